Source: an optimization exercise on an open RTL-to-GDS flow (aim: small area). Production flows keep margins and buffers that such runs may drop. The RTL was checked by simulation tests, not by an equivalence proof against the original design. Order is by start time. A run may have started before the one above it ended, and the first run may already hold edits. The series may have gaps, and a smaller design here may also do less where the tests do not look. The flow treats the clock pin as an ideal source, which a real chip does not have.

<file path="design/flow/run.sh">
#!/bin/bash
# synth_recipe.tcl (not shown) runs the flow's synth.tcl, then flattens the netlist and writes it again
# the make line also repeats each setting of config.mk as NAME=value (left out here)
make -C /OpenROAD-flow-scripts/flow DESIGN_CONFIG=/design/flow/config.mk WORK_HOME=/design/flow/orfs CLKGATE_MAP_FILE= SYNTH_SCRIPT=/design/flow/synth_recipe.tcl finish
</file>
<file path="design/flow/design.v">
`timescale 1ns / 1ps
`timescale 1ns / 1ps
module key_filter #(
    parameter CLK_FREQ = 100_000_000,  
    parameter DEBOUNCE_MS = 20         
)(
    input  wire clk,
    input  wire rst_n,
    input  wire key_in,        
    output wire key_pulse      
);
    reg key_sync_1, key_sync_2;
    always @(posedge clk or negedge rst_n) begin
        if (!rst_n) begin
            key_sync_1 <= 1'b0;
            key_sync_2 <= 1'b0;
        end else begin
            key_sync_1 <= key_in;
            key_sync_2 <= key_sync_1;
        end
    end
    localparam MAX_CNT = CLK_FREQ / 1000 * DEBOUNCE_MS;
    reg [$clog2(MAX_CNT)-1:0] cnt;
    reg key_state;
    reg key_prev;
    always @(posedge clk or negedge rst_n) begin
        if (!rst_n) begin
            cnt <= 0;
            key_state <= 1'b0;
        end else if (key_sync_2 != key_state) begin
            if (cnt == MAX_CNT - 1) begin
                key_state <= key_sync_2;  
                cnt <= 0;
            end else begin
                cnt <= cnt + 1;
            end
        end else begin
            cnt <= 0;
        end
    end
    always @(posedge clk or negedge rst_n) begin
        if (!rst_n) key_prev <= 1'b0;
        else        key_prev <= key_state;
    end
    assign key_pulse = (~key_prev) & key_state;
endmodule
`timescale 1ns / 1ps
`timescale 1ns / 1ps
module segment_driver #(
    parameter CLK_FREQ = 100_000_000
)(
    input  wire        clk,
    input  wire        rst_n,
    input  wire [31:0] display_data,  
    output reg  [7:0]  anode,         
    output reg  [6:0]  cathode        
);
    reg [$clog2(CLK_FREQ/1000)-1:0] scan_cnt;
    wire scan_tick = (scan_cnt == CLK_FREQ/1000 - 1); 
    always @(posedge clk or negedge rst_n) begin
        if (!rst_n) scan_cnt <= 0;
        else if (scan_tick) scan_cnt <= 0;
        else scan_cnt <= scan_cnt + 1;
    end
    reg [2:0] scan_idx;
    always @(posedge clk or negedge rst_n) begin
        if (!rst_n) scan_idx <= 0;
        else if (scan_tick) scan_idx <= scan_idx + 1;
    end
    reg [3:0] current_bcd;
    always @(*) begin
        case(scan_idx)
            3'd0: current_bcd = display_data[3:0];
            3'd1: current_bcd = display_data[7:4];
            3'd2: current_bcd = display_data[11:8];
            3'd3: current_bcd = display_data[15:12];
            3'd4: current_bcd = display_data[19:16];
            3'd5: current_bcd = display_data[23:20];
            3'd6: current_bcd = display_data[27:24];
            3'd7: current_bcd = display_data[31:28];
        endcase
    end
    always @(*) begin
        case(current_bcd)
            4'h0: cathode = 7'b0000001;  
            4'h1: cathode = 7'b1001111;  
            4'h2: cathode = 7'b0010010;  
            4'h3: cathode = 7'b0000110;  
            4'h4: cathode = 7'b1001100;  
            4'h5: cathode = 7'b0100100;  
            4'h6: cathode = 7'b0100000;  
            4'h7: cathode = 7'b0001111;  
            4'h8: cathode = 7'b0000000;  
            4'h9: cathode = 7'b0000100;  
            default: cathode = 7'b1111111;  
        endcase
    end
    always @(*) begin
        anode = ~(8'b0000_0001 << scan_idx);
    end
endmodule
`timescale 1ns / 1ps
module password_lock_top (
    input  wire clk,         
    input  wire rst_n,       
    input  wire [3:0] sw,    
    input  wire btnc,        
    input  wire btnu,        
    input  wire btnl,        
    input  wire btnr,        
    output wire [7:0] an,    
    output wire [6:0] seg,   
    output reg  [4:0] led    
);
    localparam CLK_FREQ = 20_000;
    wire pulse_num_enter, pulse_confirm, pulse_backspace, pulse_admin;
    key_filter #(.CLK_FREQ(CLK_FREQ)) kf_enter (.clk(clk), .rst_n(rst_n), .key_in(btnc), .key_pulse(pulse_num_enter));
    key_filter #(.CLK_FREQ(CLK_FREQ)) kf_conf  (.clk(clk), .rst_n(rst_n), .key_in(btnu), .key_pulse(pulse_confirm));
    key_filter #(.CLK_FREQ(CLK_FREQ)) kf_back  (.clk(clk), .rst_n(rst_n), .key_in(btnl), .key_pulse(pulse_backspace));
    key_filter #(.CLK_FREQ(CLK_FREQ)) kf_adm   (.clk(clk), .rst_n(rst_n), .key_in(btnr), .key_pulse(pulse_admin));
    wire action = pulse_num_enter || pulse_confirm || pulse_backspace || pulse_admin;
    localparam S_IDLE  = 3'd0,
               S_INPUT = 3'd1,
               S_OPEN  = 3'd2,
               S_ADMIN = 3'd3,
               S_ALARM = 3'd4,
               S_WEAK  = 3'd5;
    reg [2:0] current_state, next_state;
    reg [23:0] pwd_buffer;   
    reg [2:0]  pwd_idx;      
    reg [23:0] saved_pwd;    
    reg [1:0]  err_cnt;      
    wire is_weak = (pwd_buffer[23:20] == pwd_buffer[19:16]) &&
                   (pwd_buffer[19:16] == pwd_buffer[15:12]) &&
                   (pwd_buffer[15:12] == pwd_buffer[11:8])  &&
                   (pwd_buffer[11:8]  == pwd_buffer[7:4])   &&
                   (pwd_buffer[7:4]   == pwd_buffer[3:0]);
    reg [$clog2(CLK_FREQ)-1:0] clk_1hz_cnt;
    wire tick_1hz = (clk_1hz_cnt == CLK_FREQ - 1);
    reg [5:0]  timer_sec;    
    always @(posedge clk or negedge rst_n) begin
        if (!rst_n) clk_1hz_cnt <= 0;
        else if (action) clk_1hz_cnt <= 0;  
        else if (tick_1hz) clk_1hz_cnt <= 0;
        else clk_1hz_cnt <= clk_1hz_cnt + 1;
    end
    always @(posedge clk or negedge rst_n) begin
        if (!rst_n) current_state <= S_IDLE;
        else        current_state <= next_state;
    end
    always @(*) begin
        next_state = current_state; 
        case (current_state)
            S_IDLE: begin
                if (pulse_num_enter) next_state = S_INPUT;
                else if (pulse_admin) next_state = S_ADMIN;
            end
            S_INPUT: begin
                if (timer_sec == 0) next_state = S_IDLE; 
                else if (pulse_confirm) begin
                    if (pwd_buffer == saved_pwd && pwd_idx == 6) next_state = S_OPEN;
                    else if (err_cnt == 2) next_state = S_ALARM; 
                    else next_state = S_INPUT; 
                end
                else if (pulse_admin) next_state = S_ADMIN;
            end
            S_OPEN: begin
                if (timer_sec == 0) next_state = S_IDLE; 
                else if (pulse_confirm) next_state = S_IDLE; 
            end
            S_ALARM: begin
                if (pulse_admin) next_state = S_IDLE; 
            end
            S_ADMIN: begin
                if (pulse_confirm && pwd_idx == 6) begin
                    if (is_weak) next_state = S_WEAK; 
                    else next_state = S_IDLE;
                end
            end
            S_WEAK: begin
                if (pulse_confirm) next_state = S_ADMIN;
            end
            default: next_state = S_IDLE;
        endcase
    end
    always @(posedge clk or negedge rst_n) begin
        if (!rst_n) begin
            pwd_buffer <= 24'hFFFFFF; 
            pwd_idx    <= 0;
            saved_pwd  <= 24'h123456; 
            timer_sec  <= 0;
            err_cnt    <= 0;
            led        <= 5'b00000;
        end else begin
            if (tick_1hz && timer_sec > 0) timer_sec <= timer_sec - 1;
            case (current_state)
                S_IDLE: begin
                    pwd_buffer <= 24'hFFFFFF;
                    pwd_idx <= 0;
                    led <= 5'b00000; 
                    if (pulse_num_enter) timer_sec <= 15;  
                end
                S_INPUT: begin
                    led <= 5'b00001; 
                    if (pulse_num_enter && pwd_idx < 6 && sw <= 4'd9) begin
                        pwd_buffer <= {pwd_buffer[19:0], sw}; 
                        pwd_idx <= pwd_idx + 1;
                        timer_sec <= 15; 
                    end
                    else if (pulse_backspace && pwd_idx > 0) begin
                        pwd_buffer <= {4'hF, pwd_buffer[23:4]}; 
                        pwd_idx <= pwd_idx - 1;
                        timer_sec <= 15; 
                    end
                    else if (pulse_confirm && pwd_idx == 6) begin
                        if (pwd_buffer == saved_pwd) begin
                            err_cnt <= 0; 
                            timer_sec <= 30;  
                        end else begin
                            err_cnt <= err_cnt + 1;   
                            pwd_buffer <= 24'hFFFFFF; 
                            pwd_idx <= 0;
                            timer_sec <= 15;
                        end
                    end
                end
                S_OPEN: begin
                    led <= 5'b00010; 
                end
                S_ALARM: begin
                    led <= 5'b00100; 
                    pwd_buffer <= 24'hFFFFFF; 
                    if (pulse_admin) err_cnt <= 0; 
                end
                S_ADMIN: begin
                    led <= 5'b01000; 
                    if (pulse_num_enter && pwd_idx < 6 && sw <= 4'd9) begin
                        pwd_buffer <= {pwd_buffer[19:0], sw};
                        pwd_idx <= pwd_idx + 1;
                    end
                    else if (pulse_backspace && pwd_idx > 0) begin
                        pwd_buffer <= {4'hF, pwd_buffer[23:4]};
                        pwd_idx <= pwd_idx - 1;
                    end
                    else if (pulse_confirm && pwd_idx == 6) begin
                        if (!is_weak) saved_pwd <= pwd_buffer;  
                    end
                end
                S_WEAK: begin
                    led <= 5'b10000;  
                    if (pulse_confirm) begin
                        pwd_buffer <= 24'hFFFFFF;
                        pwd_idx <= 0;
                    end
                end
            endcase
        end
    end
    wire [31:0] display_bus;
    wire [3:0] sec_tens = timer_sec / 10;
    wire [3:0] sec_ones = timer_sec % 10;
    assign display_bus = (current_state == S_OPEN || current_state == S_INPUT) ? 
                         {sec_tens, sec_ones, pwd_buffer} : 
                         {4'hF, 4'hF, pwd_buffer}; 
    segment_driver #(.CLK_FREQ(CLK_FREQ)) seg_inst (
        .clk(clk),
        .rst_n(rst_n),
        .display_data(display_bus),
        .anode(an),
        .cathode(seg)
    );
endmodule
</file>
<file path="design/flow/constraint.sdc">
create_clock -name core_clock -period 10.0 [get_ports {clk}]
set_input_delay 2.0000 -clock core_clock [delete_from_list [all_inputs] [get_ports {clk}]]
set_output_delay 2.0000 -clock core_clock [all_outputs]
set_load 0.01 [all_outputs]
</file>
<file path="design/flow/config.mk">
export PLATFORM = sky130hd
export DESIGN_NAME = password_lock_top
export DESIGN_NICKNAME = password_lock_top
export VERILOG_FILES = /design/flow/design.v
export SDC_FILE = /design/flow/constraint.sdc
export NUM_CORES = 4
export LEC_CHECK = 0
export CAP_MARGIN = 20
export CORE_MARGIN = 2
export CORE_UTILIZATION = 40
export SLEW_MARGIN = 20
</file>
==> impl_metrics.yaml, run 1 <==
logic_synthesis:
  synth_cell_types: 78
  yosysTopAreaCell: "dfrtp_1"
  synth_commonest_cells: "109 x dfrtp_1, 108 x nand2_1, 81 x nor2_1"
  synth_area_per_cell_um2: 9.583
  synthFlopType: "dfrtp_1"
  async_reset_ff_share_pct: 100.0
  synth_area_leaders: "dfrtp_1 34%, dfstp_2 11%, xnor2_1 5.2%, nand2_1 5.0%, ha_1 4.8%"
  ys_seq_area_share_pct: 44.45
  ys_ff_latch: 142
  synth_edf_count: 0
  synth_nets: 885
  synth.most_common_cell: "dfrtp_1"
  synth_top_area_share_pct: 33.73
  synth_cells: 844
  yosysWarningCount: 3
  mappedNetlistArea_um2: 8088
place:
  dp_cells: 1091
  port_buffers: 29
  gp_congestion: 0.8156
  postPlaceCellArea_um2: 8493
  dp_slack_ns: 3.999
  dpl.hpwl_mm: 11.06
clocking:
  clkSinkCount: 142
  cts_root_buf: "clkbuf_16"
  cts_buffer_depth: 2
  clk_latency_ns: 0.42
  path_clk_slew_ns: 0.06
  cts_hold_buf: 0
  cts_buffers: 17
  post_cts_buffers: 0
  cts_tree: "built"
  htreeDepth: 4
  cts_resized: 0
sta:
  slew_headroom_pct: 33.90
  fmax_mhz: 154.4
  finalSetupViolations: 0
  setup_slack_ns: 3.525
  layout_min_cycle_time_ns: 6.475
  worst_pin_slew_ns: 0.9887
  period_share_pct: 64.75
  slew_viol_final: 0
  fin_setup_tns_ns: 0
  final_hold_viol_count: 0
  rsz0062_at_grt: "no"
  clock_skew_ns: 0.008303
drt:
  via_per_inst: 5.241
  drcViolationCount: 0
  routedWlPerCell_um: 14.35
  drt_iter0_markers: 337
  drt-pass1-iter-count: 4
  routed_wl_mm: 16.12
  via_count: 5886
  antenna_left: 0
worst_setup_path:
  cp.required_ns: 8.00
  max_stage_delay_ns: 0.60
  arrival_ns: 4.48
  critPathLaunchType: "register"
  crit_type: "reg -> out"
  cpMaxStageDelayCell: "dfrtp_1"
  crit_top_cell: "ha_1"
  crit_path_start: "timer_sec[4]$_DFF_PN0_"
  regToRegStartpoint: "kf_enter.key_state$_DFFE_PN0P_"
  cp_max_fo: 13
  critPathCaptureType: "output pin"
  cp_cell_sequence: "inv_2 > ha_1 > or2_2 > ha_1 > nor2b_1 > o22ai_2 > nand3_1 > a31oi_1 > a211oi_1 > nor3_2 > inv_2 > ha_1 > nor4_1 > a21oi_1 > clkdlybuf4s50_1"
global_route:
  track_usage_pct: 16.10
  use_met3_pct: 2.688
  first_global_vias: 5787
  antenna_found_initial: 0
  use_met1_pct: 22.41
  grt_max_degree: 74
  overflow: 0
  grt_pass1_wl_mm: 28.52
  grt-busiest-layer: "met2"
  met2_usage_pct: 25.40
die:
  io-pin-count: 30
  initial_core_util_pct: 40.36
  die-area_um2: 21370
  die_width_um: 146.2
  core-area_um2: 20040
  die_h_um: 146.2
  rows: 52
final_layout:
  final_layout_size_suffix_gt1_share_pct: 14.54
  final_area_um2: 9061
  syn_to_final_growth_pct: 12.04
  nFillCells: 1925
  antennaDiodeCount: 0
  nets: 882
  final_cells: 1123
run_status:
  outcome: "timing/DRC/antenna clean"
hold_path:
  min_from: "kf_conf.key_sync_1$_DFF_PN0_"
  min_path_type: "reg -> reg"
job:
  max_cap_violations: 0
critical path: cells and delay by family, from the launching register on:
kind                     cells  cell delay, ns
adder cells (fa/ha/maj)      3            0.72
AO/OA/AOI/OAI                4            0.71
buffers and inverters        3            0.75
flip-flops                   1            0.60
AND/OR/NAND/NOR              5            1.26
metal layers:
| layer | vias to the layer above | part of all wire [%] | wire length (µm) |
|---|---|---|---|
| met5 | - | 0 | 0 |
| met4 | 0 | 1.7 | 276 |
| met3 | 16 | 2.9 | 470 |
| met2 | 96 | 46 | 7460 |
| met1 | 2857 | 49 | 7912 |
| li1 | 2917 | - | - |
worst paths after layout:
| kind | endpoint | slack [ns] | cells past startpoint |
|---|---|---|---|
| max | seg[6] | 3.52 | 15 |
| min | kf_conf.key_sync_2$_DFF_PN0_ | 0.35 | 0 |
| max reg2reg | pwd_buffer[16]$_DFFE_PN1P_ | 6.82 | 9 |
| min reg2reg | kf_conf.key_sync_2$_DFF_PN0_ | 0.35 | 0 |
| max in group asynchronous | saved_pwd[23]$_DFFE_PN0P_ | 7.08 | 2 |
| min in group asynchronous | kf_adm.cnt[8]$_DFF_PN0_ | 1.58 | 1 |
layout make-up:
class                   instances  area, µm²  area share [%]
clock inverters                10      80.08          0.8837
flip-flops and latches        142       3595           39.67
well taps                     270      337.8           3.728
repair buffers                 32      334.1           3.687
multi-input cells             622       4156           45.87
clock buffers                  21      460.4           5.081
inverters                      26      97.59           1.077
registers in the layout, indices dropped and copies added, names as in the netlist, 6 cells and up:
name          count
timer_sec         6
kf_conf.cnt       9
kf_adm.cnt        9
pwd_buffer       24
kf_back.cnt       9
kf_enter.cnt      9
saved_pwd        24
clk_1hz_cnt      15
through the flow:
stage	util [%]	hold WS (ns)
after floorplan	-	0.3312
after global placement	42.35	0.3334
after detailed placement	42.38	0.3347
after CTS	45.08	0.3474
after global routing	45.22	0.3531
final	45.22	0.3459
cells in the final DEF (no fill, tap or decap), drive strengths merged, types with 3 or more instances in the layout:
| cell type | instances |
|---|---|
| and2 | 5 |
| inv | 31 |
| nand4 | 12 |
| a32o | 3 |
| a21o | 24 |
| o21a | 3 |
| o22ai | 7 |
| o31ai | 3 |
| nand3b | 3 |
| nand2b | 10 |
| nor2b | 12 |
| nor2 | 81 |
| a21oi | 15 |
| buf | 4 |
| nand3 | 32 |
| mux2 | 28 |
| xor2 | 30 |
| clkbuf | 21 |
| dfstp | 33 |
| nor4b | 4 |
| mux2i | 7 |
| xnor2 | 48 |
| clkinvlp | 3 |
| dfrtp | 109 |
| nand2 | 109 |
| a211oi | 4 |
| and3 | 23 |
| a31oi | 26 |
| o21ai | 37 |
| nor4 | 17 |
| nor3 | 8 |
| a22oi | 8 |
| clkdlybuf4s50 | 28 |
| ha | 31 |
cell families (layout without fill, tap and decap cells):
group | count (synthesis) | in the layout | synth area share, %
and+or+nand+nor | 327 | 327 | 19.99
AOI/OAI and AO/OA | 151 | 151 | 13.18
DFF | 142 | 142 | 44.45
buffers and inverters | 80 | 89 | 4.378
xor gates and xnor gates | 78 | 78 | 8.447
muxes | 35 | 35 | 4.765
adders and majority gates | 31 | 31 | 4.796
Power of run 1 is not shown: the default activity estimate is doubtful for this run.
==> run 2, diff against run 1 <==
==> design/flow/design.v (replaced) <==
`timescale 1ns / 1ps
module key_filter (
    input  wire clk,
    input  wire rst_n,
    input  wire key_in,
    output wire key_pulse
);
    localparam [8:0] TERM      = 9'b110010110;
    localparam [8:0] TERM_MASK = 9'b101111011;
    reg key_sync_1, key_sync_2, key_state;
    reg [8:0] cnt;
    reg key_prev;
    wire differ = key_sync_2 ^ key_state;
    wire term   = (cnt & TERM_MASK) == (TERM & TERM_MASK);
    always @(posedge clk or negedge rst_n) begin
        if (!rst_n) begin
            key_sync_1 <= 1'b0;
            key_sync_2 <= 1'b0;
            key_state  <= 1'b0;
        end else begin
            key_sync_1 <= key_in;
            key_sync_2 <= key_sync_1;
            if (differ && term) key_state <= key_sync_2;
        end
    end
    always @(posedge clk) begin
        cnt      <= (differ && !term) ? {~cnt[7:0], cnt[6] ^ cnt[8]} : 9'd0;
        key_prev <= key_state;
    end
    assign key_pulse = key_state & ~key_prev;
endmodule
`timescale 1ns / 1ps
module segment_driver (
    input  wire       clk,
    input  wire       rst_n,
    output reg  [2:0] scan_idx
);
    localparam [4:0] TERM      = 5'b11000;
    localparam [4:0] TERM_MASK = 5'b10011;
    reg [4:0] scan_cnt;
    wire scan_tick = (scan_cnt & TERM_MASK) == (TERM & TERM_MASK);
    always @(posedge clk or negedge rst_n) begin
        if (!rst_n) begin
            scan_cnt <= 5'd0;
            scan_idx <= 3'd0;
        end else begin
            scan_cnt <= scan_tick ? 5'd0 : {~scan_cnt[3:0], scan_cnt[1] ^ scan_cnt[4]};
            if (scan_tick) scan_idx <= scan_idx + 3'd1;
        end
    end
endmodule
`timescale 1ns / 1ps
module password_lock_top (
    input  wire clk,
    input  wire rst_n,
    input  wire [3:0] sw,
    input  wire btnc,
    input  wire btnu,
    input  wire btnl,
    input  wire btnr,
    output wire [7:0] an,
    output reg  [6:0] seg,
    output reg  [4:0] led
);
    wire p_enter, p_confirm, p_back, p_admin;
    key_filter kf_enter (.clk(clk), .rst_n(rst_n), .key_in(btnc), .key_pulse(p_enter));
    key_filter kf_conf  (.clk(clk), .rst_n(rst_n), .key_in(btnu), .key_pulse(p_confirm));
    key_filter kf_back  (.clk(clk), .rst_n(rst_n), .key_in(btnl), .key_pulse(p_back));
    key_filter kf_adm   (.clk(clk), .rst_n(rst_n), .key_in(btnr), .key_pulse(p_admin));
    wire action = p_enter | p_confirm | p_back | p_admin;
    localparam [14:0] HZ_TERM      = 15'b000011111000110;
    localparam [14:0] HZ_TERM_MASK = 15'b101011111111011;
    reg [14:0] hz_cnt;
    wire tick = (hz_cnt & HZ_TERM_MASK) == (HZ_TERM & HZ_TERM_MASK);
    always @(posedge clk)
        hz_cnt <= (action | tick) ? 15'd0 : {~hz_cnt[13:0], hz_cnt[6] ^ hz_cnt[14]};
    localparam S_IDLE  = 3'd0,
               S_INPUT = 3'd1,
               S_OPEN  = 3'd2,
               S_ADMIN = 3'd3,
               S_ALARM = 3'd4,
               S_WEAK  = 3'd5;
    reg [2:0]  state;
    reg [2:0]  next_state;
    reg [23:0] pwd_buffer;
    reg [23:0] saved_pwd;
    reg [1:0]  err_cnt;
    reg [1:0]  sec_tens;
    reg [3:0]  sec_ones;
    wire st_idle  = state == S_IDLE;
    wire st_input = state == S_INPUT;
    wire st_open  = state == S_OPEN;
    wire st_admin = state == S_ADMIN;
    wire st_alarm = state == S_ALARM;
    wire st_weak  = state == S_WEAK;
    wire full     = ~(pwd_buffer[23] & pwd_buffer[22]);
    wire nonempty = ~(pwd_buffer[3] & pwd_buffer[2]);
    wire digit_ok = ~(sw[3] & (sw[2] | sw[1]));
    wire match    = pwd_buffer == saved_pwd;
    wire is_weak  = (pwd_buffer[23:20] == pwd_buffer[19:16]) &&
                    (pwd_buffer[19:16] == pwd_buffer[15:12]) &&
                    (pwd_buffer[15:12] == pwd_buffer[11:8])  &&
                    (pwd_buffer[11:8]  == pwd_buffer[7:4])   &&
                    (pwd_buffer[7:4]   == pwd_buffer[3:0]);
    wire timer_zero = (sec_tens == 2'd0) && (sec_ones == 4'd0);
    wire do_digit   = p_enter & ~full & digit_ok;
    wire do_back    = ~do_digit & p_back & nonempty;
    wire do_confirm = ~do_digit & ~do_back & p_confirm & full;
    wire edit     = st_input | st_admin;
    wire shift_in = edit & do_digit;
    wire shift_out = edit & do_back;
    wire wrong    = st_input & do_confirm & ~match;
    wire clear    = st_idle | st_alarm | (st_weak & p_confirm) | wrong;
    wire load30   = st_input & do_confirm & match;
    wire load15   = (st_idle & p_enter) | (st_input & (do_digit | do_back)) | wrong;
    always @(*) begin
        next_state = state;
        case (state)
            S_IDLE:  if (p_enter) next_state = S_INPUT;
                     else if (p_admin) next_state = S_ADMIN;
            S_INPUT: if (timer_zero) next_state = S_IDLE;
                     else if (p_confirm) begin
                         if (match && full) next_state = S_OPEN;
                         else if (err_cnt == 2'd2) next_state = S_ALARM;
                     end
                     else if (p_admin) next_state = S_ADMIN;
            S_OPEN:  if (timer_zero || p_confirm) next_state = S_IDLE;
            S_ALARM: if (p_admin) next_state = S_IDLE;
            S_ADMIN: if (p_confirm && full) next_state = is_weak ? S_WEAK : S_IDLE;
            S_WEAK:  if (p_confirm) next_state = S_ADMIN;
            default: next_state = S_IDLE;
        endcase
    end
    always @(posedge clk or negedge rst_n) begin
        if (!rst_n) begin
            state     <= S_IDLE;
            led       <= 5'b00000;
            err_cnt   <= 2'd0;
            saved_pwd <= 24'h123456;
        end else begin
            state <= next_state;
            led   <= {st_weak, st_admin, st_alarm, st_open, st_input};
            if (load30 || (st_alarm && p_admin)) err_cnt <= 2'd0;
            else if (wrong) err_cnt <= err_cnt + 2'd1;
            if (st_admin && do_confirm && !is_weak) saved_pwd <= pwd_buffer;
        end
    end
    always @(posedge clk) begin
        if (clear) pwd_buffer <= 24'hFFFFFF;
        else if (shift_in) pwd_buffer <= {pwd_buffer[19:0], sw};
        else if (shift_out) pwd_buffer <= {4'hF, pwd_buffer[23:4]};
        if (load30) begin
            sec_tens <= 2'd3;
            sec_ones <= 4'd0;
        end else if (load15) begin
            sec_tens <= 2'd1;
            sec_ones <= 4'd5;
        end else if (tick && !timer_zero) begin
            if (sec_ones == 4'd0) begin
                sec_ones <= 4'd9;
                sec_tens <= sec_tens - 2'd1;
            end else begin
                sec_ones <= sec_ones - 4'd1;
            end
        end
    end
    wire [2:0] scan_idx;
    segment_driver seg_inst (.clk(clk), .rst_n(rst_n), .scan_idx(scan_idx));
    wire show_timer = st_input | st_open;
    wire blank = (led == 5'b00000) & ~(scan_idx[2] & scan_idx[1]);
    reg [3:0] digit;
    always @(*) begin
        case (scan_idx)
            3'd0: digit = pwd_buffer[3:0];
            3'd1: digit = pwd_buffer[7:4];
            3'd2: digit = pwd_buffer[11:8];
            3'd3: digit = pwd_buffer[15:12];
            3'd4: digit = pwd_buffer[19:16];
            3'd5: digit = pwd_buffer[23:20];
            3'd6: digit = show_timer ? sec_ones : 4'hF;
            default: digit = show_timer ? {2'b00, sec_tens} : 4'hF;
        endcase
    end
    wire [3:0] bcd = digit | {4{blank}};
    always @(*) begin
        case (bcd)
            4'h0: seg = 7'b0000001;
            4'h1: seg = 7'b1001111;
            4'h2: seg = 7'b0010010;
            4'h3: seg = 7'b0000110;
            4'h4: seg = 7'b1001100;
            4'h5: seg = 7'b0100100;
            4'h6: seg = 7'b0100000;
            4'h7: seg = 7'b0001111;
            4'h8: seg = 7'b0000000;
            4'h9: seg = 7'b0000100;
            default: seg = 7'b1111111;
        endcase
    end
    assign an = ~(8'b0000_0001 << scan_idx);
endmodule
==> impl_metrics.yaml, run 2 <==
die:
  die_width_um: 128.0
  die-area_um2: 16380
  io-pin-count: 30
  core-area_um2: 15090
  die_h_um: 128.0
  initial_core_util_pct: 40.74
  rows: 45
logic_synthesis:
  yosysTopAreaCell: "dfxtp_1"
  ys_seq_area_share_pct: 49.85
  synth_nets: 644
  ys_ff_latch: 139
  synth_commonest_cells: "85 x dfxtp_1, 84 x nor2_1, 54 x nand2_1"
  synthFlopType: "dfxtp_1"
  synth_area_per_cell_um2: 9.915
  mappedNetlistArea_um2: 6147
  synthAdderAreaFrac_pct: 2.850
  yosysWarningCount: 3
  synth.most_common_cell: "dfxtp_1"
  synth_top_family_by_area: "simple AND/OR/NAND/NOR gates"
  synth_top_area_share_pct: 27.68
  synth_cells: 620
  synth_cell_types: 63
  synth-compound-area-share_pct: 10.87
  synthXorXnorAreaFrac_pct: 5.272
  synth.mux.area_fraction_pct: 7.551
  yosys.area_share.simple_pct: 19.01
  synth_edf_count: 0
  async_reset_ff_share_pct: 38.85
  synth_area_leaders: "dfxtp_1 28%, dfrtp_1 18%, nor2_1 5.1%, mux2_4 4.9%, xnor2_1 4.6%"
worst_setup_path:
  arrival_ns: 4.06
  cp_cell_sequence: "inv_1 > ha_1 > nor4_1 > a22oi_1 > nand3_1 > inv_1 > ha_1 > a22o_1 > o21ai_1 > clkdlybuf4s50_1"
  critPathCaptureType: "output pin"
  cpMaxStageDelayCell: "dfrtp_1"
  cp.required_ns: 8.00
  regToRegStartpoint: "pwd_buffer[2]$_SDFFE_PP1P_"
  crit_path_start: "seg_inst.scan_idx[2]$_DFFE_PN0P_"
  cp_max_fo: 19
  critPathLaunchType: "register"
  max_stage_delay_ns: 0.68
  crit_type: "reg -> out"
clocking:
  post_cts_buffers: 0
  clkSinkCount: 139
  cts_buffers: 17
  cts_root_buf: "clkbuf_16"
  cts_hold_buf: 0
  cts_resized: 0
  clk_latency_ns: 0.42
  htreeDepth: 4
  cts_buffer_depth: 2
  cts_tree: "built"
  path_clk_slew_ns: 0.06
sta:
  slew_viol_final: 0
  slew_headroom_pct: 29.51
  clock_skew_ns: 0.01042
  fin_setup_tns_ns: 0
  period_share_pct: 60.62
  worst_pin_slew_ns: 1.055
  rsz0062_at_grt: "no"
  finalSetupViolations: 0
  layout_min_cycle_time_ns: 6.062
  fmax_mhz: 165.0
  hold_slack_ns: 0.3498
  final_hold_viol_count: 0
final_layout:
  syn_to_final_growth_pct: 14.61
  nFillCells: 1394
  final_common_cell: "dfxtp_1"
  final_layout_size_suffix_gt1_share_pct: 13.48
  largest_registers: "pwd_buffer (24), saved_pwd (24), hz_cnt (15)"
  final_cell_mix: "85 x dfxtp_1, 83 x nor2_1, 54 x nand2_1, 45 x dfrtp_1, 32 x xnor2_1"
  nets: 649
  antennaDiodeCount: 0
drt:
  routed_wl_mm: 13.33
  drcViolationCount: 0
  via_per_inst: 5.418
  routedWlPerCell_um: 16.13
  antenna_left: 0
  drt-pass1-iter-count: 5
  drt_iter0_markers: 376
  via_count: 4475
global_route:
  antenna_found_initial: 0
  grt_pass1_wl_mm: 22.54
  grt_max_degree: 55
  first_global_vias: 4475
  track_usage_pct: 17.49
  overflow: 0
hold_path:
  min_path_type: "reg -> reg"
  min_from: "kf_back.key_sync_1$_DFF_PN0_"
place:
  dpl.hpwl_mm: 9.144
  gp_congestion: 0.8896
  port_buffers: 29
job:
  max_cap_violations: 0
run_status:
  outcome: "timing/DRC/antenna clean"
-- run 2: worst paths after layout --
path | to | slack (ns) | depth (start not counted)
setup / recovery | seg[2] | 3.94 | 10
max in group asynchronous | kf_back.key_sync_1$_DFF_PN0_ | 7.79 | 2
setup reg to reg | saved_pwd[0]$_DFFE_PN0P_ | 7.43 | 5
hold reg to reg | kf_back.key_sync_2$_DFF_PN0_ | 0.35 | 0
min in group asynchronous | saved_pwd[9]$_DFFE_PN0P_ | 1.73 | 2
hold / removal | kf_back.key_sync_2$_DFF_PN0_ | 0.35 | 0
-- run 2: final cells by class --
| cell class | count | area, µm² | area share [%] |
|---|---|---|---|
| clock inverter | 12 | 138.9 | 1.971 |
| sequential | 139 | 3064 | 43.49 |
| inverter | 14 | 52.55 | 0.7459 |
| multi-input combinational | 420 | 2803 | 39.78 |
| clock buffer | 20 | 436.7 | 6.198 |
| timing repair buffer | 33 | 315.3 | 4.475 |
| tap | 188 | 235.2 | 3.339 |
-- run 2: through the flow --
step / cell area [µm²] / worst slack [ns] / std cells / utilization, %
5_1_grt: 7046 / 3.672 / 826 / 46.69
6_report: 7046 / 3.938 / 826 / 46.69
2_1_floorplan: 6147 / 5.500 / 620 / -
3_5_place_dp: 6467 / 4.519 / 794 / 42.86
3_3_place_gp: 6467 / 4.701 / 794 / 42.86
4_1_cts: 7043 / 4.048 / 826 / 46.68
-- run 2: cell families after synthesis --
| group | count (synthesis) |
|---|---|
| compound gates | 94 |
| xor+xnor | 37 |
| fa+ha+maj | 14 |
| buf+inv | 61 |
| flops | 139 |
| mux | 35 |
| simple gates | 240 |
-- run 2: metal layers --
layer  track usage [%]  wire, µm  share of wire [%]
met5                 0         0                  0
met4             6.917       145                1.1
met3             4.048       458                3.4
met2             29.73      6639                 50
met1             21.55      6082                 46
-- run 2: worst max-delay path: cells and delay by family (launching register included) --
kind | cells | cell delay [ns]
fa+ha+maj | 2 | 0.58
compound gates | 3 | 0.73
buf+inv | 3 | 0.92
flops | 1 | 0.68
simple gates | 2 | 0.72
Power of run 2 is not shown: the default activity estimate is doubtful for this run.
==> run 3, diff against run 2 <==
--- a/design/flow/design.v
+++ b/design/flow/design.v
@@ -22,3 +22,3 @@
             key_sync_2 <= key_sync_1;
-            if (differ && term) key_state <= key_sync_2;
+            if (term) key_state <= key_sync_2;
         end
@@ -26,3 +26,3 @@
     always @(posedge clk) begin
-        cnt      <= (differ && !term) ? {~cnt[7:0], cnt[6] ^ cnt[8]} : 9'd0;
+        cnt      <= (!differ || term) ? 9'd0 : {~cnt[7:0], cnt[6] ^ cnt[8]};
         key_prev <= key_state;
@@ -62,3 +62,3 @@
     output reg  [6:0] seg,
-    output reg  [4:0] led
+    output wire [4:0] led
 );
@@ -91,6 +91,11 @@
     wire st_input = state == S_INPUT;
-    wire st_open  = state == S_OPEN;
-    wire st_admin = state == S_ADMIN;
-    wire st_alarm = state == S_ALARM;
-    wire st_weak  = state == S_WEAK;
+    wire st_open  = state[1] & ~state[0];
+    wire st_admin = state[1] & state[0];
+    wire st_alarm = state[2] & ~state[0];
+    wire st_weak  = state[2] & state[0];
+    reg [2:0] prev_state;
+    assign led = {prev_state[2] & prev_state[0], prev_state[1] & prev_state[0],
+                  prev_state[2] & ~prev_state[0], prev_state[1] & ~prev_state[0],
+                  prev_state == S_INPUT};
+    wire prev_idle = prev_state == S_IDLE;
     wire full     = ~(pwd_buffer[23] & pwd_buffer[22]);
@@ -99,7 +104,7 @@
     wire match    = pwd_buffer == saved_pwd;
-    wire is_weak  = (pwd_buffer[23:20] == pwd_buffer[19:16]) &&
-                    (pwd_buffer[19:16] == pwd_buffer[15:12]) &&
-                    (pwd_buffer[15:12] == pwd_buffer[11:8])  &&
-                    (pwd_buffer[11:8]  == pwd_buffer[7:4])   &&
-                    (pwd_buffer[7:4]   == pwd_buffer[3:0]);
+    wire [3:0] bit_all1 = pwd_buffer[23:20] & pwd_buffer[19:16] & pwd_buffer[15:12] &
+                          pwd_buffer[11:8] & pwd_buffer[7:4] & pwd_buffer[3:0];
+    wire [3:0] bit_any1 = pwd_buffer[23:20] | pwd_buffer[19:16] | pwd_buffer[15:12] |
+                          pwd_buffer[11:8] | pwd_buffer[7:4] | pwd_buffer[3:0];
+    wire is_weak  = &(bit_all1 | ~bit_any1);
     wire timer_zero = (sec_tens == 2'd0) && (sec_ones == 4'd0);
@@ -117,17 +122,26 @@
         next_state = state;
-        case (state)
-            S_IDLE:  if (p_enter) next_state = S_INPUT;
-                     else if (p_admin) next_state = S_ADMIN;
-            S_INPUT: if (timer_zero) next_state = S_IDLE;
-                     else if (p_confirm) begin
-                         if (match && full) next_state = S_OPEN;
-                         else if (err_cnt == 2'd2) next_state = S_ALARM;
-                     end
-                     else if (p_admin) next_state = S_ADMIN;
-            S_OPEN:  if (timer_zero || p_confirm) next_state = S_IDLE;
-            S_ALARM: if (p_admin) next_state = S_IDLE;
-            S_ADMIN: if (p_confirm && full) next_state = is_weak ? S_WEAK : S_IDLE;
-            S_WEAK:  if (p_confirm) next_state = S_ADMIN;
-            default: next_state = S_IDLE;
-        endcase
+        if (st_idle) begin
+            if (p_enter) next_state = S_INPUT;
+            else if (p_admin) next_state = S_ADMIN;
+        end
+        if (st_input) begin
+            if (timer_zero) next_state = S_IDLE;
+            else if (p_confirm) begin
+                if (match && full) next_state = S_OPEN;
+                else if (err_cnt == 2'd2) next_state = S_ALARM;
+            end
+            else if (p_admin) next_state = S_ADMIN;
+        end
+        if (st_open) begin
+            if (timer_zero || p_confirm) next_state = S_IDLE;
+        end
+        if (st_alarm) begin
+            if (p_admin) next_state = S_IDLE;
+        end
+        if (st_admin) begin
+            if (p_confirm && full) next_state = is_weak ? S_WEAK : S_IDLE;
+        end
+        if (st_weak) begin
+            if (p_confirm) next_state = S_ADMIN;
+        end
     end
@@ -135,4 +149,4 @@
         if (!rst_n) begin
-            state     <= S_IDLE;
-            led       <= 5'b00000;
+            state      <= S_IDLE;
+            prev_state <= S_IDLE;
             err_cnt   <= 2'd0;
@@ -140,4 +154,4 @@
         end else begin
-            state <= next_state;
-            led   <= {st_weak, st_admin, st_alarm, st_open, st_input};
+            state      <= next_state;
+            prev_state <= state;
             if (load30 || (st_alarm && p_admin)) err_cnt <= 2'd0;
@@ -169,3 +183,3 @@
     wire show_timer = st_input | st_open;
-    wire blank = (led == 5'b00000) & ~(scan_idx[2] & scan_idx[1]);
+    wire blank = prev_idle & ~(scan_idx[2] & scan_idx[1]);
     reg [3:0] digit;
--- a/design/flow/config.mk
+++ b/design/flow/config.mk
@@ -10,2 +10,5 @@
 export CORE_UTILIZATION = 40
+export CTS_BUF_LIST = sky130_fd_sc_hd__clkbuf_8
+export CTS_CLUSTER_DIAMETER = 100
+export CTS_CLUSTER_SIZE = 40
 export SLEW_MARGIN = 20
==> impl_metrics.yaml, run 3 <==
logic_synthesis:
  synth_commonest_cells: "85 x dfxtp_1, 73 x nor2_1, 51 x nand2_1"
  synthXorXnorAreaFrac_pct: 5.156
  synth-compound-area-share_pct: 12.61
  ys_seq_area_share_pct: 50.69
  synth_area_per_cell_um2: 9.993
  synthAdderAreaFrac_pct: 2.946
  synth.most_common_cell: "dfxtp_1"
  async_reset_ff_share_pct: 37.96
  synth_area_leaders: "dfxtp_1 29%, dfrtp_1 18%, nor2_1 4.6%, dfstp_2 4.0%, mux2_1 3.8%"
  synth_edf_count: 0
  mappedNetlistArea_um2: 5946
  ys_ff_latch: 137
  synth_top_family_by_area: "simple AND/OR/NAND/NOR gates"
  yosysWarningCount: 3
  synthFlopType: "dfxtp_1"
  synth_nets: 619
  synth_cell_types: 61
  synth.mux.area_fraction_pct: 6.040
  synth_cells: 595
  yosys.area_share.simple_pct: 18.08
  yosysTopAreaCell: "dfxtp_1"
  synth_top_area_share_pct: 28.62
global_route:
  antenna_found_initial: 0
  grt_pass1_wl_mm: 21.36
  track_usage_pct: 16.70
  overflow: 0
  first_global_vias: 4242
  grt_max_degree: 53
worst_setup_path:
  critPathLaunchType: "register"
  r2r_cells: 6
  ff2ff_setup_slack_ns: 7.18
  regToRegStartpoint: "pwd_buffer[18]$_SDFFE_PP1P_"
  arrival_ns: 3.89
  crit_path_start: "seg_inst.scan_idx[2]$_DFFE_PN0P_"
  cp.required_ns: 8.00
  r2r_end: "pwd_buffer[3]$_SDFFE_PP1P_"
  crit_type: "reg -> out"
  cp_max_fo: 17
  critPathCaptureType: "output pin"
  critPathCapture: "seg[0]"
sta:
  clock_skew_ns: 0.01111
  layout_min_cycle_time_ns: 5.894
  slew_viol_final: 0
  final_hold_viol_count: 0
  slew_headroom_pct: 43.60
  rsz0062_at_grt: "no"
  fin_setup_tns_ns: 0
  fmax_mhz: 169.7
  finalSetupViolations: 0
  period_share_pct: 58.94
  worst_pin_slew_ns: 0.8442
die:
  io-pin-count: 30
  die_width_um: 125.9
  die-area_um2: 15860
  die_h_um: 125.9
  rows: 44
  core-area_um2: 14530
  initial_core_util_pct: 40.91
clocking:
  cts_hold_buf: 0
  path_clk_slew_ns: 0.08
  cts_buffer_depth: 2
  post_cts_buffers: 0
  cts_root_buf: "clkbuf_8"
  clk_latency_ns: 0.45
  cts_tree: "built"
  clkSinkCount: 137
  htreeDepth: 4
  cts_resized: 0
  cts_buffers: 17
final_layout:
  syn_to_final_growth_pct: 12.73
  antennaDiodeCount: 0
  final_cell_mix: "85 x dfxtp_1, 73 x nor2_1, 51 x nand2_1, 43 x dfrtp_1, 28 x clkdlybuf4s50_1"
  final_common_cell: "dfxtp_1"
  multi_input_area_um2: 2665
  seqCellArea_um2: 3014
  nets: 628
  largest_registers: "pwd_buffer (24), saved_pwd (24), hz_cnt (15)"
  nFillCells: 1386
  final_layout_size_suffix_gt1_share_pct: 10.70
place:
  gp_congestion: 0.9260
  dpl.hpwl_mm: 8.586
  port_buffers: 29
job:
  max_cap_violations: 0
drt:
  routedWlPerCell_um: 15.37
  drt-pass1-iter-count: 6
  via_per_inst: 5.413
  antenna_left: 0
  via_count: 4336
  drt_iter0_markers: 445
  drcViolationCount: 0
  routed_wl_mm: 12.31
hold_path:
  min_path_type: "reg -> reg"
run_status:
  outcome: "timing/DRC/antenna clean"
[run 3: cell count changes after synthesis, moves of 6 or more]
cell	before	now
mux2_1	0	20
mux2_4	20	0
xnor2_1	32	15
xor2_1	5	20
clkbuf_1	35	22
nor2_1	84	73
buf_2	5	12
nor3_1	14	8
[run 3: logic make-up (layout without fill, tap and decap cells)]
group | after synthesis | after routing
adder cells (fa/ha/maj) | 14 | 14
buffers and inverters | 58 | 80
flip-flops | 137 | 137
AO/OA/AOI/OAI | 100 | 100
multiplexers | 32 | 32
XOR/XNOR | 35 | 35
AND/OR/NAND/NOR | 219 | 219
[run 3: worst max-delay path, cell delays in order, from the launching register on]
cell,delay (ns)
dfrtp_1,0.66
inv_1,0.20
ha_1,0.33
a32oi_1,0.18
o211ai_1,0.16
a2111oi_4,0.55
inv_1,0.15
ha_1,0.25
a2111oi_0,0.38
a21oi_1,0.07
clkdlybuf4s50_1,0.50
[run 3: worst min-delay path by stage]
stage / start / end / slack, ns / depth (start not counted)
after floorplan: kf_adm.key_sync_1$_DFF_PN0_ / kf_adm.key_sync_2$_DFF_PN0_ / 0.33 / 0
after global placement: kf_enter.key_sync_1$_DFF_PN0_ / kf_enter.key_sync_2$_DFF_PN0_ / 0.33 / 0
after detailed placement: kf_adm.key_sync_1$_DFF_PN0_ / kf_adm.key_sync_2$_DFF_PN0_ / 0.33 / 0
after CTS: kf_adm.key_sync_1$_DFF_PN0_ / kf_adm.key_sync_2$_DFF_PN0_ / 0.35 / 0
after global routing: kf_conf.key_sync_1$_DFF_PN0_ / kf_conf.key_sync_2$_DFF_PN0_ / 0.37 / 0
final: kf_adm.key_sync_1$_DFF_PN0_ / kf_adm.key_sync_2$_DFF_PN0_ / 0.35 / 0
[run 3: metrics by stage]
| stage | utilization (%) | hold WS [ns] | cell area (µm²) | cells | setup slack, ns |
|---|---|---|---|---|---|
| global route | 46.12 | 0.3654 | 6703 | 801 | 3.756 |
| floorplan | - | 0.3312 | 5946 | 595 | 5.327 |
| global placement | 43.14 | 0.3331 | 6270 | 768 | 4.752 |
| finish | 46.12 | 0.3537 | 6703 | 801 | 4.106 |
| CTS | 46.12 | 0.3543 | 6703 | 801 | 4.111 |
| detailed placement | 43.22 | 0.3347 | 6281 | 769 | 4.621 |
[run 3: metal layers]
metal	global-route usage, %	up-vias	routed length [µm]
met3	4.078	23	709
li1	-	2136	-
met1	23.16	2050	5905
met4	8.662	0	292
met2	24.19	127	5405
met5	0	-	0
[run 3: area by class of cell]
cell class / instances / share of cell area, %
inverter: 16 / 0.8960
multi-input combinational: 400 / 39.76
sequential: 137 / 44.97
clock buffer: 17 / 3.491
clock inverter: 15 / 2.800
timing repair buffer: 32 / 4.648
tap: 184 / 3.435
Power of run 3 is not shown: the default activity estimate is doubtful for this run.
==> run 4, diff against run 3 <==
--- a/design/flow/config.mk
+++ b/design/flow/config.mk
@@ -10,5 +10,3 @@
 export CORE_UTILIZATION = 40
-export CTS_BUF_LIST = sky130_fd_sc_hd__clkbuf_8
-export CTS_CLUSTER_DIAMETER = 100
-export CTS_CLUSTER_SIZE = 40
+export CTS_BUF_LIST = sky130_fd_sc_hd__clkbuf_4 sky130_fd_sc_hd__clkbuf_8
 export SLEW_MARGIN = 20
==> impl_metrics.yaml, run 4 <==
worst_setup_path:
  crit_type: "reg -> out"
  critPathTopFamily: "compound AO/OA/AOI/OAI gates"
  arrival_ns: 3.89
  crit_path_start: "seg_inst.scan_idx[2]$_DFFE_PN0P_"
  critPathCaptureType: "output pin"
  r2r_cells: 6
  critPathLaunchType: "register"
  cp_max_fo: 17
  critPathCapture: "seg[0]"
  max_stage_delay_ns: 0.66
  cp_cell_sequence: "inv_1 > ha_1 > a32oi_1 > o211ai_1 > a2111oi_4 > inv_1 > ha_1 > a2111oi_0 > a21oi_1 > clkdlybuf4s50_1"
  cpMaxStageDelayCell: "dfrtp_1"
  ff2ff_setup_slack_ns: 7.18
  crit_buf_inv: 3
  regToRegStartpoint: "pwd_buffer[18]$_SDFFE_PP1P_"
  cp.required_ns: 8.00
  r2r_end: "pwd_buffer[3]$_SDFFE_PP1P_"
  critical_path_depth: 10
clocking:
  cts_root_buf: "clkbuf_8"
  clkSinkCount: 137
  cts_resized: 0
  clk_latency_ns: 0.45
  cts_buffers: 17
  path_clk_slew_ns: 0.08
  cts_hold_buf: 0
  htreeDepth: 4
  post_cts_buffers: 0
  cts_tree: "built"
  cts_buffer_depth: 2
logic_synthesis:
  synth_area_leaders: "dfxtp_1 29%, dfrtp_1 18%, nor2_1 4.6%, dfstp_2 4.0%, mux2_1 3.8%"
  synthFlopType: "dfxtp_1"
  synth.most_common_cell: "dfxtp_1"
  ys_seq_area_share_pct: 50.69
  synth_cells: 595
  yosysWarningCount: 3
  synth_area_per_cell_um2: 9.993
  yosysTopAreaCell: "dfxtp_1"
  synth_nets: 619
  async_reset_ff_share_pct: 37.96
  ys_ff_latch: 137
  synth_top_area_share_pct: 28.62
  mappedNetlistArea_um2: 5946
  synth_commonest_cells: "85 x dfxtp_1, 73 x nor2_1, 51 x nand2_1"
  synth_cell_types: 61
  synth_edf_count: 0
run_status:
  outcome: "timing/DRC/antenna clean"
global_route:
  grt_max_degree: 53
  first_global_vias: 4242
  overflow: 0
  grt_pass1_wl_mm: 21.36
  antenna_found_initial: 0
  track_usage_pct: 16.70
die:
  rows: 44
  io-pin-count: 30
  die-area_um2: 15860
  die_width_um: 125.9
  core-area_um2: 14530
  initial_core_util_pct: 40.91
  die_h_um: 125.9
sta:
  final_hold_viol_count: 0
  layout_min_cycle_time_ns: 5.889
  clock_skew_ns: 0.01092
  finalSetupViolations: 0
  slew_viol_final: 0
  period_share_pct: 58.89
  rsz0062_at_grt: "no"
  fin_setup_tns_ns: 0
  worst_pin_slew_ns: 0.8456
  fmax_mhz: 169.8
  slew_headroom_pct: 43.50
  hold_slack_ns: 0.3537
final_layout:
  final_layout_size_suffix_gt1_share_pct: 10.86
  final_common_cell: "dfxtp_1"
  final_cell_mix: "85 x dfxtp_1, 73 x nor2_1, 51 x nand2_1, 43 x dfrtp_1, 28 x clkdlybuf4s50_1"
  antennaDiodeCount: 0
  nFillCells: 1387
  nets: 628
  final_area_um2: 6706
  largest_registers: "pwd_buffer (24), saved_pwd (24), hz_cnt (15)"
  syn_to_final_growth_pct: 12.79
place:
  postPlaceCellArea_um2: 6281
  gp_congestion: 0.9260
  port_buffers: 29
  dpl.hpwl_mm: 8.586
drt:
  drt_iter0_markers: 445
  via_per_inst: 5.416
  antenna_left: 0
  routed_wl_mm: 12.33
  routedWlPerCell_um: 15.39
  via_count: 4338
  drcViolationCount: 0
  drt-pass1-iter-count: 5
hold_path:
  min_path_cells: 0
  min_path_type: "reg -> reg"
job:
  max_cap_violations: 0
run 4: cell count changes in the layout (fill, tap and decap cells not counted):
cell,before,now
inv_1,17,16
clkbuf_4,0,1
run 4: worst register-to-register path, stage by stage (launching register included):
cell and delay (ns):
dfxtp_1 0.55, xor2_1 0.12, nor4_1 0.53, nand4_1 0.33, nor3_4 0.40, o221a_2 0.59
o211ai_1 0.16
run 4: metrics by stage:
stage	instances	util, %	setup slack [ns]
global route	801	46.14	3.756
finish	801	46.14	4.111
floorplan	595	-	5.327
CTS	801	46.14	4.111
global placement	768	43.14	4.752
detailed placement	769	43.22	4.621
run 4: logic make-up after synthesis:
group           after synthesis  synth area share, %
buf+inv                      58                4.482
compound gates              100                12.61
xor+xnor                     35                5.156
simple gates                219                18.08
flops                       137                50.69
fa+ha+maj                    14                2.946
mux                          32                6.040
run 4: how the worst min path moves through the flow:
stage / from / endpoint / slack (ns)
final: kf_adm.key_sync_1$_DFF_PN0_ / kf_adm.key_sync_2$_DFF_PN0_ / 0.35
after floorplan: kf_adm.key_sync_1$_DFF_PN0_ / kf_adm.key_sync_2$_DFF_PN0_ / 0.33
after detailed placement: kf_adm.key_sync_1$_DFF_PN0_ / kf_adm.key_sync_2$_DFF_PN0_ / 0.33
after global placement: kf_enter.key_sync_1$_DFF_PN0_ / kf_enter.key_sync_2$_DFF_PN0_ / 0.33
after global routing: kf_conf.key_sync_1$_DFF_PN0_ / kf_conf.key_sync_2$_DFF_PN0_ / 0.37
after CTS: kf_adm.key_sync_1$_DFF_PN0_ / kf_adm.key_sync_2$_DFF_PN0_ / 0.35
run 4: area by class of cell:
cell class	instances	area, µm²	share of cell area, %
well taps	184	230.2	3.433
clock inverters	14	183.9	2.743
repair buffers	32	311.5	4.646
clock buffers	18	241.5	3.601
multi-input cells	400	2665	39.74
inverters	16	60.06	0.8955
flip-flops and latches	137	3014	44.94
run 4: routing by layer:
metal,track usage [%],vias to the layer above,share of wire (%)
met1,23.16,2056,48
met2,24.19,126,44
met4,8.662,0,2.2
met5,0,-,0
met3,4.078,21,5.9
li1,-,2135,-
Power of run 4 is not shown: the default activity estimate is doubtful for this run.
==> run 5, diff against run 4 <==
==> design/flow/flow/run.sh (new file) <==
#!/bin/bash
# Standard ORFS layout with an area-recovery pass: after floorplan and after
# placement every combinational cell is swapped for the smallest cell of the
# same function (the port buffers included); the flow's own repair steps
# then size up what timing, slew or capacitance needs. Registers are left as
# synthesis made them.
set -euo pipefail
RES="$PWD/orfs/results/$FLOW_PLATFORM/password_lock_top/base"
bash standard.sh synth floorplan > std_1_synth_floorplan.log 2>&1
ODB="$RES/2_floorplan.odb" openroad -no_init -exit flow/downsize.tcl > downsize_2_floorplan.log 2>&1
bash standard.sh place > std_2_place.log 2>&1
ODB="$RES/3_place.odb" openroad -no_init -exit flow/downsize.tcl > downsize_3_place.log 2>&1
bash standard.sh finish > std_3_finish.log 2>&1
==> design/flow/flow/downsize.tcl (new file) <==
# Swap each combinational cell for the smallest library cell of the same
# function and pins. Reads and rewrites the database named by $ODB.
read_db $::env(ODB)
set db [ord::get_db]
set block [ord::get_db_block]
array set masters {}
foreach lib [$db getLibs] {
  foreach m [$lib getMasters] { set masters([$m getName]) $m }
}
set pre sky130_fd_sc_hd__
# families that are the same function as another, smaller family
array set alias {bufinv inv clkinv inv clkinvlp inv clkbuf buf clkdlybuf4s50 buf}
set saved 0.0
set n 0
foreach inst [$block getInsts] {
  set m [$inst getMaster]
  set name [$m getName]
  if {![regexp "^${pre}(.+)_(\\d+)\$" $name -> base size]} { continue }
  if {[regexp {^(df|sdf|edf|dl|tap|fill|decap|conb|diode|lpflow|probe)} $base]} { continue }
  set fam $base
  if {[info exists alias($base)]} { set fam $alias($base) }
  set best $m
  foreach cand [array names masters "${pre}${fam}_*"] {
    if {![regexp "^${pre}${fam}_\\d+\$" $cand]} { continue }
    set c $masters($cand)
    if {[$c getWidth] < [$best getWidth]} { set best $c }
  }
  if {$best ne $m} {
    set dw [expr {([$m getWidth] - [$best getWidth]) * [$m getHeight] / 1e6}]
    if {[$inst swapMaster $best]} {
      set saved [expr {$saved + $dw}]
      incr n
      puts "swap [$inst getName] $name -> [$best getName]"
    } else {
      puts "could not swap [$inst getName] $name -> [$best getName]"
    }
  }
}
puts "swapped $n cells, saved [format %.2f $saved] um2"
write_db $::env(ODB)
==> design/flow/standard.sh (new file) <==
#!/bin/bash
# synth_recipe.tcl (not shown) runs the flow's synth.tcl, then flattens the netlist and writes it again
# the make line also repeats each setting of config.mk as NAME=value (left out here)
make -C /OpenROAD-flow-scripts/flow DESIGN_CONFIG=/design/flow/config.mk WORK_HOME=/design/flow/orfs CLKGATE_MAP_FILE= SYNTH_SCRIPT=/design/flow/synth_recipe.tcl "${@:-finish}"
--- a/design/flow/config.mk
+++ b/design/flow/config.mk
@@ -10,3 +10,3 @@
 export CORE_UTILIZATION = 40
-export CTS_BUF_LIST = sky130_fd_sc_hd__clkbuf_4 sky130_fd_sc_hd__clkbuf_8
+export CTS_BUF_LIST = sky130_fd_sc_hd__clkbuf_8
 export SLEW_MARGIN = 20
removed: design/flow/run.sh
==> impl_metrics.yaml, run 5 <==
run_status:
  outcome: "timing/DRC/antenna clean"
global_route:
  antenna_found_initial: 0
  overflow: 0
  grt_max_degree: 53
  track_usage_pct: 16.40
  first_global_vias: 4076
  grt_pass1_wl_mm: 20.88
place:
  dp_slack_ns: 4.599
  gp_congestion: 0.8834
  postPlaceCellArea_um2: 6221
  port_buffers: 29
  dpl.hpwl_mm: 8.424
logic_synthesis:
  synth_area_leaders: "dfxtp_1 29%, dfrtp_1 18%, nor2_1 4.6%, dfstp_2 4.0%, mux2_1 3.8%"
  synth_edf_count: 0
  yosysTopAreaCell: "dfxtp_1"
  mappedNetlistArea_um2: 5946
  synth_top_area_share_pct: 28.62
  synth_cells: 595
  synth.most_common_cell: "dfxtp_1"
  synth_area_per_cell_um2: 9.993
  ys_ff_latch: 137
  synth_commonest_cells: "85 x dfxtp_1, 73 x nor2_1, 51 x nand2_1"
  async_reset_ff_share_pct: 37.96
  synth_cell_types: 61
  synthFlopType: "dfxtp_1"
  synth_nets: 619
  ys_seq_area_share_pct: 50.69
  yosysWarningCount: 3
sta:
  rsz0062_at_grt: "no"
  clock_skew_ns: 0.009491
  setup_slack_ns: 4.295
  period_share_pct: 57.05
  finalSetupViolations: 0
  layout_min_cycle_time_ns: 5.705
  fin_setup_tns_ns: 0
  hold_slack_ns: 0.3519
  slew_viol_final: 0
  slew_headroom_pct: 39.60
  final_hold_viol_count: 0
  worst_pin_slew_ns: 0.9060
  fmax_mhz: 175.3
clocking:
  clkSinkCount: 137
  cts_tree: "built"
  path_clk_slew_ns: 0.09
  htreeDepth: 4
  cts_buffers: 17
  clk_latency_ns: 0.46
  cts_root_buf: "clkbuf_8"
  cts_buffer_depth: 2
  cts_hold_buf: 0
  cts_resized: 0
  post_cts_buffers: 0
drt:
  via_per_inst: 5.397
  antenna_left: 0
  routed_wl_mm: 12.36
  drt-pass1-iter-count: 4
  via_count: 4334
  drcViolationCount: 0
  drt_iter0_markers: 331
  routedWlPerCell_um: 15.40
worst_setup_path:
  cp.required_ns: 8.00
  max_stage_delay_ns: 0.70
  critPathTopFamily: "compound AO/OA/AOI/OAI gates"
  critPathCaptureType: "output pin"
  cp_max_fo: 17
  critPathLaunchType: "register"
  cp_cell_sequence: "inv_1 > ha_1 > a32oi_1 > o211ai_1 > a2111oi_0 > buf_1 > inv_1 > ha_1 > a2111oi_0 > a21oi_1 > buf_1"
  crit_type: "reg -> out"
  arrival_ns: 3.71
  crit_buf_inv: 4
  cpMaxStageDelayCell: "dfrtp_1"
die:
  die_h_um: 125.9
  core-area_um2: 14530
  rows: 44
  initial_core_util_pct: 40.91
  io-pin-count: 30
  die-area_um2: 15860
  die_width_um: 125.9
final_layout:
  final_cell_mix: "85 x dfxtp_1, 73 x nor2_1, 52 x nand2_1, 43 x dfrtp_1, 31 x buf_1"
  final_layout_size_suffix_gt1_share_pct: 9.532
  final_common_cell: "dfxtp_1"
  antennaDiodeCount: 0
  final_area_um2: 6534
  nets: 630
  syn_to_final_growth_pct: 9.891
  largest_registers: "pwd_buffer (24), saved_pwd (24), hz_cnt (15)"
job:
  max_cap_violations: 0
hold_path:
  min_path_type: "reg -> reg"
==> run 5: cell counts after synthesis <==
No cell type changed its count.
==> run 5: kinds of logic after synthesis <==
logic type | share of synthesized area [%]
AO/OA/AOI/OAI | 12.61
XOR/XNOR | 5.156
adder cells (fa/ha/maj) | 2.946
buffers and inverters | 4.482
flip-flops | 50.69
multiplexers | 6.040
AND/OR/NAND/NOR | 18.08
==> run 5: cell type report <==
type                            count  area [µm²]
Fill cell                        1403        8000
Sequential cell                   137        3014
Multi-Input combinational cell    400        2616
Clock buffer                       18       247.7
Tap cell                          184       230.2
Clock inverter                     14       210.2
Timing Repair Buffer               34       155.1
Inverter                           16       60.06
==> run 5: metal layers <==
layer  vias up  share of wire, %  GRT usage (%)
met5         -                 0              0
li1       2137                 -              -
met4         0               1.7          5.495
met2       115                43          24.64
met3        21               5.4          4.715
met1      2061                49          22.81
==> run 5: through the flow <==
stage	instances	util (%)
floorplan	595	-
global placement	769	42.80
detailed placement	769	42.80
CTS	801	44.66
global route	803	44.96
finish	803	44.96
==> run 5: final timing paths <==
check | start | end | slack, ns | depth (start not counted)
max in group asynchronous | rst_n | saved_pwd[12]$_DFFE_PN1P_ | 7.91 | 3
worst min register to register | kf_conf.key_sync_1$_DFF_PN0_ | kf_conf.key_sync_2$_DFF_PN0_ | 0.35 | 0
worst min-delay path | kf_conf.key_sync_1$_DFF_PN0_ | kf_conf.key_sync_2$_DFF_PN0_ | 0.35 | 0
worst max-delay path | seg_inst.scan_idx[2]$_DFFE_PN0P_ | seg[0] | 4.29 | 11
worst max register to register | pwd_buffer[5]$_SDFFE_PP1P_ | pwd_buffer[3]$_SDFFE_PP1P_ | 6.92 | 6
min in group asynchronous | rst_n | saved_pwd[8]$_DFFE_PN0P_ | 1.55 | 2
Power of run 5 is not shown: the default activity estimate is doubtful for this run.
==> run 6, diff against run 5 <==
--- a/design/flow/flow/run.sh
+++ b/design/flow/flow/run.sh
@@ -12,2 +12,2 @@
 ODB="$RES/3_place.odb" openroad -no_init -exit flow/downsize.tcl > downsize_3_place.log 2>&1
-bash standard.sh finish > std_3_finish.log 2>&1
+bash standard.sh finish "CTS_ARGS=-sink_clustering_enable -repair_clock_nets -dont_use_dummy_load -buf_list sky130_fd_sc_hd__clkbuf_8" > std_3_finish.log 2>&1
==> impl_metrics.yaml, run 6 <==
clocking:
  cts_resized: 0
  clkSinkCount: 137
  clk_latency_ns: 0.45
  cts_hold_buf: 0
  cts_buffers: 17
  cts_buffer_depth: 2
  post_cts_buffers: 0
  htreeDepth: 4
  cts_root_buf: "clkbuf_8"
  cts_tree: "built"
  path_clk_slew_ns: 0.08
logic_synthesis:
  synth.most_common_cell: "dfxtp_1"
  synth.mux.area_fraction_pct: 6.040
  synth_top_area_share_pct: 28.62
  yosys.area_share.simple_pct: 18.08
  ys_seq_area_share_pct: 50.69
  synthAdderAreaFrac_pct: 2.946
  mappedNetlistArea_um2: 5946
  synth_area_per_cell_um2: 9.993
  yosysTopAreaCell: "dfxtp_1"
  synth_cell_types: 61
  synthFlopType: "dfxtp_1"
  synth_nets: 619
  yosysWarningCount: 3
  ys_ff_latch: 137
  synthXorXnorAreaFrac_pct: 5.156
  synth_top_family_by_area: "simple AND/OR/NAND/NOR gates"
  synth_cells: 595
  async_reset_ff_share_pct: 37.96
  synth_edf_count: 0
  synth-compound-area-share_pct: 12.61
  synth_area_leaders: "dfxtp_1 29%, dfrtp_1 18%, nor2_1 4.6%, dfstp_2 4.0%, mux2_1 3.8%"
  synth_commonest_cells: "85 x dfxtp_1, 73 x nor2_1, 51 x nand2_1"
final_layout:
  final_cell_mix: "85 x dfxtp_1, 73 x nor2_1, 52 x nand2_1, 43 x dfrtp_1, 31 x buf_1"
  final_area_um2: 6310
  antennaDiodeCount: 0
  final_layout_size_suffix_gt1_share_pct: 7.450
  largest_registers: "pwd_buffer (24), saved_pwd (24), hz_cnt (15)"
  syn_to_final_growth_pct: 6.124
  final_common_cell: "dfxtp_1"
  nets: 630
  nFillCells: 1423
die:
  core-area_um2: 14530
  die-area_um2: 15860
  rows: 44
  die_h_um: 125.9
  io-pin-count: 30
  die_width_um: 125.9
  initial_core_util_pct: 40.91
place:
  postPlaceCellArea_um2: 6221
  port_buffers: 29
  gp_congestion: 0.8834
  dpl.hpwl_mm: 8.424
drt:
  routedWlPerCell_um: 15.51
  drt-pass1-iter-count: 5
  routed_wl_mm: 12.22
  via_count: 4308
  antenna_left: 0
  drcViolationCount: 0
  drt_iter0_markers: 327
  via_per_inst: 5.467
sta:
  rsz0062_at_grt: "no"
  layout_min_cycle_time_ns: 5.661
  fmax_mhz: 176.7
  period_share_pct: 56.61
  worst_pin_slew_ns: 0.9006
  slew_viol_final: 0
  final_hold_viol_count: 0
  finalSetupViolations: 0
  hold_slack_ns: 0.3516
  slew_headroom_pct: 39.96
  fin_setup_tns_ns: 0
  clock_skew_ns: 0.02709
worst_setup_path:
  arrival_ns: 3.66
  crit_type: "reg -> out"
  cpMaxStageDelayCell: "dfrtp_1"
  max_stage_delay_ns: 0.69
  critPathLaunchType: "register"
  cp_cell_sequence: "inv_1 > ha_1 > a32oi_1 > o211ai_1 > a2111oi_0 > buf_1 > inv_1 > ha_1 > a2111oi_0 > a21oi_1 > buf_1"
  critPathCaptureType: "output pin"
  cp_max_fo: 17
  cp.required_ns: 8.00
run_status:
  outcome: "timing/DRC/antenna clean"
global_route:
  first_global_vias: 4095
  grt_pass1_wl_mm: 20.68
  overflow: 0
  track_usage_pct: 16.20
  antenna_found_initial: 0
  grt_max_degree: 53
hold_path:
  min_path_type: "reg -> reg"
job:
  max_cap_violations: 0
[run 6: cell counts after synthesis]
No cell type changed its count.
[run 6: per-layer routing]
| layer | GRT usage (%) | part of all wire (%) | up-vias |
|---|---|---|---|
| met5 | 0 | 0 | - |
| met4 | 5.818 | 1.3 | 0 |
| met3 | 4.333 | 5.6 | 11 |
| met2 | 24.73 | 45 | 103 |
| met1 | 22.23 | 48 | 2078 |
| li1 | - | - | 2116 |
[run 6: critical path, delay by kind of cell (launching register included)]
| family | cells | cell delay [ns] |
|---|---|---|
| AOI/OAI and AO/OA | 5 | 1.20 |
| buffers and inverters | 4 | 0.76 |
| DFF | 1 | 0.69 |
| adders and majority gates | 2 | 0.57 |
[run 6: final timing paths]
path | from | end | slack [ns] | cells after the start
setup / recovery | seg_inst.scan_idx[2]$_DFFE_PN0P_ | seg[0] | 4.34 | 11
hold / removal | kf_conf.key_sync_1$_DFF_PN0_ | kf_conf.key_sync_2$_DFF_PN0_ | 0.35 | 0
setup reg to reg | pwd_buffer[12]$_SDFFE_PP1P_ | pwd_buffer[3]$_SDFFE_PP1P_ | 6.97 | 6
hold reg to reg | kf_conf.key_sync_1$_DFF_PN0_ | kf_conf.key_sync_2$_DFF_PN0_ | 0.35 | 0
max in group asynchronous | rst_n | saved_pwd[12]$_DFFE_PN1P_ | 7.88 | 3
min in group asynchronous | rst_n | kf_conf.key_sync_2$_DFF_PN0_ | 1.58 | 2
[run 6: final cells by class]
class	instances	area [µm²]	area share (%)
flip-flops and latches	137	3014	47.77
multi-input cells	400	2616	41.46
clock buffers	17	234.0	3.708
well taps	184	230.2	3.649
repair buffers	34	155.1	2.459
inverters	16	60.06	0.9518
[run 6: through the flow]
| step | util (%) | cells | worst slack (ns) |
|---|---|---|---|
| floorplan | - | 595 | 5.327 |
| global placement | 42.80 | 769 | 4.697 |
| detailed placement | 42.80 | 769 | 4.599 |
| CTS | 43.12 | 786 | 4.363 |
| global route | 43.41 | 788 | 3.971 |
| finish | 43.41 | 788 | 4.339 |
[run 6: kinds of logic (layout without fill, tap and decap cells)]
| family | after synthesis | after routing |
|---|---|---|
| mux | 32 | 32 |
| buf+inv | 58 | 67 |
| flops | 137 | 137 |
| xor+xnor | 35 | 35 |
| simple gates | 219 | 219 |
| fa+ha+maj | 14 | 14 |
| compound gates | 100 | 100 |
Power of run 6 is not shown: the default activity estimate is doubtful for this run.
==> run 7, diff against run 6 <==
--- a/design/flow/flow/run.sh
+++ b/design/flow/flow/run.sh
@@ -5,3 +5,5 @@
 # then size up what timing, slew or capacitance needs. Registers are left as
-# synthesis made them.
+# synthesis made them. The clock tree is built of clkbuf_4 without dummy
+# loads; leaf buffers whose flip-flops would see too slow a clock edge are
+# then swapped for clkbuf_8.
 set -euo pipefail
@@ -12,2 +14,5 @@
 ODB="$RES/3_place.odb" openroad -no_init -exit flow/downsize.tcl > downsize_3_place.log 2>&1
-bash standard.sh finish "CTS_ARGS=-sink_clustering_enable -repair_clock_nets -dont_use_dummy_load -buf_list sky130_fd_sc_hd__clkbuf_8" > std_3_finish.log 2>&1
+bash standard.sh cts "CTS_ARGS=-sink_clustering_enable -repair_clock_nets -dont_use_dummy_load -buf_list sky130_fd_sc_hd__clkbuf_4" > std_3_cts.log 2>&1
+ODB="$RES/4_cts.odb" SDC="$RES/4_cts.sdc" LIB="$FLOW_HOME/platforms/$FLOW_PLATFORM/lib/sky130_fd_sc_hd__tt_025C_1v80.lib" \
+  openroad -no_init -exit flow/cts_fix.tcl > cts_fix_4_cts.log 2>&1
+bash standard.sh finish > std_4_finish.log 2>&1
==> design/flow/flow/cts_fix.tcl (new file) <==
# After CTS: swap each clkbuf_4 of the clock tree whose flip-flop clock pins
# would see a slew over $LIMIT (placement parasitics) for a clkbuf_8, then
# legalise the placement. Reads and rewrites the database named by $ODB.
set limit 0.115
read_db $::env(ODB)
read_liberty $::env(LIB)
read_sdc $::env(SDC)
source $::env(FLOW_HOME)/platforms/$::env(FLOW_PLATFORM)/setRC.tcl
set_propagated_clock [all_clocks]
estimate_parasitics -placement
set db [ord::get_db]
set big [$db findMaster sky130_fd_sc_hd__clkbuf_8]
set swaps {}
foreach cell [get_cells clkbuf_*] {
  if {[get_property $cell ref_name] ne "sky130_fd_sc_hd__clkbuf_4"} { continue }
  set net [get_nets -of_objects [get_pins -of_objects $cell -filter "direction == output"]]
  set worst 0
  foreach p [get_pins -of_objects $net -filter "direction == input"] {
    set s [get_property $p slew_max]
    if {$s > $worst} { set worst $s }
  }
  puts "[get_full_name $cell] worst load slew $worst"
  if {$worst > $limit} { lappend swaps [get_full_name $cell] }
}
set block [ord::get_db_block]
foreach name $swaps {
  set inst [$block findInst $name]
  puts "upsize $name: [$inst swapMaster $big]"
}
if {[llength $swaps] > 0} {
  detailed_placement
  check_placement -verbose
}
write_db $::env(ODB)
--- a/design/flow/config.mk
+++ b/design/flow/config.mk
@@ -10,3 +10,2 @@
 export CORE_UTILIZATION = 40
-export CTS_BUF_LIST = sky130_fd_sc_hd__clkbuf_8
 export SLEW_MARGIN = 20
==> impl_metrics.yaml, run 7 <==
clocking:
  cts_root_buf: "clkbuf_4"
  cts_tree: "built"
  cts_resized: 0
  cts_hold_buf: 0
  clk_latency_ns: 0.42
  path_clk_slew_ns: 0.09
  cts_buffer_depth: 2
  clkSinkCount: 137
  cts_buffers: 17
  htreeDepth: 4
  post_cts_buffers: 0
worst_setup_path:
  arrival_ns: 3.66
  cp_cell_sequence: "inv_1 > ha_1 > a32oi_1 > o211ai_1 > a2111oi_0 > buf_1 > inv_1 > ha_1 > a2111oi_0 > a21oi_1 > buf_1"
  critPathCaptureType: "output pin"
  critPathLaunchType: "register"
  crit_type: "reg -> out"
  max_stage_delay_ns: 0.70
  cp_max_fo: 17
  cpMaxStageDelayCell: "dfrtp_1"
  cp.required_ns: 8.00
global_route:
  grt_max_degree: 53
  grt_pass1_wl_mm: 20.60
  antenna_found_initial: 0
  track_usage_pct: 16.21
  first_global_vias: 4054
  overflow: 0
logic_synthesis:
  mappedNetlistArea_um2: 5946
  synth_nets: 619
  synth_area_leaders: "dfxtp_1 29%, dfrtp_1 18%, nor2_1 4.6%, dfstp_2 4.0%, mux2_1 3.8%"
  ys_seq_area_share_pct: 50.69
  synth_top_area_share_pct: 28.62
  async_reset_ff_share_pct: 37.96
  ys_ff_latch: 137
  synthFlopType: "dfxtp_1"
  synth_cells: 595
  synth_commonest_cells: "85 x dfxtp_1, 73 x nor2_1, 51 x nand2_1"
  synth_area_per_cell_um2: 9.993
  synth_cell_types: 61
  yosysTopAreaCell: "dfxtp_1"
  yosysWarningCount: 3
  synth_edf_count: 0
  synth.most_common_cell: "dfxtp_1"
sta:
  clock_skew_ns: 0.03370
  slew_viol_final: 0
  fin_setup_tns_ns: 0
  worst_pin_slew_ns: 0.9016
  rsz0062_at_grt: "no"
  layout_min_cycle_time_ns: 5.656
  slew_headroom_pct: 39.89
  period_share_pct: 56.56
  final_hold_viol_count: 0
  fmax_mhz: 176.8
  finalSetupViolations: 0
drt:
  routed_wl_mm: 12.20
  antenna_left: 0
  drt_iter0_markers: 351
  drcViolationCount: 0
  routedWlPerCell_um: 15.48
  via_per_inst: 5.476
  drt-pass1-iter-count: 5
  via_count: 4315
job:
  max_cap_violations: 0
hold_path:
  min_path_type: "reg -> reg"
final_layout:
  final_common_cell: "dfxtp_1"
  nets: 630
  largest_registers: "pwd_buffer (24), saved_pwd (24), hz_cnt (15)"
  antennaDiodeCount: 0
  syn_to_final_growth_pct: 4.756
  final_cell_mix: "85 x dfxtp_1, 73 x nor2_1, 52 x nand2_1, 43 x dfrtp_1, 31 x buf_1"
  final_layout_size_suffix_gt1_share_pct: 7.450
die:
  die_width_um: 125.9
  io-pin-count: 30
  rows: 44
  die-area_um2: 15860
  core-area_um2: 14530
  die_h_um: 125.9
  initial_core_util_pct: 40.91
run_status:
  outcome: "timing/DRC/antenna clean"
place:
  port_buffers: 29
  gp_congestion: 0.8834
  dpl.hpwl_mm: 8.424
-- run 7: cell count changes in the layout (fill, tap and decap cells not counted) --
cell | previous run | this run
clkbuf_4 | 1 | 14
clkbuf_8 | 17 | 4
-- run 7: metal layers --
| layer | GRT usage (%) | share of wire (%) | vias to the layer above |
|---|---|---|---|
| met3 | 4.163 | 6.4 | 14 |
| met5 | 0 | 0 | - |
| met1 | 22.56 | 48 | 2042 |
| li1 | - | - | 2129 |
| met2 | 24.35 | 44 | 130 |
| met4 | 6.141 | 1.4 | 0 |
-- run 7: metrics by stage --
stage / cell area (µm²) / utilization [%] / hold WS (ns) / cells / setup WS (ns)
global placement: 6221 / 42.80 / 0.3336 / 769 / 4.697
detailed placement: 6221 / 42.80 / 0.3347 / 769 / 4.599
floorplan: 5946 / - / 0.3312 / 595 / 5.327
global route: 6228 / 42.85 / 0.3607 / 788 / 3.968
CTS: 6161 / 42.39 / 0.3568 / 786 / 4.266
finish: 6228 / 42.85 / 0.3514 / 788 / 4.344
-- run 7: cells by family after synthesis --
group	share of synthesized area [%]
xor+xnor	5.156
fa+ha+maj	2.946
compound gates	12.61
buf+inv	4.482
mux	6.040
flops	50.69
simple gates	18.08
-- run 7: critical path: cells and delay by family (launching register included) --
| family | cells | cell delay (ns) |
|---|---|---|
| AOI/OAI and AO/OA | 5 | 1.21 |
| adders and majority gates | 2 | 0.57 |
| buffers and inverters | 4 | 0.76 |
| DFF | 1 | 0.70 |
-- run 7: worst paths after layout --
path | start | endpoint | slack (ns) | cells past startpoint
max | seg_inst.scan_idx[2]$_DFFE_PN0P_ | seg[0] | 4.34 | 11
min | kf_conf.key_sync_1$_DFF_PN0_ | kf_conf.key_sync_2$_DFF_PN0_ | 0.35 | 0
max reg2reg | pwd_buffer[12]$_SDFFE_PP1P_ | pwd_buffer[3]$_SDFFE_PP1P_ | 6.92 | 6
min reg2reg | kf_conf.key_sync_1$_DFF_PN0_ | kf_conf.key_sync_2$_DFF_PN0_ | 0.35 | 0
max in group asynchronous | rst_n | saved_pwd[12]$_DFFE_PN1P_ | 7.88 | 3
min in group asynchronous | rst_n | saved_pwd[9]$_DFFE_PN0P_ | 1.59 | 2
-- run 7: final cells by class --
type	instances	area (µm²)
clock buffer	17	152.6
fill	1432	8305
inverter	16	60.06
multi-input combinational	400	2616
sequential	137	3014
tap	184	230.2
timing repair buffer	34	155.1
Power of run 7 is not shown: the default activity estimate is doubtful for this run.
==> run 8, diff against run 7 <==
--- a/design/flow/flow/run.sh
+++ b/design/flow/flow/run.sh
@@ -1,3 +1,5 @@
 #!/bin/bash
-# Standard ORFS layout with an area-recovery pass: after floorplan and after
+# Standard ORFS layout with area recovery. The combinational logic of the
+# standard synthesis netlist is re-mapped for area by ABC (flow/reopt.tcl),
+# the flip-flops kept as they are. Then, after floorplan and after
 # placement every combinational cell is swapped for the smallest cell of the
@@ -10,3 +12,9 @@
 RES="$PWD/orfs/results/$FLOW_PLATFORM/password_lock_top/base"
-bash standard.sh synth floorplan > std_1_synth_floorplan.log 2>&1
+bash standard.sh synth > std_1_synth.log 2>&1
+cp "$RES/1_2_yosys.v" std_synth_netlist.v
+IN=std_synth_netlist.v OUT=reopt_netlist.v DEEPSYN_T=60 \
+  LIB="$FLOW_HOME/platforms/$FLOW_PLATFORM/lib/sky130_fd_sc_hd__tt_025C_1v80.lib" \
+  yosys -c flow/reopt.tcl > reopt.log 2>&1
+cp reopt_netlist.v "$RES/1_2_yosys.v"
+bash standard.sh floorplan > std_1_floorplan.log 2>&1
 ODB="$RES/2_floorplan.odb" openroad -no_init -exit flow/downsize.tcl > downsize_2_floorplan.log 2>&1
==> design/flow/flow/reopt.tcl (new file) <==
# Re-map the combinational logic of the standard synthesis netlist for area.
# The flip-flops stay exactly as synthesis made them (same instances, names
# and cell types): they are kept as boxes, so ABC only sees the logic between
# them. Reads $IN, writes $OUT (yosys -c).
yosys -import
set lib $::env(LIB)
read_liberty -wb -ignore_miss_func -ignore_miss_dir $lib
read_verilog $::env(IN)
hierarchy -check -top $::env(FLOW_TOP)
setattr -mod -set keep_hierarchy 1 =sky130_fd_sc_hd__df*
flatten -wb
# names of the flattened cells' inner wires are not kept
yosys rename -hide w:*.*
opt -full
# the platform's don't-use cells (lpflow and probe cells)
set du {}
set fh [open $lib r]
foreach {- c} [regexp -all -inline {cell\s*\(\s*"?(sky130_fd_sc_hd__(?:lpflow|probe)\w*)} [read $fh]] {
  lappend du -dont_use $c
}
close $fh
abc -liberty $lib {*}$du -script "+strash;&get,-n;&deepsyn,-T,$::env(DEEPSYN_T);&put;&get,-n;&dch,-f;&nf,-R,1000;&put"
opt_clean -purge
splitnets
opt_clean -purge
hilomap -singleton -hicell sky130_fd_sc_hd__conb_1 HI -locell sky130_fd_sc_hd__conb_1 LO
insbuf -buf sky130_fd_sc_hd__buf_1 A X
# left out here: hide names made inside functions
tee -o reopt_stat.log stat -liberty $lib
check
delete =sky130_fd_sc_hd__*
write_verilog -noattr -nohex -nodec $::env(OUT)
==> impl_metrics.yaml, run 8 <==
global_route:
  overflow: 0
  grt_max_degree: 53
  grt_pass1_wl_mm: 19.42
  antenna_found_initial: 0
  first_global_vias: 3928
  track_usage_pct: 17.56
die:
  core-area_um2: 13090
  io-pin-count: 30
  rows: 42
  initial_core_util_pct: 40.54
  die_width_um: 119.2
  die-area_um2: 14200
  die_h_um: 119.2
worst_setup_path:
  cp.required_ns: 8.00
  crit_path_start: "seg_inst.scan_idx[1]$_DFFE_PN0P_"
  critPathCaptureType: "output pin"
  cp_max_fo: 10
  critPathLaunchType: "register"
  crit_type: "reg -> out"
  arrival_ns: 3.40
  r2r_cells: 8
  regToRegStartpoint: "pwd_buffer[22]$_SDFFE_PP1P_"
final_layout:
  largest_registers: "pwd_buffer (24), saved_pwd (24), hz_cnt (15)"
  nets: 605
  final_cells: 769
  final_layout_size_suffix_gt1_share_pct: 5.059
  post-route-util_pct: 44.66
  final_cell_mix: "106 x nor2_1, 85 x dfxtp_1, 43 x dfrtp_1, 32 x clkinv_1"
  final_common_cell: "nor2_1"
  antennaDiodeCount: 0
  syn_to_final_growth_pct: 10.17
clocking:
  cts_tree: "built"
  clkSinkCount: 137
  cts_buffers: 17
  clk_latency_ns: 0.42
  post_cts_buffers: 0
  cts_root_buf: "clkbuf_4"
  htreeDepth: 4
  cts_buffer_depth: 2
  path_clk_slew_ns: 0.09
  cts_resized: 0
  cts_hold_buf: 0
drt:
  routedWlPerCell_um: 15.31
  drt-pass1-iter-count: 5
  via_per_inst: 5.351
  routed_wl_mm: 11.77
  antenna_left: 0
  via_count: 4115
  drt_iter0_markers: 311
  drcViolationCount: 0
logic_synthesis:
  synth_cells: 542
  mappedNetlistArea_um2: 5305
  synth_area_per_cell_um2: 9.788
  yosysWarningCount: 3
  synth_nets: 552
sta:
  finalSetupViolations: 0
  layout_min_cycle_time_ns: 5.397
  fin_setup_tns_ns: 0
  worst_pin_slew_ns: 0.9624
  final_hold_viol_count: 0
  slew_headroom_pct: 35.66
  fmax_mhz: 185.3
  slew_viol_final: 0
  period_share_pct: 53.97
  rsz0062_at_grt: "no"
  clock_skew_ns: 0.03331
job:
  max_cap_violations: 0
place:
  port_buffers: 29
  gp_congestion: 0.8618
  dpl.hpwl_mm: 8.206
  dp_cells: 750
run_status:
  outcome: "timing/DRC/antenna clean"
hold_path:
  min_path_type: "reg -> reg"
  min_path_cells: 0
  min_from: "kf_enter.key_sync_1$_DFF_PN0_"
==> run 8: cell types whose count changed in the layout (fill, tap and decap cells not counted), moves of 9 or more <==
cell      before  now
clkinv_1       0   32
ha_1          14    0
mux2_2        11    0
a31oi_1        1   11
nor2_1        73  106
nand3_1       27   12
o22ai_1        0   26
xor2_1        20   11
o221ai_1      18    0
inv_1         16    0
nand2_1       52   30
==> run 8: worst paths after layout <==
check	endpoint	slack, ns
setup / recovery	seg[3]	4.60
hold / removal	kf_enter.key_sync_2$_DFF_PN0_	0.36
setup reg to reg	pwd_buffer[5]$_SDFFE_PP1P_	6.81
hold reg to reg	kf_enter.key_sync_2$_DFF_PN0_	0.36
max in group asynchronous	saved_pwd[13]$_DFFE_PN1P_	7.83
min in group asynchronous	err_cnt[0]$_DFFE_PN0P_	1.61
==> run 8: routing by layer <==
| layer | vias to the layer above | GRT usage [%] | wire (µm) |
|---|---|---|---|
| met3 | 16 | 4.454 | 696 |
| li1 | 2032 | - | - |
| met5 | - | 0 | 0 |
| met1 | 1951 | 23.36 | 5446 |
| met4 | 0 | 8.854 | 221 |
| met2 | 116 | 26.51 | 5409 |
==> run 8: layout make-up <==
cell class,instances,area (µm²)
inverter,32,120.1
clock buffer,17,146.4
multi-input combinational,373,2171
sequential,137,3014
fill,1274,7241
timing repair buffer,34,172.7
tap,176,220.2
==> run 8: through the flow <==
stage               setup slack (ns)  hold slack, ns  cell area (µm²)
finish                         4.603          0.3583             5844
detailed placement             4.717          0.3363             5833
CTS                            4.460          0.3595             5773
floorplan                      5.491          0.3312             5305
global route                   4.333          0.3670             5844
global placement               4.909          0.3326             5833
==> run 8: worst max-delay path, stage by stage, from the launching register on <==
cell,delay [ns]
dfrtp_1,0.48
nand2_1,0.14
nor2_1,0.12
a222oi_1,0.39
nand4_1,0.27
nand2b_1,0.24
a221oi_1,0.48
clkinv_1,0.17
o21ai_0,0.25
nand2_1,0.10
or2_0,0.23
buf_1,0.13
Power of run 8 is not shown: the default activity estimate is doubtful for this run.
==> run 9, diff against run 8 <==
--- a/design/flow/design.v
+++ b/design/flow/design.v
@@ -171,3 +171,3 @@
             sec_ones <= 4'd5;
-        end else if (tick && !timer_zero) begin
+        end else if (tick) begin
             if (sec_ones == 4'd0) begin
@@ -198,16 +198,8 @@
     wire [3:0] bcd = digit | {4{blank}};
+    localparam [15:0] SEG_A = 16'hf012, SEG_B = 16'he060, SEG_C = 16'ha804,
+                      SEG_D = 16'hf892, SEG_E = 16'hbaba, SEG_F = 16'h888e,
+                      SEG_G = 16'h8083;
     always @(*) begin
-        case (bcd)
-            4'h0: seg = 7'b0000001;
-            4'h1: seg = 7'b1001111;
-            4'h2: seg = 7'b0010010;
-            4'h3: seg = 7'b0000110;
-            4'h4: seg = 7'b1001100;
-            4'h5: seg = 7'b0100100;
-            4'h6: seg = 7'b0100000;
-            4'h7: seg = 7'b0001111;
-            4'h8: seg = 7'b0000000;
-            4'h9: seg = 7'b0000100;
-            default: seg = 7'b1111111;
-        endcase
+        seg = {SEG_A[bcd], SEG_B[bcd], SEG_C[bcd], SEG_D[bcd],
+               SEG_E[bcd], SEG_F[bcd], SEG_G[bcd]};
     end
==> impl_metrics.yaml, run 9 <==
place:
  dp_cells: 761
  dpl.hpwl_mm: 8.148
  gp_congestion: 0.8442
  port_buffers: 29
  dp_slack_ns: 4.904
worst_setup_path:
  cp_max_fo: 14
  crit_type: "reg -> out"
  critPathCaptureType: "output pin"
  cp.required_ns: 8.00
  critPathLaunchType: "register"
  arrival_ns: 3.20
clocking:
  post_cts_buffers: 0
  clk_latency_ns: 0.41
  cts_hold_buf: 0
  clkSinkCount: 137
  htreeDepth: 4
  cts_tree: "built"
  cts_root_buf: "clkbuf_4"
  path_clk_slew_ns: 0.10
  cts_buffer_depth: 2
  cts_buffers: 17
  cts_resized: 0
sta:
  fin_setup_tns_ns: 0
  final_hold_viol_count: 0
  slew_viol_final: 0
  rsz0062_at_grt: "no"
  fmax_mhz: 192.1
  hold_slack_ns: 0.3578
  worst_pin_slew_ns: 0.8822
  layout_min_cycle_time_ns: 5.205
  slew_headroom_pct: 41.19
  setup_slack_ns: 4.795
  finalSetupViolations: 0
  period_share_pct: 52.05
  clock_skew_ns: 0.03984
final_layout:
  nets: 615
  syn_to_final_growth_pct: 9.607
  antennaDiodeCount: 0
  largest_registers: "pwd_buffer (24), saved_pwd (24), hz_cnt (15)"
  final_layout_size_suffix_gt1_share_pct: 4.809
  final_cells: 779
  final_cell_mix: "121 x nor2_1, 85 x dfxtp_1, 43 x dfrtp_1, 37 x nand2_1, 34 x clkinv_1"
  nFillCells: 1314
  final_common_cell: "nor2_1"
die:
  initial_core_util_pct: 40.41
  core-area_um2: 13090
  die_h_um: 119.0
  io-pin-count: 30
  rows: 42
  die_width_um: 119.0
  die-area_um2: 14160
logic_synthesis:
  yosysWarningCount: 3
  synth_cells: 554
  synth_nets: 564
  synth_area_per_cell_um2: 9.544
  mappedNetlistArea_um2: 5288
drt:
  routed_wl_mm: 11.36
  via_count: 4078
  drt-pass1-iter-count: 5
  routedWlPerCell_um: 14.58
  via_per_inst: 5.235
  drt_iter0_markers: 246
  antenna_left: 0
  drcViolationCount: 0
global_route:
  overflow: 0
  use_met3_pct: 5.316
  antenna_found_initial: 0
  use_met1_pct: 22.98
  grt_max_degree: 53
  grt-busiest-layer: "met2"
  grt_pass1_wl_mm: 19.39
  met2_usage_pct: 26.08
  track_usage_pct: 17.21
  first_global_vias: 3918
run_status:
  outcome: "timing/DRC/antenna clean"
hold_path:
  min_path_type: "reg -> reg"
job:
  max_cap_violations: 0
==> run 9: cell type report <==
cell class | count | area, µm² | share of cell area, %
sequential | 137 | 3014 | 52.01
multi-input combinational | 383 | 2146 | 37.03
tap | 176 | 220.2 | 3.800
clock buffer | 17 | 146.4 | 2.526
timing repair buffer | 32 | 141.4 | 2.440
inverter | 34 | 127.6 | 2.202
==> run 9: critical path, cell delays in order (launching register included) <==
cell      delay, ns
dfrtp_1        0.58
o21ai_0        0.14
o21ai_0        0.13
nor2_1         0.08
a21oi_1        0.42
nand4b_1       0.27
or2_0          0.19
clkinv_1       0.07
nor2_1         0.16
nor2_1         0.09
nand2_1        0.08
o21ai_0        0.11
a21o_1         0.20
o211ai_1       0.09
nand2_1        0.07
buf_1          0.12
==> run 9: path summary, 6_finish.rpt <==
check                                         startpoint                             to  slack [ns]  depth (start not counted)
max in group asynchronous                          rst_n       saved_pwd[2]$_DFFE_PN1P_        7.83                          3
min reg2reg                kf_enter.key_sync_1$_DFF_PN0_  kf_enter.key_sync_2$_DFF_PN0_        0.36                          0
min                        kf_enter.key_sync_1$_DFF_PN0_  kf_enter.key_sync_2$_DFF_PN0_        0.36                          0
max                                   state[0]$_DFF_PN0_                         seg[4]        4.80                         15
max reg2reg                   pwd_buffer[7]$_SDFFE_PP1P_    pwd_buffer[12]$_SDFFE_PP1P_        6.06                         12
min in group asynchronous                          rst_n    kf_adm.key_sync_2$_DFF_PN0_        1.60                          2
==> run 9: routing by layer <==
layer	routed length [µm]	vias up
met4	184	0
li1	-	2051
met2	5099	103
met3	610	17
met1	5465	1907
met5	0	-
==> run 9: through the flow <==
step	utilization, %	instance area (µm²)
finish	44.29	5796
global route	44.29	5796
CTS	43.96	5752
detailed placement	44.41	5811
global placement	44.41	5811
floorplan	-	5288
Power of run 9 is not shown: the default activity estimate is doubtful for this run.
==> run 10, diff against run 9 <==
--- a/design/flow/flow/downsize.tcl
+++ b/design/flow/flow/downsize.tcl
@@ -21,2 +21,17 @@
   if {[info exists alias($base)]} { set fam $alias($base) }
+  # a cell driving many pins keeps (or gets) a drive of 4, so that the
+  # repair steps need no large buffer on its net
+  set fanout 0
+  foreach it [$inst getITerms] {
+    if {[$it isOutputSignal] && [$it getNet] ne "NULL"} {
+      set fanout [expr {[llength [[$it getNet] getITerms]] - 1}]
+    }
+  }
+  if {$fanout > 12 && [info exists masters(${pre}${fam}_4)]} {
+    set c $masters(${pre}${fam}_4)
+    if {$c ne $m} {
+      if {[$inst swapMaster $c]} { puts "fanout $fanout: [$inst getName] $name -> [$c getName]" }
+    }
+    continue
+  }
   set best $m
--- a/design/flow/flow/reopt.tcl
+++ b/design/flow/flow/reopt.tcl
@@ -21,3 +21,3 @@
 close $fh
-abc -liberty $lib {*}$du -script "+strash;&get,-n;&deepsyn,-T,$::env(DEEPSYN_T);&put;&get,-n;&dch,-f;&nf,-R,1000;&put"
+abc -liberty $lib {*}$du -script "+strash;&get,-n;&deepsyn,-T,$::env(DEEPSYN_T);&put;dch,-f;amap;topo"
 opt_clean -purge
==> impl_metrics.yaml, run 10 <==
sta:
  finalSetupViolations: 0
  layout_min_cycle_time_ns: 5.372
  period_share_pct: 53.72
  fin_setup_tns_ns: 0
  worst_pin_slew_ns: 0.9546
  final_hold_viol_count: 0
  clock_skew_ns: 0.03494
  fmax_mhz: 186.2
  rsz0062_at_grt: "no"
  slew_headroom_pct: 36.21
  slew_viol_final: 0
place:
  dpl.hpwl_mm: 8.924
  postPlaceCellArea_um2: 5799
  port_buffers: 29
  gp_congestion: 0.9182
final_layout:
  syn_to_final_growth_pct: 9.707
  nets: 650
  final_common_cell: "nor2_1"
  multi_input_area_um2: 1982
  final_area_um2: 5769
  final_cell_mix: "153 x nor2_1, 85 x dfxtp_1, 77 x clkinv_1, 53 x a21oi_1, 43 x dfrtp_1"
  final_layout_size_suffix_gt1_share_pct: 5.016
  nFillCells: 1299
  largest_registers: "pwd_buffer (24), saved_pwd (24), hz_cnt (15)"
  antennaDiodeCount: 0
  seqCellArea_um2: 3014
die:
  rows: 41
  die-area_um2: 14080
  die_width_um: 118.7
  die_h_um: 118.7
  initial_core_util_pct: 41.34
  core-area_um2: 12720
  io-pin-count: 30
drt:
  drt-pass1-iter-count: 6
  drt-met1-wl_mm: 5.693
  dr_wl_met3_um: 909
  met2_length_mm: 5.667
  antenna_left: 0
  drcViolationCount: 0
  routed_wl_mm: 12.59
  via_per_inst: 5.437
  drt_iter0_markers: 331
  top_layer: "met4"
  via_count: 4404
  routedWlPerCell_um: 15.55
clocking:
  htreeDepth: 4
  cts_buffer_depth: 2
  cts_resized: 0
  clkSinkCount: 137
  cts_buffers: 17
  post_cts_buffers: 0
  clk_latency_ns: 0.43
  cts_tree: "built"
  cts_root_buf: "clkbuf_4"
  path_clk_slew_ns: 0.11
  cts_hold_buf: 0
worst_setup_path:
  crit_type: "reg -> out"
  ff2ff_setup_slack_ns: 6.79
  regToRegStartpoint: "pwd_buffer[11]$_SDFFE_PP1P_"
  critPathTopFamily: "simple AND/OR/NAND/NOR gates"
  cp_cell_sequence: "clkinv_1 > nand2_1 > o21ai_0 > nand2_1 > o41ai_1 > nor4_1 > clkinv_1 > nor2_1 > nor2_1 > nor2_1 > clkinv_1 > o22ai_1 > a21oi_1 > o32ai_1 > buf_1"
  cp.required_ns: 8.00
  critPathCaptureType: "output pin"
  max_stage_delay_ns: 0.48
  cp_max_fo: 8
  cpMaxStageDelayCell: "dfrtp_1"
  critical_path_depth: 15
  r2r_end: "pwd_buffer[5]$_SDFFE_PP1P_"
  crit_buf_inv: 4
  arrival_ns: 3.37
  critPathLaunchType: "register"
  r2r_cells: 11
hold_path:
  min_path_cells: 0
  min_from: "kf_conf.key_sync_1$_DFF_PN0_"
  min_to: "kf_conf.key_sync_2$_DFF_PN0_"
  min_path_type: "reg -> reg"
global_route:
  track_usage_pct: 19.12
  first_global_vias: 4293
  overflow: 0
  antenna_found_initial: 0
  grt_pass1_wl_mm: 21.07
  grt_max_degree: 53
logic_synthesis:
  yosysWarningCount: 3
  synth_area_per_cell_um2: 8.898
  mappedNetlistArea_um2: 5259
  synth_cells: 591
  synth_nets: 601
run_status:
  outcome: "timing/DRC/antenna clean"
job:
  max_cap_violations: 0
## run 10: worst max path at each step
stage	from	to	slack, ns
6_report	state[0]$_DFF_PN0_	seg[4]	4.63
5_1_grt	state[0]$_DFF_PN0_	seg[4]	4.12
4_1_cts	state[0]$_DFF_PN0_	seg[4]	4.49
3_5_place_dp	state[0]$_DFF_PN0_	seg[4]	4.74
3_3_place_gp	state[0]$_DFF_PN0_	seg[4]	4.90
2_1_floorplan	seg_inst.scan_idx[1]$_DFFE_PN0P_	seg[4]	5.24
## run 10: stage by stage
stage | setup WS (ns) | instances | hold slack (ns) | util [%]
after floorplan | 5.237 | 591 | 0.3312 | -
after global placement | 4.898 | 793 | 0.3342 | 45.58
after detailed placement | 4.744 | 793 | 0.3355 | 45.58
after CTS | 4.492 | 810 | 0.3310 | 45.20
after global routing | 4.122 | 810 | 0.3655 | 45.35
final | 4.628 | 810 | 0.3430 | 45.35
## run 10: area by class of cell
class	instances	area share, %
Clock buffer	17	2.537
Tap cell	172	3.730
Multi-Input combinational cell	376	34.35
Timing Repair Buffer	30	2.017
Inverter	78	5.118
Sequential cell	137	52.24
## run 10: metal layers
| metal | global-route usage (%) | up-vias |
|---|---|---|
| li1 | - | 2170 |
| met1 | 24.32 | 2041 |
| met2 | 28.95 | 159 |
| met3 | 7.239 | 34 |
| met4 | 8.333 | 0 |
| met5 | 0 | - |
Power of run 10 is not shown: the default activity estimate is doubtful for this run.
==> run 11, diff against run 10 <==
--- a/design/flow/flow/run.sh
+++ b/design/flow/flow/run.sh
@@ -5,3 +5,4 @@
 # placement every combinational cell is swapped for the smallest cell of the
-# same function (the port buffers included); the flow's own repair steps
+# same function (the port buffers included), except that a cell driving
+# more than 12 pins gets drive strength 4; the flow's own repair steps
 # then size up what timing, slew or capacitance needs. Registers are left as
--- a/design/flow/flow/reopt.tcl
+++ b/design/flow/flow/reopt.tcl
@@ -21,3 +21,3 @@
 close $fh
-abc -liberty $lib {*}$du -script "+strash;&get,-n;&deepsyn,-T,$::env(DEEPSYN_T);&put;dch,-f;amap;topo"
+abc -liberty $lib {*}$du -script "+strash;&get,-n;&deepsyn,-T,$::env(DEEPSYN_T);&put;dch,-f;amap,-F,20,-A,20;topo"
 opt_clean -purge
==> impl_metrics.yaml, run 11 <==
clocking:
  clk_latency_ns: 0.42
  cts_buffer_depth: 2
  cts_buffers: 17
  cts_tree: "built"
  cts_resized: 0
  path_clk_slew_ns: 0.09
  cts_root_buf: "clkbuf_4"
  cts_hold_buf: 0
  clkSinkCount: 137
  htreeDepth: 4
  post_cts_buffers: 0
drt:
  drcViolationCount: 0
  drt-pass1-iter-count: 6
  drt_iter0_markers: 359
  routedWlPerCell_um: 15.11
  via_count: 4251
  antenna_left: 0
  via_per_inst: 5.388
  routed_wl_mm: 11.92
final_layout:
  final_layout_size_suffix_gt1_share_pct: 5.186
  final_common_cell: "nor2_1"
  syn_to_final_growth_pct: 9.733
  nets: 629
  final_cell_mix: "128 x nor2_1, 85 x clkinv_1, 85 x dfxtp_1, 43 x dfrtp_1, 42 x a21oi_1"
  antennaDiodeCount: 0
  largest_registers: "pwd_buffer (24), saved_pwd (24), hz_cnt (15)"
worst_setup_path:
  arrival_ns: 3.49
  cp.required_ns: 8.00
  cp_max_fo: 9
  critPathLaunchType: "register"
  critPathCaptureType: "output pin"
  crit_type: "reg -> out"
sta:
  final_hold_viol_count: 0
  slew_headroom_pct: 42.10
  layout_min_cycle_time_ns: 5.489
  rsz0062_at_grt: "no"
  clock_skew_ns: 0.03398
  period_share_pct: 54.89
  fin_setup_tns_ns: 0
  slew_viol_final: 0
  finalSetupViolations: 0
  fmax_mhz: 182.2
  worst_pin_slew_ns: 0.8573
run_status:
  outcome: "timing/DRC/antenna clean"
place:
  gp_congestion: 0.9390
  port_buffers: 29
  dpl.hpwl_mm: 8.420
logic_synthesis:
  synth_nets: 580
  synth_area_per_cell_um2: 9.134
  synth_cells: 570
  yosysWarningCount: 3
  mappedNetlistArea_um2: 5206
global_route:
  antenna_found_initial: 0
  grt_max_degree: 53
  grt_pass1_wl_mm: 19.89
  overflow: 0
  track_usage_pct: 17.91
  first_global_vias: 4039
die:
  rows: 41
  initial_core_util_pct: 41.09
  die-area_um2: 13940
  io-pin-count: 30
  core-area_um2: 12670
  die_h_um: 118.1
  die_width_um: 118.1
job:
  max_cap_violations: 0
hold_path:
  min_path_type: "reg -> reg"
-- run 11: changes by cell type in the layout (fill, tap and decap cells not counted), sizes merged, moves of 4 or more --
cell	delta
nor2	-25
a222oi	+20
a221oi	-14
a21oi	-11
clkinv	+8
o21ai	+6
o22ai	+4
-- run 11: per-stage QoR --
stage	cell area (µm²)	cells	hold slack, ns	utilization, %	worst slack, ns
detailed placement	5743	772	0.3356	45.32	4.632
CTS	5694	789	0.3276	44.94	4.413
finish	5713	789	0.3522	45.09	4.511
floorplan	5206	570	0.3312	-	5.143
global route	5713	789	0.3656	45.09	4.183
global placement	5743	772	0.3335	45.32	4.799
-- run 11: per-layer routing --
metal  global-route usage (%)  wire length, µm  part of all wire, %
met4                    5.572              219                  1.8
met3                    6.250              693                  5.8
met5                        0                0                    0
met1                    23.21             5465                   46
met2                    28.07             5545                   47
-- run 11: cell type report --
cell class	instances	area, µm²
well taps	172	215.2
flip-flops and latches	137	3014
fillers	1293	6958
inverters	86	325.3
clock buffers	17	146.4
repair buffers	30	116.4
multi-input cells	347	1896
-- run 11: path summary, 6_finish.rpt --
kind                                          startpoint                            end  slack, ns  cells past startpoint
setup / recovery                      state[1]$_DFF_PN0_                         seg[4]       4.51                     14
hold / removal             kf_enter.key_sync_1$_DFF_PN0_  kf_enter.key_sync_2$_DFF_PN0_       0.35                      0
setup reg to reg              pwd_buffer[1]$_SDFFE_PP1P_     pwd_buffer[4]$_SDFFE_PP1P_       5.85                     11
hold reg to reg            kf_enter.key_sync_1$_DFF_PN0_  kf_enter.key_sync_2$_DFF_PN0_       0.35                      0
max in group asynchronous                          rst_n         err_cnt[1]$_DFFE_PN0P_       7.80                      2
min in group asynchronous                          rst_n      saved_pwd[11]$_DFFE_PN0P_       1.71                      2
-- run 11: worst max-delay path: stages (launching register included) --
cell and delay (ns):
dfrtp_1 0.48, nor2_1 0.34, o22ai_1 0.16, nand2_1 0.08, o41ai_1 0.15, nor4_1 0.51
clkinv_1 0.18, nor2_1 0.17, nor2_1 0.08, nor2_1 0.13, clkinv_1 0.10, o21ai_0 0.21
a21oi_1 0.09, o32ai_1 0.22, buf_1 0.18
Power of run 11 is not shown: the default activity estimate is doubtful for this run.
==> run 12, diff against run 11 <==
--- a/design/flow/flow/run.sh
+++ b/design/flow/flow/run.sh
@@ -23,3 +23,3 @@
 ODB="$RES/3_place.odb" openroad -no_init -exit flow/downsize.tcl > downsize_3_place.log 2>&1
-bash standard.sh cts "CTS_ARGS=-sink_clustering_enable -repair_clock_nets -dont_use_dummy_load -buf_list sky130_fd_sc_hd__clkbuf_4" > std_3_cts.log 2>&1
+bash standard.sh cts "CTS_ARGS=-sink_clustering_enable -sink_clustering_size 24 -sink_clustering_max_diameter 200 -sink_clustering_levels 1 -repair_clock_nets -dont_use_dummy_load -buf_list sky130_fd_sc_hd__clkbuf_8" > std_3_cts.log 2>&1
 ODB="$RES/4_cts.odb" SDC="$RES/4_cts.sdc" LIB="$FLOW_HOME/platforms/$FLOW_PLATFORM/lib/sky130_fd_sc_hd__tt_025C_1v80.lib" \
==> impl_metrics.yaml, run 12 <==
place:
  gp_congestion: 0.9390
  dpl.hpwl_mm: 8.420
  dp_slack_ns: 4.632
  postPlaceCellArea_um2: 5743
  port_buffers: 29
final_layout:
  nets: 629
  final_area_um2: 5801
  final_cell_mix: "128 x nor2_1, 85 x clkinv_1, 85 x dfxtp_1, 43 x dfrtp_1, 42 x a21oi_1"
  syn_to_final_growth_pct: 11.42
  largest_registers: "pwd_buffer (24), saved_pwd (24), hz_cnt (15)"
  final_common_cell: "nor2_1"
  antennaDiodeCount: 0
  final_layout_size_suffix_gt1_share_pct: 5.186
sta:
  finalSetupViolations: 0
  setup_slack_ns: 4.532
  final_hold_viol_count: 0
  clock_skew_ns: 0.03113
  period_share_pct: 54.68
  fin_setup_tns_ns: 0
  slew_headroom_pct: 42.12
  layout_min_cycle_time_ns: 5.468
  hold_slack_ns: 0.3296
  rsz0062_at_grt: "no"
  worst_pin_slew_ns: 0.8571
  slew_viol_final: 0
  fmax_mhz: 182.9
die:
  die_h_um: 118.1
  core-area_um2: 12670
  die-area_um2: 13940
  initial_core_util_pct: 41.09
  rows: 41
  io-pin-count: 30
  die_width_um: 118.1
clocking:
  cts_hold_buf: 0
  post_cts_buffers: 0
  clk_latency_ns: 0.45
  cts_buffer_depth: 2
  cts_tree: "built"
  cts_resized: 0
  cts_root_buf: "clkbuf_8"
  htreeDepth: 4
  cts_buffers: 17
  path_clk_slew_ns: 0.08
  clkSinkCount: 137
drt:
  via_per_inst: 5.456
  drt-pass1-iter-count: 7
  via_count: 4305
  routedWlPerCell_um: 15.07
  antenna_left: 0
  drcViolationCount: 0
  routed_wl_mm: 11.89
  drt_iter0_markers: 331
worst_setup_path:
  cp_max_fo: 9
  crit_type: "reg -> out"
  critPathLaunchType: "register"
  critPathCaptureType: "output pin"
  arrival_ns: 3.47
  cp.required_ns: 8.00
logic_synthesis:
  synth_area_per_cell_um2: 9.134
  yosysWarningCount: 3
  mappedNetlistArea_um2: 5206
  synth_cells: 570
  synth_nets: 580
global_route:
  grt_pass1_wl_mm: 19.93
  antenna_found_initial: 0
  grt_max_degree: 53
  track_usage_pct: 17.98
  overflow: 0
  first_global_vias: 4051
run_status:
  outcome: "timing/DRC/antenna clean"
job:
  max_cap_violations: 0
hold_path:
  min_path_type: "reg -> reg"
[run 12: layout make-up]
| type | instances | area, µm² |
|---|---|---|
| Inverter | 86 | 325.3 |
| Sequential cell | 137 | 3014 |
| Multi-Input combinational cell | 347 | 1896 |
| Fill cell | 1281 | 6870 |
| Tap cell | 172 | 215.2 |
| Timing Repair Buffer | 30 | 116.4 |
| Clock buffer | 17 | 234.0 |
[run 12: path summary, 6_finish.rpt]
path | startpoint | endpoint | slack (ns) | depth (start not counted)
min in group asynchronous | rst_n | kf_adm.key_sync_1$_DFF_PN0_ | 1.70 | 2
worst max register to register | pwd_buffer[1]$_SDFFE_PP1P_ | pwd_buffer[4]$_SDFFE_PP1P_ | 5.86 | 11
worst min-delay path | kf_conf.key_sync_1$_DFF_PN0_ | kf_conf.key_sync_2$_DFF_PN0_ | 0.33 | 0
max in group asynchronous | rst_n | err_cnt[1]$_DFFE_PN0P_ | 7.82 | 2
worst min register to register | kf_conf.key_sync_1$_DFF_PN0_ | kf_conf.key_sync_2$_DFF_PN0_ | 0.33 | 0
worst max-delay path | state[1]$_DFF_PN0_ | seg[4] | 4.53 | 14
[run 12: worst max-delay path: stages (launching register included)]
cell      delay, ns
dfrtp_1        0.47
nor2_1         0.33
o22ai_1        0.16
nand2_1        0.08
o41ai_1        0.15
nor4_1         0.50
clkinv_1       0.18
nor2_1         0.17
nor2_1         0.08
nor2_1         0.13
clkinv_1       0.09
o21ai_0        0.21
a21oi_1        0.09
o32ai_1        0.22
buf_1          0.18
[run 12: stage by stage]
step           instances  util [%]
5_1_grt              789     45.78
3_3_place_gp         772     45.32
4_1_cts              789     45.78
3_5_place_dp         772     45.32
2_1_floorplan        570         -
6_report             789     45.78
[run 12: per-layer routing]
layer / global-route usage [%] / up-vias / routed length [µm]
met5: 0 / - / 0
met4: 6.476 / 0 / 260
met3: 5.959 / 23 / 821
met2: 28.03 / 135 / 5476
met1: 23.27 / 2017 / 5334
li1: - / 2130 / -
Power of run 12 is not shown: the default activity estimate is doubtful for this run.
==> run 13, diff against run 12 <==
--- a/design/flow/flow/run.sh
+++ b/design/flow/flow/run.sh
@@ -2,3 +2,4 @@
 # Standard ORFS layout with area recovery. The combinational logic of the
-# standard synthesis netlist is re-mapped for area by ABC (flow/reopt.tcl),
+# standard synthesis netlist is re-mapped for area by ABC (flow/reopt.tcl:
+# deep AIG optimisation, then repeated area mapping),
 # the flip-flops kept as they are. Then, after floorplan and after
@@ -23,3 +24,3 @@
 ODB="$RES/3_place.odb" openroad -no_init -exit flow/downsize.tcl > downsize_3_place.log 2>&1
-bash standard.sh cts "CTS_ARGS=-sink_clustering_enable -sink_clustering_size 24 -sink_clustering_max_diameter 200 -sink_clustering_levels 1 -repair_clock_nets -dont_use_dummy_load -buf_list sky130_fd_sc_hd__clkbuf_8" > std_3_cts.log 2>&1
+bash standard.sh cts "CTS_ARGS=-sink_clustering_enable -repair_clock_nets -dont_use_dummy_load -buf_list sky130_fd_sc_hd__clkbuf_4" > std_3_cts.log 2>&1
 ODB="$RES/4_cts.odb" SDC="$RES/4_cts.sdc" LIB="$FLOW_HOME/platforms/$FLOW_PLATFORM/lib/sky130_fd_sc_hd__tt_025C_1v80.lib" \
--- a/design/flow/flow/reopt.tcl
+++ b/design/flow/flow/reopt.tcl
@@ -21,3 +21,5 @@
 close $fh
-abc -liberty $lib {*}$du -script "+strash;&get,-n;&deepsyn,-T,$::env(DEEPSYN_T);&put;dch,-f;amap,-F,20,-A,20;topo"
+# deep AIG optimisation, then area mapping repeated until it settles
+set remap "strash;dch,-f;amap,-F,20,-A,20;topo"
+abc -liberty $lib {*}$du -script "+strash;&get,-n;&deepsyn,-T,$::env(DEEPSYN_T);&put;dch,-f;amap,-F,20,-A,20;topo;$remap;$remap;$remap;$remap"
 opt_clean -purge
==> impl_metrics.yaml, run 13 <==
clocking:
  htreeDepth: 4
  clk_latency_ns: 0.42
  path_clk_slew_ns: 0.10
  cts_buffers: 17
  cts_resized: 0
  cts_hold_buf: 0
  cts_buffer_depth: 2
  clkSinkCount: 137
  cts_root_buf: "clkbuf_4"
  cts_tree: "built"
  post_cts_buffers: 0
sta:
  finalSetupViolations: 0
  fmax_mhz: 183.7
  hold_slack_ns: 0.3500
  fin_setup_tns_ns: 0
  final_hold_viol_count: 0
  layout_min_cycle_time_ns: 5.442
  worst_pin_slew_ns: 0.8540
  period_share_pct: 54.42
  slew_viol_final: 0
  rsz0062_at_grt: "no"
  slew_headroom_pct: 42.46
  clock_skew_ns: 0.03921
final_layout:
  seqCellArea_um2: 3014
  syn_to_final_growth_pct: 10.06
  final_cell_mix: "108 x nor2_1, 85 x dfxtp_1, 80 x clkinv_1, 44 x o22ai_1, 43 x dfrtp_1"
  final_area_um2: 5668
  final_common_cell: "nor2_1"
  post-route-util_pct: 44.91
  nFillCells: 1270
  multi_input_area_um2: 1866
  nets: 615
  largest_registers: "pwd_buffer (24), saved_pwd (24), hz_cnt (15)"
  final_layout_size_suffix_gt1_share_pct: 5.638
  antennaDiodeCount: 0
worst_setup_path:
  cp_max_fo: 9
  ff2ff_setup_slack_ns: 6.18
  arrival_ns: 3.44
  regToRegStartpoint: "pwd_buffer[22]$_SDFFE_PP1P_"
  critPathLaunchType: "register"
  crit_path_start: "state[1]$_DFF_PN0_"
  r2r_end: "pwd_buffer[9]$_SDFFE_PP1P_"
  critPathCapture: "seg[4]"
  crit_type: "reg -> out"
  cp.required_ns: 8.00
  r2r_cells: 10
  critPathCaptureType: "output pin"
die:
  die_width_um: 117.5
  initial_core_util_pct: 40.81
  die-area_um2: 13800
  io-pin-count: 30
  rows: 41
  die_h_um: 117.5
  core-area_um2: 12620
drt:
  drt-pass1-iter-count: 9
  drt_iter0_markers: 400
  antenna_left: 0
  routed_wl_mm: 12.30
  via_count: 4293
  routedWlPerCell_um: 15.87
  via_per_inst: 5.539
  drcViolationCount: 0
logic_synthesis:
  yosysWarningCount: 3
  synth_area_per_cell_um2: 9.262
  synth_cells: 556
  synth_nets: 566
  mappedNetlistArea_um2: 5150
run_status:
  outcome: "timing/DRC/antenna clean"
global_route:
  grt_pass1_wl_mm: 20.22
  track_usage_pct: 18.36
  overflow: 0
  grt_max_degree: 36
  antenna_found_initial: 0
  first_global_vias: 4045
hold_path:
  min_path_type: "reg -> reg"
place:
  postPlaceCellArea_um2: 5694
  gp_congestion: 0.9348
  port_buffers: 29
  dpl.hpwl_mm: 8.727
job:
  max_cap_violations: 0
run 13: cell type report:
class                      instances  share of cell area (%)
inverter                          81                   5.408
timing repair buffer              30                   2.119
multi-input combinational        338                   32.91
clock buffer                      17                   2.583
tap                              172                   3.797
sequential                       137                   53.18
run 13: stage by stage:
| stage | instances | setup WS, ns |
|---|---|---|
| finish | 775 | 4.558 |
| global route | 775 | 4.148 |
| CTS | 775 | 4.407 |
| detailed placement | 758 | 4.596 |
| global placement | 758 | 4.824 |
| floorplan | 556 | 5.190 |
run 13: metal layers:
metal	global-route usage (%)	vias to the layer above	routed length, µm
li1	-	2109	-
met1	24.43	2015	5584
met2	28.62	158	5643
met3	5.911	11	948
met4	5.648	0	121
met5	0	-	0
run 13: how the worst min path moves through the flow:
stage | start | to | slack (ns) | cells past startpoint
final | kf_adm.key_sync_1$_DFF_PN0_ | kf_adm.key_sync_2$_DFF_PN0_ | 0.35 | 0
after global routing | kf_conf.key_sync_1$_DFF_PN0_ | kf_conf.key_sync_2$_DFF_PN0_ | 0.37 | 0
after CTS | kf_back.key_sync_1$_DFF_PN0_ | kf_back.key_sync_2$_DFF_PN0_ | 0.36 | 0
after detailed placement | kf_adm.key_sync_1$_DFF_PN0_ | kf_adm.key_sync_2$_DFF_PN0_ | 0.34 | 0
after global placement | kf_adm.key_sync_1$_DFF_PN0_ | kf_adm.key_sync_2$_DFF_PN0_ | 0.34 | 0
after floorplan | kf_adm.key_sync_1$_DFF_PN0_ | kf_adm.key_sync_2$_DFF_PN0_ | 0.33 | 0
run 13: worst max-delay path, stage by stage, from the launching register on:
cell	delay [ns]
dfrtp_1	0.49
nor2_1	0.32
o22ai_1	0.15
nand2_1	0.08
o41ai_1	0.13
nor4_1	0.43
clkinv_1	0.19
nor2_1	0.16
nor2_1	0.08
nor2_1	0.15
clkinv_1	0.10
o21ai_0	0.22
nor2_1	0.10
o32ai_1	0.25
buf_1	0.19
Power of run 13 is not shown: the default activity estimate is doubtful for this run.

re-timing with driven ports:
No port has a modelled driver above. Below, the same layouts with a new extraction and two added sets of constraints.
Step 1 (the two cells are an assumption about what drives the block):
set clk [get_ports {clk}]
set_driving_cell -lib_cell sky130_fd_sc_hd__clkbuf_16 $clk
set_driving_cell -lib_cell sky130_fd_sc_hd__buf_2 [delete_from_list [all_inputs] $clk]
Step 2 moves the port delays by t, midway between the first and last clock arrival at a register: inputs arrive t later, outputs are due t later. That takes back most of the time a late clock gives input paths.
a / b / c = ideal ports / drivers / drivers and shift; a / b = the first two.
run | t (ns) | slack for setup (ns) | slew at the worst register clock pin (ns) | worst slew at a driven data input, ns | pins driven straight from the clock port
run 1 | 0.456 | 3.525 / 3.483 / 3.939 | 0.06 / 0.06 | 0.04 | 1
run 2 | 0.453 | 3.938 / 3.898 / 4.351 | 0.06 / 0.06 | 0.03 | 1
run 3 | 0.479 | 4.106 / 4.072 / 4.552 | 0.08 / 0.08 | 0.04 | 1
run 4 | 0.479 | 4.111 / 4.078 / 4.557 | 0.08 / 0.08 | 0.04 | 1
run 5 | 0.492 | 4.295 / 4.261 / 4.754 | 0.09 / 0.09 | 0.04 | 1
run 6 | 0.466 | 4.339 / 4.302 / 4.768 | 0.08 / 0.08 | 0.04 | 1
run 7 | 0.446 | 4.344 / 4.307 / 4.752 | 0.10 / 0.10 | 0.04 | 1
run 8 | 0.441 | 4.603 / 4.566 / 5.007 | 0.11 / 0.11 | 0.03 | 1
run 9 | 0.428 | 4.795 / 4.759 / 5.187 | 0.11 / 0.11 | 0.03 | 1
run 10 | 0.453 | 4.628 / 4.593 / 5.046 | 0.11 / 0.11 | 0.05 | 1
run 11 | 0.438 | 4.511 / 4.479 / 4.917 | 0.11 / 0.11 | 0.03 | 1
run 12 | 0.463 | 4.532 / 4.499 / 4.962 | 0.08 / 0.08 | 0.03 | 1
run 13 | 0.433 | 4.558 / 4.521 / 4.954 | 0.11 / 0.11 | 0.05 | 1
After both steps setup and hold are still met in every run listed.
